Background: an optimization exercise with open tools, aiming at small area. Do not read the settings as production practice.
Where RTL was checked, it was by simulation tests only, not by an equivalence proof against the original.
The runs stand in the order in which they began. Some may have run side by side, so a run need not build on the results above it, and the first need not be the original design.
Not every run is shown, and edits may drop behaviour that the tests do not exercise.
No functional check of the RTL was part of runs 2 to 4.
The flow treats the clock pin as an ideal source, which a real chip does not have.

<file path="design/flow/design.v">
module udiv_laccp_q #(
    parameter integer DW = 16,
    parameter integer QI = 16,
    parameter integer QF = 8
)(
    input  wire                clk,
    input  wire                rst,         
    input  wire                start,       
    input  wire [DW-1:0]       dividend,    
    input  wire [DW-1:0]       divisor,     
    output reg                 busy,
    output reg                 valid,
    output reg                 div_by_zero,
    output reg  [QI-1:0]       q_int,
    output reg  [QF-1:0]       q_frac,
    output reg  [DW-1:0]       remainder
);
    localparam integer QW   = QI + QF;      
    localparam integer NUMW = DW + QF;      
    localparam integer REMW = DW + 1;       
    localparam integer CW = (QW > 1) ? $clog2(QW+1) : 1;
    reg [CW-1:0]     cnt;
    reg [NUMW-1:0]   num;      
    reg [REMW-1:0]   rem;      
    reg [QW-1:0]     quo;      
    reg [REMW-1:0]   rem_shift;
    reg [NUMW-1:0]   num_shift;
    reg [REMW-1:0]   d_wide;
    wire start_ok        = (!busy) && start;
    wire divisor_is_zero = (divisor == {DW{1'b0}});
    always @(posedge clk) begin
        if (rst) begin
            busy        <= 1'b0;
            valid       <= 1'b0;
            div_by_zero <= 1'b0;
            cnt         <= {CW{1'b0}};
            num         <= {NUMW{1'b0}};
            rem         <= {REMW{1'b0}};
            quo         <= {QW{1'b0}};
            q_int       <= {QI{1'b0}};
            q_frac      <= {QF{1'b0}};
            remainder   <= {DW{1'b0}};
        end else begin
            valid <= 1'b0;
            if (start_ok) begin
                busy        <= 1'b1;
                div_by_zero <= divisor_is_zero;
                num         <= {dividend, {QF{1'b0}}};  
                rem         <= {REMW{1'b0}};
                quo         <= {QW{1'b0}};
                cnt         <= QW[CW-1:0];
            end else if (busy) begin
                if (div_by_zero) begin
                    if (cnt != 0) begin
                        cnt <= cnt - 1'b1;
                    end else begin
                        busy      <= 1'b0;
                        valid     <= 1'b1;
                        q_int     <= {QI{1'b0}};
                        q_frac    <= {QF{1'b0}};
                        remainder <= {DW{1'b0}};
                    end
                end else begin
                    rem_shift = {rem[REMW-2:0], num[NUMW-1]};
                    num_shift = {num[NUMW-2:0], 1'b0};
                    d_wide    = {1'b0, divisor};
                    if (rem_shift >= d_wide) begin
                        rem <= rem_shift - d_wide;
                        quo <= {quo[QW-2:0], 1'b1};
                    end else begin
                        rem <= rem_shift;
                        quo <= {quo[QW-2:0], 1'b0};
                    end
                    num <= num_shift;
                    if (cnt != 0) begin
                        cnt <= cnt - 1'b1;
                    end else begin
                        busy    <= 1'b0;
                        valid   <= 1'b1;
                        q_int   <= quo[QW-1:QF];
                        q_frac  <= quo[QF-1:0];
                        remainder <= rem[DW-1:0];
                    end
                end
            end
        end
    end
endmodule
module udiv_q_laccp_axis #(
    parameter integer DW = 16,   
    parameter integer QI = 16,   
    parameter integer QF = 8     
)(
    input  wire                 clk,
    input  wire                 rst,
    input  wire                 s_axis_tvalid,
    output wire                 s_axis_tready,
    input  wire [DW-1:0]        s_axis_dividend,
    input  wire [DW-1:0]        s_axis_divisor,
    output wire                 m_axis_tvalid,
    input  wire                 m_axis_tready,    
    output wire                 m_axis_div_by_zero,
    output wire [QI-1:0]        m_axis_q_int,
    output wire [QF-1:0]        m_axis_q_frac,
    output wire [DW-1:0]        m_axis_remainder
);
    wire                core_busy, core_valid, core_dz;
    wire [QI-1:0]       core_qi;
    wire [QF-1:0]       core_qf;
    wire [DW-1:0]       core_rem;
    reg out_hold_valid;
    assign s_axis_tready = (!core_busy) && (!out_hold_valid);
    wire in_fire = s_axis_tvalid && s_axis_tready;
    reg  core_start;
    always @(posedge clk) begin
        if (rst) core_start <= 1'b0;
        else     core_start <= in_fire;  
    end
    udiv_laccp_q #(
        .DW(DW), .QI(QI), .QF(QF)
    ) core (
        .clk       (clk),
        .rst       (rst),
        .start     (core_start),
        .dividend  (s_axis_dividend),
        .divisor   (s_axis_divisor),
        .busy      (core_busy),
        .valid     (core_valid),
        .div_by_zero(core_dz),
        .q_int     (core_qi),
        .q_frac    (core_qf),
        .remainder (core_rem)
    );
    reg                 hold_dz;
    reg [QI-1:0]        hold_qi;
    reg [QF-1:0]        hold_qf;
    reg [DW-1:0]        hold_rem;
    assign m_axis_tvalid      = out_hold_valid;
    assign m_axis_div_by_zero = hold_dz;
    assign m_axis_q_int       = hold_qi;
    assign m_axis_q_frac      = hold_qf;
    assign m_axis_remainder   = hold_rem;
    wire out_fire = m_axis_tvalid && m_axis_tready;
    always @(posedge clk) begin
        if (rst) begin
            out_hold_valid <= 1'b0;
            hold_dz        <= 1'b0;
            hold_qi        <= {QI{1'b0}};
            hold_qf        <= {QF{1'b0}};
            hold_rem       <= {DW{1'b0}};
        end else begin
            if (out_fire)
                out_hold_valid <= 1'b0;
            if (core_valid) begin
                out_hold_valid <= 1'b1;
                hold_dz        <= core_dz;
                hold_qi        <= core_qi;
                hold_qf        <= core_qf;
                hold_rem       <= core_rem;
            end
        end
    end
endmodule
`timescale 1ns / 1ps
module CalcFineLantency_US(
        CLK,
        CNTVALUEOUTInit,
        CNTVALUEOUT_slaveInit,
        idelay_tap,
        serdes_latency,
        result,
        is_ultrascale    
    );
    localparam real revision_time = 1.024;      
    parameter kCNTVALUEbit = 9;
    parameter kDELAY_VALUE = 1000.0;      
    parameter kAlignDelay = 54;
    parameter kFreqFastClk = 500;
    parameter kBitPut = 4;       
    parameter kWidthTap = 5;
    parameter kWidthSerdesOffset = 4;
    parameter kFastClkFreq = 500;
    parameter kWidthLaccpFineOffset = 16;
    parameter kdiv_tap_shift = 8;        
    input CLK;
    input [kCNTVALUEbit-1:0] CNTVALUEOUTInit;
    input [kCNTVALUEbit-1:0] CNTVALUEOUT_slaveInit;
    input [kWidthTap-1:0] idelay_tap;
    input signed [kWidthSerdesOffset-1:0] serdes_latency;
    output signed [kWidthLaccpFineOffset-1:0] result;
    output is_ultrascale;      
    localparam DELAY_VALUE_width = 16; 
    wire [DELAY_VALUE_width-1:0] DELAY_VALUE_set;
    assign DELAY_VALUE_set = kDELAY_VALUE * revision_time;  
    localparam quotient_integer_width = 16;
    localparam quotient_fractional_width = 8;
    wire [quotient_integer_width+quotient_fractional_width-1:0] tap_master;
    wire [quotient_integer_width+quotient_fractional_width-1:0] tap_slave;  
    wire [quotient_integer_width+quotient_fractional_width-1:0]s_axis_dividend_tdata_master;
    wire [quotient_integer_width+quotient_fractional_width-1:0] s_axis_divisor_tdata_master;
    assign s_axis_dividend_tdata_master = DELAY_VALUE_set;
    assign s_axis_divisor_tdata_master = CNTVALUEOUTInit - kAlignDelay;
    udiv_q_laccp_axis #(
        .DW(DELAY_VALUE_width), .QI(quotient_integer_width), .QF(quotient_fractional_width)
    ) div_tap_master (
        .clk(CLK),
        .rst(1'b0),
        .s_axis_tvalid(1'b1),
        .s_axis_tready(),
        .s_axis_dividend(s_axis_dividend_tdata_master),
        .s_axis_divisor(s_axis_divisor_tdata_master),
        .m_axis_tvalid(),
        .m_axis_tready(1'b1),
        .m_axis_div_by_zero(),
        .m_axis_q_int(tap_master[quotient_integer_width+quotient_fractional_width-1:quotient_fractional_width]),
        .m_axis_q_frac(tap_master[quotient_fractional_width-1:0]),
        .m_axis_remainder()
    );   
    wire [quotient_integer_width+quotient_fractional_width-1:0] s_axis_dividend_tdata_slave;
    wire [quotient_integer_width+quotient_fractional_width-1:0] s_axis_divisor_tdata_slave;
    assign s_axis_dividend_tdata_slave = DELAY_VALUE_set;
    assign s_axis_divisor_tdata_slave = CNTVALUEOUT_slaveInit;
    udiv_q_laccp_axis #(
        .DW(DELAY_VALUE_width), .QI(quotient_integer_width), .QF(quotient_fractional_width)
    ) div_tap_slave (
        .clk(CLK),
        .rst(1'b0),
        .s_axis_tvalid(1'b1),
        .s_axis_tready(),
        .s_axis_dividend(s_axis_dividend_tdata_slave),
        .s_axis_divisor(s_axis_divisor_tdata_slave),
        .m_axis_tvalid(),
        .m_axis_tready(1'b1),
        .m_axis_div_by_zero(),
        .m_axis_q_int(tap_slave[quotient_integer_width+quotient_fractional_width-1:quotient_fractional_width]),
        .m_axis_q_frac(tap_slave[quotient_fractional_width-1:0]),
        .m_axis_remainder()
    );        
    wire [quotient_integer_width+quotient_fractional_width-1:0] tap_delay;
    assign tap_delay = tap_master + tap_slave;
    reg [quotient_integer_width+quotient_fractional_width-1:0] tap_delay_old;
    always@(posedge CLK)begin
        tap_delay_old <= (tap_delay << kBitPut);
    end     
    wire [kWidthLaccpFineOffset + kdiv_tap_shift-1:0] idelay_val_level1;
    wire [kWidthLaccpFineOffset + kdiv_tap_shift-1:0] idelay_val_level2;
    reg [kWidthLaccpFineOffset-1:0] idelay_val;
    assign idelay_val_level1 = (idelay_tap*tap_delay_old[quotient_integer_width-1:0]);
    assign idelay_val_level2 = idelay_val_level1 >> kdiv_tap_shift;   
    always@(posedge CLK)begin
        idelay_val <= idelay_val_level2;
    end
    wire [11:0] period;
    assign period = 1000 * 500 / kFastClkFreq * revision_time;         
    wire signed [kWidthLaccpFineOffset-1:0] serdes_val_level1;
    reg signed [kWidthLaccpFineOffset-1:0] serdes_val;
    assign serdes_val_level1 = serdes_latency * $signed({1'b0, period});
    always@(posedge CLK)begin
        serdes_val <= serdes_val_level1;
    end   
    assign result = idelay_val + serdes_val;
    assign is_ultrascale = (CNTVALUEOUTInit == 0) ? 1'b0 : 1'b1;
endmodule
`timescale 1ns / 1ps
module CalcCalibDelay(
        CLK,
        is_ultrascale_sec,
        is_ultrascale_pri,
        CalibDelay,
        calibdelay_rx,
        result
    );
    localparam TRUE  = 1'b1;
    localparam FALSE = 1'b0;    
    parameter enCalibDelay = TRUE;
    parameter kCalibDelayWidth = 12;
    parameter kWidthLaccpFineOffset = 16;
    parameter kFastClkFreq = 500;
    input CLK;
    input is_ultrascale_sec;
    input is_ultrascale_pri;    
    input signed [kCalibDelayWidth-1:0] CalibDelay;
    input signed [kCalibDelayWidth-1:0] calibdelay_rx;
    output signed [kWidthLaccpFineOffset-1:0] result;
    wire signed [kCalibDelayWidth:0] diff;   
    assign diff = CalibDelay - calibdelay_rx;
    wire signed [kWidthLaccpFineOffset-1:0] analog_result;
    assign analog_result = {{(kWidthLaccpFineOffset-(kCalibDelayWidth+1)){diff[kCalibDelayWidth]}}, diff};
    reg signed [kWidthLaccpFineOffset-1:0] analog_result_old;
    always@(posedge CLK)begin
        analog_result_old <= analog_result;
    end
    localparam integer period = (1000 * 500) / kFastClkFreq * 1.024;    
    parameter digital_bit = 4;
    parameter digital_delay_7S = 1;
    parameter digital_delay_US = 8;
    wire signed [kWidthLaccpFineOffset-1:0] sec_digital_delay;
    wire signed [kWidthLaccpFineOffset-1:0] prim_digital_delay;
    wire signed [kWidthLaccpFineOffset-1:0] digital_reslt;
    wire signed [15:0] sel_sec  = $signed(is_ultrascale_sec ? digital_delay_US : digital_delay_7S);
    wire signed [15:0] sel_prim = $signed(is_ultrascale_pri ? digital_delay_US : digital_delay_7S);
    wire signed [31:0] sec_tmp  = $signed(period) * sel_sec;
    wire signed [31:0] prim_tmp = $signed(period) * sel_prim;
    assign sec_digital_delay  = sec_tmp [kWidthLaccpFineOffset-1:0];
    assign prim_digital_delay = prim_tmp[kWidthLaccpFineOffset-1:0];
    assign digital_reslt = $signed(sec_digital_delay) - $signed(prim_digital_delay);                                
    reg signed [kWidthLaccpFineOffset-1:0] digital_reslt_old;         
    always@(posedge CLK)begin
        digital_reslt_old <= digital_reslt;
    end         
    wire signed [kWidthLaccpFineOffset-1:0] all_reslt_level1; 
    assign all_reslt_level1 = digital_reslt_old + analog_result_old;
    reg signed [kWidthLaccpFineOffset-1:0] all_result_level1old; 
    always@(posedge CLK)begin
        all_result_level1old <= all_reslt_level1;
    end    
    generate
    if (enCalibDelay == TRUE) begin : g_TRUE  
        assign result = all_result_level1old;
    end else begin : g_False
        assign result = 0;
    end
    endgenerate      
endmodule
`timescale 1ns / 1ps
module LaccpFineOffset (
    input  wire               clk,
    input  wire [8:0]         cntValueInitSec,
    input  wire [8:0]         cntValueSlaveInitSec,
    input  wire [4:0]         idelayTapSec,
    input  wire signed [3:0]  serdesLatencySec,
    input  wire [8:0]         cntValueInitPri,
    input  wire [8:0]         cntValueSlaveInitPri,
    input  wire [4:0]         idelayTapPri,
    input  wire signed [3:0]  serdesLatencyPri,
    input  wire signed [11:0] calibDelay,
    input  wire signed [11:0] calibDelayRx,
    output reg  signed [15:0] fineOffset
);
    localparam integer kFastClkFreq          = 500;
    localparam integer kWidthLaccpFineOffset = 16;
    localparam integer kCalibDelayWidth      = 12;
    wire signed [15:0] dT_sec_US;
    wire signed [15:0] dT_pri_US;
    wire               is_ultrascale_sec;
    wire               is_ultrascale_pri;
    wire signed [15:0] calibdelay_result;
    CalcFineLantency_US #(
        .kFastClkFreq(kFastClkFreq)
    ) u_CalcFineLantency_US_sec (
        .CLK                  (clk),
        .CNTVALUEOUTInit      (cntValueInitSec),
        .CNTVALUEOUT_slaveInit(cntValueSlaveInitSec),
        .idelay_tap           (idelayTapSec),
        .serdes_latency       (serdesLatencySec),
        .result               (dT_sec_US),
        .is_ultrascale        (is_ultrascale_sec)
    );
    CalcFineLantency_US #(
        .kFastClkFreq(kFastClkFreq)
    ) u_CalcFineLantency_US_pri (
        .CLK                  (clk),
        .CNTVALUEOUTInit      (cntValueInitPri),
        .CNTVALUEOUT_slaveInit(cntValueSlaveInitPri),
        .idelay_tap           (idelayTapPri),
        .serdes_latency       (serdesLatencyPri),
        .result               (dT_pri_US),
        .is_ultrascale        (is_ultrascale_pri)
    );
    CalcCalibDelay #(
        .enCalibDelay         (1'b1),
        .kCalibDelayWidth     (kCalibDelayWidth),
        .kWidthLaccpFineOffset(kWidthLaccpFineOffset),
        .kFastClkFreq         (kFastClkFreq)
    ) u_CalcCalibDelay (
        .CLK              (clk),
        .is_ultrascale_sec(is_ultrascale_sec),
        .is_ultrascale_pri(is_ultrascale_pri),
        .CalibDelay       (calibDelay),
        .calibdelay_rx    (calibDelayRx),
        .result           (calibdelay_result)
    );
    localparam signed [9:0]  kTapDelay = 10'sd80;
    localparam signed [11:0] kPeriod   = 12'sd1024;
    wire signed [15:0] dT_sec_7S = $signed({1'b0, idelayTapSec}) * kTapDelay
                                 + serdesLatencySec * kPeriod;
    wire signed [15:0] dT_pri_7S = $signed({1'b0, idelayTapPri}) * kTapDelay
                                 + serdesLatencyPri * kPeriod;
    wire signed [15:0] dT_sec = is_ultrascale_sec ? dT_sec_US : dT_sec_7S;
    wire signed [15:0] dT_pri = is_ultrascale_pri ? dT_pri_US : dT_pri_7S;
    wire signed [15:0] result = dT_sec - dT_pri + calibdelay_result;
    always @(posedge clk) begin
        fineOffset <= {result[15], result[15:1]};
    end
endmodule
</file>
<file path="design/flow/config.mk">
export PLATFORM = sky130hd
export DESIGN_NAME = LaccpFineOffset
export DESIGN_NICKNAME = LaccpFineOffset
export VERILOG_FILES = /design/flow/design.v
export SDC_FILE = /design/flow/constraint.sdc
export NUM_CORES = 4
export LEC_CHECK = 0
export CAP_MARGIN = 20
export CORE_MARGIN = 2
export CORE_UTILIZATION = 40
export SLEW_MARGIN = 20
</file>
<file path="design/flow/constraint.sdc">
create_clock -name core_clock -period 8.0 [get_ports {clk}]
set_input_delay 1.6000 -clock core_clock [delete_from_list [all_inputs] [get_ports {clk}]]
set_output_delay 1.6000 -clock core_clock [all_outputs]
set_load 0.01 [all_outputs]
</file>
<file path="design/flow/run.sh">
#!/bin/bash
# synth_recipe.tcl (not shown) runs the flow's synth.tcl, then flattens the netlist and writes it again
# the make line also repeats each setting of config.mk as NAME=value (left out here)
make -C /OpenROAD-flow-scripts/flow DESIGN_CONFIG=/design/flow/config.mk WORK_HOME=/design/flow/orfs CLKGATE_MAP_FILE= SYNTH_SCRIPT=/design/flow/synth_recipe.tcl finish
</file>
==> qor.csv, run 1 <==
stage,metric,value,unit
synthesis,synth_top_area_cell,dfxtp_1,
worst_setup_path,worst-path-buf-inv,3,
synthesis,avgSynthCellArea,9.26,um2
worst_setup_path,critPathMaxFanout,15,
final_layout,seq_area,8550,um2
worst_setup_path,worstReg2RegEnd,u_CalcFineLantency_US_sec.idelay_val[12],
synthesis,synth_seq_cells,377,
die,start_util,40.5,%
worst_setup_path,start_kind,input pin,
clock_network,cts_resized,0,
routing,viasPerCell,5.10,
worst_setup_path,crit_top_cell,fa_1,
synthesis,synth-xor-area-share,5.19,%
synthesis,synthCells,2353,
timing,timing.final.crit_period,6.07,ns
timing,skew,0.0206,ns
grt,grt_max_degree,47,
worst_setup_path,cp.required,8.50,ns
clock_network,clkTransAtPathRegs,0.06,ns
synthesis,synth_area,21800,um2
synthesis,synth-simple-area-share,17.6,%
timing,relSlewSlack,29.9,%
worst_setup_path,crit_path_max_incr_delay,0.73,ns
worst_setup_path,crit_family,adder cells,
routing,wl_per_cell,14.0,um
grt,antenna_found_initial,0,
final_layout,antenna_cells,0,
grt,grt_pass1_vias,15900,
run_status,outcome,no timing/DRC/antenna violations,
timing,hold_viol,0,
routing,drt_iter0_drc,835,
worst_setup_path,rrSetupSlack,3.47,ns
job,maxCapViolations,0,
worst_setup_path,critPathKind,input pin to flop,
worst_setup_path,cp.depth,15,
timing,max_freq,165,MHz
routing,route.detailed.drc,0,
synthesis,post-synth-top-area-fraction,25.4,%
placement,portBuffers,94,
synthesis,synth_nets,2698,
synthesis,synth_top_family_by_area,adder cells,
placement,place_congestion,0.881,
placement,dp.final_hpwl,32900,um
worst_setup_path,startpoint,idelayTapSec[4],
synthesis,ys_types,75,
worst_setup_path,crit_chain,clkdlybuf4s50_1 -> and2_1 -> fa_1 -> fa_1 -> inv_1 -> fa_1 -> inv_1 -> ha_1 -> or3_1 -> a21oi_1 -> a31oi_1 -> a2111oi_2 -> o21ai_0 -> or4b_1 -> nand3_1,
worst_setup_path,critical_path_arrival,6.57,ns
die,boundaryPins,95,
worst_setup_path,endpoint_kind,flop,
synthesis,ys_warn_count,12,
timing,worstMarginPinSlew,1.05,ns
clock_network,clock_sinks,377,
die,dieArea,56400,um2
grt,grt_use_total,15.9,%
die,die_y,237,um
synthesis,synthAdderAreaFrac,18.3,%
clock_network,htree_num_levels,2,
clock_network,cts_max_path_buffers,3,
timing,tns,0,ns
synthesis,yosysSeqAreaShare,39.2,%
worst_hold_path,whs_path_depth,0,
synthesis,async_reset_ff_share,0,%
routing,first_pass_iters,5,
worst_setup_path,crit_end,u_CalcFineLantency_US_sec.idelay_val[12],
die,die_x,237,um
grt,grt_pass1_wl,75000,um
clock_network,cts-buffers-inserted,42,
timing,final_max_slew_viol_count,0,
worst_setup_path,slowest_stage,clkdlybuf4s50_1,
clock_network,cts_tree,yes,
worst_setup_path,rr_startpoint,u_CalcFineLantency_US_sec.tap_delay_old[7],
final_layout,n_fill_cell,5110,
synthesis,ys_dominant_reg_cell,dfxtp_1,
clock_network,postCtsSetupBuffers,0,
clock_network,clk_latency,0.55,ns
grt,grt_overflow,0,
die,rows,85,
worst_hold_path,hp-class,flop to flop,
synthesis,synth_edf_count,100,
clock_network,cts_hold_buf,0,
timing,rsz0062_at_grt,false,
timing,period_share,75.9,%
routing,postRouteAntennaNets,0,
synthesis,synth_compound_area_share,13.6,%
worst_setup_path,rr_worst_depth,14,
timing,finalSetupViolations,0,
die,core,53800,um2
clock_network,root_buffer,clkbuf_16,
synthesis,muxShareOfSynthArea,1.29,%
final_layout,drive_gt1_share,4.15,%
routing,wl,44200,um
synthesis,ys_top_cells_by_area,"dfxtp_1 (25%), edfxtp_1 (14%), ha_1 (10%), fa_1 (8.0%), nand2_1 (5.5%)",
final_layout,multiInputGateArea,12200,um2
routing,vias,16100,
final_layout,nets,2770,
final_layout,area_growth,13.5,%
[worst min path at each step]
stage	to	from	slack [ns]
after floorplan	u_CalcCalibDelay.all_result_level1old[0]	u_CalcCalibDelay.analog_result_old[0]	0.31
after global placement	u_CalcCalibDelay.all_result_level1old[6]	u_CalcCalibDelay.analog_result_old[6]	0.31
after detailed placement	u_CalcCalibDelay.all_result_level1old[8]	u_CalcCalibDelay.analog_result_old[8]	0.31
after CTS	u_CalcCalibDelay.all_result_level1old[9]	u_CalcCalibDelay.analog_result_old[9]	0.33
after global routing	u_CalcCalibDelay.all_result_level1old[6]	u_CalcCalibDelay.analog_result_old[6]	0.33
final	u_CalcCalibDelay.all_result_level1old[5]	u_CalcCalibDelay.analog_result_old[5]	0.33
[registers in the layout, indices dropped and copies added (netlist names), 12 cells and up]
register                                           count
u_CalcFineLantency_US_sec.idelay_val                  13
u_CalcCalibDelay.all_result_level1old                 16
u_CalcFineLantency_US_sec.div_tap_slave.core.quo      12
u_CalcFineLantency_US_sec.div_tap_master.core.rem     16
u_CalcFineLantency_US_sec.tap_delay_old               12
u_CalcFineLantency_US_sec.div_tap_master.core.quo     12
u_CalcCalibDelay.analog_result_old                    13
u_CalcFineLantency_US_pri.div_tap_master.core.rem     16
u_CalcFineLantency_US_sec.div_tap_slave.core.rem      16
u_CalcFineLantency_US_pri.div_tap_master.core.quo     12
u_CalcFineLantency_US_pri.div_tap_slave.core.quo      12
fineOffset                                            15
u_CalcFineLantency_US_pri.idelay_val                  13
u_CalcFineLantency_US_pri.tap_delay_old               12
u_CalcFineLantency_US_pri.div_tap_slave.core.rem      16
[cell families (layout without fill, tap and decap cells)]
logic type / Yosys count / count (layout)
AND/OR/NAND/NOR: 802 / 802
AO/OA/AOI/OAI: 478 / 478
flip-flops: 377 / 377
buffers and inverters: 273 / 376
adder cells (fa/ha/maj): 266 / 266
XOR/XNOR: 129 / 129
multiplexers: 28 / 28
[cell usage after synthesis (9+ instances only)]
library cell / number
nor3_1: 34
nor2b_1: 78
a21o_1: 31
o21ai_0: 101
a21boi_0: 9
inv_1: 200
and3_1: 9
ha_1: 179
clkbuf_1: 60
xnor2_1: 82
nand4_1: 14
dfxtp_1: 277
fa_1: 87
mux2i_1: 28
a31oi_1: 16
nand2_1: 317
o21a_1: 24
o31ai_1: 11
a211oi_1: 30
edfxtp_1: 100
nor4_1: 13
a21oi_1: 177
or3_1: 15
nand3b_1: 9
nand2b_1: 19
xor2_1: 47
nor2_1: 155
and2_1: 61
a2111oi_0: 13
nand3_1: 38
o211ai_1: 9
[cells in the final DEF (no fill, tap or decap), types with 87 or more instances in the layout]
cell type / n
nor2_1: 155
ha_1: 179
edfxtp_1: 100
o21ai_0: 101
clkdlybuf4s50_1: 94
nand2_1: 317
fa_1: 87
inv_1: 200
a21oi_1: 177
dfxtp_1: 277
[stage by stage]
step,cells,setup slack (ns),cell area (um2),util [%],hold slack (ns)
3_3_place_gp,3077,1.46,23400,43.4,0.315
2_1_floorplan,2353,2.34,21800,-,0.310
5_1_grt,3152,1.64,24700,46.0,0.332
3_5_place_dp,3077,1.36,23400,43.4,0.313
6_report,3152,1.93,24700,46.0,0.326
4_1_cts,3152,1.94,24700,46.0,0.329
[final cells by class]
cell class,instances,area share (%)
clock buffers,52,4.57
clock inverters,23,0.956
inverters,200,3.03
multi-input cells,1703,49.4
flip-flops and latches,377,34.6
well taps,696,3.52
repair buffers,101,4.02
[metal layers]
layer | global-route usage (%) | vias to the layer above | wire, um
met5 | 0 | - | 0
met4 | 4.14 | 0 | 836
met3 | 2.78 | 61 | 1670
met2 | 28.0 | 255 | 21300
met1 | 20.0 | 7570 | 20300
li1 | - | 8193 | -
Power of run 1 is not shown: the default activity estimate is doubtful for this run.
==> inputs of run 2 (changes only) <==
==> design/flow/design.v (replaced) <==
`timescale 1ns / 1ps
module LaccpFineOffset (
    input  wire               clk,
    input  wire [8:0]         cntValueInitSec,
    input  wire [8:0]         cntValueSlaveInitSec,
    input  wire [4:0]         idelayTapSec,
    input  wire signed [3:0]  serdesLatencySec,
    input  wire [8:0]         cntValueInitPri,
    input  wire [8:0]         cntValueSlaveInitPri,
    input  wire [4:0]         idelayTapPri,
    input  wire signed [3:0]  serdesLatencyPri,
    input  wire signed [11:0] calibDelay,
    input  wire signed [11:0] calibDelayRx,
    output reg  signed [15:0] fineOffset
);
    reg [5:0]  cnt;
    reg [8:0]  r1, r2;
    reg [15:0] T;
    reg [19:0] acc;
    wire       endP = cnt[5];
    wire [4:0] j    = cnt[4:0];
    wire [8:0] c  = endP ? cntValueInitPri      : cntValueInitSec;
    wire [8:0] s  = endP ? cntValueSlaveInitPri : cntValueSlaveInitSec;
    wire [4:0] t  = endP ? idelayTapPri         : idelayTapSec;
    wire [3:0] l  = endP ? serdesLatencyPri     : serdesLatencySec;
    wire c_zero = (c == 9'd0);
    wire c_ge54 = (c >= 9'd54);
    wire c_ge56 = (c >= 9'd56);
    wire div_act = (j >= 5'd5)  && (j <= 5'd23);
    wire step0   = (j == 5'd5);
    wire horner  = (j >= 5'd12) && (j <= 5'd23);
    wire mult    = (j >= 5'd24) && (j <= 5'd28);
    wire [2:0] mi = j[2:0];              
    wire frc     = (cnt == 6'd28);
    wire cdr_cyc = (cnt == 6'd61);
    wire ld_cyc  = (cnt == 6'd62);
    wire [8:0]  x1 = c - 9'd54;
    wire        ok1 = div_act && c_ge56;
    wire        ok2 = div_act && (s[8:1] != 8'd0) && !c_zero;
    wire [9:0]  w1 = {r1, step0};
    wire [9:0]  w2 = {r2, step0};
    wire [9:0]  xb1 = ~{1'b0, x1};
    wire [9:0]  xb2 = ~{1'b0, s};
    wire [10:0] k1, k2;
    wire [9:0]  d1, d2;
    assign k1[0] = 1'b1;
    assign k2[0] = 1'b1;
    genvar i;
    generate for (i = 0; i < 10; i = i + 1) begin : g_div
        assign d1[i]   = w1[i] ^ xb1[i] ^ k1[i];
        assign k1[i+1] = (w1[i] & xb1[i]) | (k1[i] & (w1[i] ^ xb1[i]));
        assign d2[i]   = w2[i] ^ xb2[i] ^ k2[i];
        assign k2[i+1] = (w2[i] & xb2[i]) | (k2[i] & (w2[i] ^ xb2[i]));
    end endgenerate
    wire q1 = ok1 && k1[10];
    wire q2 = ok2 && k2[10];
    always @(posedge clk) begin
        r1 <= q1 ? d1[8:0] : w1[8:0];
        r2 <= q2 ? d2[8:0] : w2[8:0];
    end
    wire [3:0] h = j[3:0] - 4'd12;    
    wire inj = horner && ((c_zero && (h == 4'd1 || h == 4'd3)) ||
                          (!c_zero && !c_ge54 && h == 4'd9));
    wire q1e = (q1 && horner) || inj;
    wire q2e = q2 && horner;
    wire [11:0] tc;
    assign tc[0] = 1'b0;
    assign tc[1] = q1e & q2e;
    generate for (i = 1; i < 11; i = i + 1) begin : g_t
        assign tc[i+1] = T[i-1] & tc[i];
    end endgenerate
    always @(posedge clk) begin
        T[0] <= q1e ^ q2e;
        T[11:1] <= T[10:0] ^ tc[11:1];
        T[15:12] <= mult ? T[14:11] : 4'd0;
    end
    wire        tb  = mult && t[mi];
    wire        s0  = mult && (mi == 3'd0);
    wire        s1  = mult && (mi == 3'd1);
    wire        us  = !c_zero;
    wire [5:0]  hi  = s0 ? {l[3], l[3], l} : (s1 ? {2'b00, us, 2'b00, !us} : 6'd0);
    wire [19:0] op_t = tb ? {4'd0, T} : 20'd0;
    wire [19:0] op_k = ld_cyc  ? {{4{calibDelay[11]}},   calibDelay,   4'd0} :
                       cdr_cyc ? {{4{calibDelayRx[11]}}, calibDelayRx, 4'd0} : 20'd0;
    wire [19:0] op   = op_t | op_k | {hi, 14'd0};
    wire        sub  = endP && (mult || cdr_cyc);
    wire [19:0] ob   = op ^ {20{sub}};
    wire [19:0] a_in = ld_cyc ? 20'd0 : acc;
    wire [20:0] ac;
    wire [19:0] sum;
    assign ac[0] = sub;
    generate for (i = 0; i < 20; i = i + 1) begin : g_acc
        assign sum[i]  = a_in[i] ^ ob[i] ^ ac[i];
        assign ac[i+1] = (a_in[i] & ob[i]) | (ac[i] & (a_in[i] ^ ob[i]));
    end endgenerate
    always @(posedge clk) begin
        acc <= {sum[19:4], sum[3:0] | {4{frc}}};
        if (ld_cyc)
            fineOffset <= {acc[19], acc[19:5]};
        cnt <= cnt + 6'd1;
    end
endmodule
==> design/flow/flow/run.sh (new file) <==
#!/bin/bash
# Standard ORFS flow (standard.sh) with two changes:
#  - ports are buffered with sky130_fd_sc_hd__buf_1 (the smallest buffer)
#    instead of the cell buffer_ports picks by default;
#  - CTS uses small clock buffers and inserts no dummy loads.
set -euo pipefail
export BUFFER_PORTS_ARGS="-buffer_cell sky130_fd_sc_hd__buf_1"
export CTS_ARGS="-sink_clustering_enable -repair_clock_nets -dont_use_dummy_load -buf_list {sky130_fd_sc_hd__clkbuf_4 sky130_fd_sc_hd__clkbuf_8}"
bash standard.sh > standard_flow.log 2>&1
==> design/flow/standard.sh (new file) <==
#!/bin/bash
# synth_recipe.tcl (not shown) runs the flow's synth.tcl, then flattens the netlist and writes it again
# the make line also repeats each setting of config.mk as NAME=value (left out here)
make -C /OpenROAD-flow-scripts/flow DESIGN_CONFIG=/design/flow/config.mk WORK_HOME=/design/flow/orfs CLKGATE_MAP_FILE= SYNTH_SCRIPT=/design/flow/synth_recipe.tcl "${@:-finish}"
removed: design/flow/run.sh
==> qor.csv, run 2 <==
stage,metric,value,unit
timing,final_max_slew_viol_count,0,
run_status,so.violations,setup timing,
timing,hold_viol,0,
synthesis,synth_seq_cells,75,
placement,dp.final_hpwl,6850,um
die,boundaryPins,95,
grt,grt_pass1_wl,13900,um
placement,placed_area,5060,um2
final_layout,nets,633,
timing,finalSetupViolations,4,
clock_network,cts_tree,yes,
worst_setup_path,cp.required,8.23,ns
routing,vias,3108,
timing,hold_slack,0.434,ns
timing,relSlewSlack,53.3,%
final_layout,area_growth,18.1,%
synthesis,ys_warn_count,1,
final_layout,final_cells,640,
grt,grt_pass1_vias,3066,
worst_hold_path,hold_path_end,fineOffset[9],
worst_setup_path,critPathKind,input pin to flop,
synthesis,ys_types,55,
clock_network,cts-buffers-inserted,9,
run_status,outcome,failed layout checks,
die,start_util,40.9,%
synthesis,post-synth-top-count-cell,dfxtp_1,
routing,wl_per_cell,13.3,um
die,rows,38,
final_layout,final_common_cell,buf_1,
synthesis,synth_edf_count,15,
synthesis,synth_nets,523,
worst_setup_path,critPathMaxFanout,5,
die,core,10800,um2
clock_network,htree_num_levels,3,
final_layout,top_regs,"acc x20, T x16, fineOffset x15",
synthesis,post-synth-top-area-fraction,27.2,%
routing,viasPerCell,4.86,
worst_hold_path,hp-start,acc[14],
placement,place_congestion,0.842,
routing,postRouteAntennaNets,0,
routing,wl,8540,um
final_layout,antenna_cells,0,
worst_setup_path,rr_startpoint,cnt[5],
grt,antenna_found_initial,0,
synthesis,yosysSeqAreaShare,37.4,%
clock_network,cts_max_path_buffers,2,
final_layout,design_area,5210,um2
die,die_y,109,um
synthesis,ys_dominant_reg_cell,dfxtp_1,
synthesis,avgSynthCellArea,11.3,um2
worst_setup_path,rrSetupSlack,0.01,ns
timing,worstMarginPinSlew,0.694,ns
die,dieArea,11900,um2
final_layout,drive_gt1_share,18.8,%
synthesis,async_reset_ff_share,0,%
synthesis,synth_area,4410,um2
final_layout,top_register,acc,
grt,grt_overflow,0,
clock_network,clkTransAtPathRegs,0.08,ns
timing,max_freq,113,MHz
worst_setup_path,rr_worst_depth,26,
die,die_x,109,um
worst_setup_path,worstReg2RegEnd,acc[19],
final_layout,largest_reg_flops,20,
worst_setup_path,endpoint_kind,flop,
grt,grt_max_degree,38,
clock_network,clock_sinks,75,
job,maxCapViolations,0,
placement,place_inst,628,
grt,grt_use_total,15.2,%
worst_setup_path,start_kind,input pin,
clock_network,root_buffer,clkbuf_8,
synthesis,ys_top_cells_by_area,"dfxtp_1 (27%), fa_1 (15%), edfxtp_1 (10%), mux2_2 (5.9%), ha_1 (5.1%)",
synthesis,synthCells,392,
placement,portBuffers,94,
synthesis,yosys-top-cells-count,"dfxtp_1 (60), fa_1 (34), inv_1 (32)",
timing,timing.final.crit_period,8.87,ns
worst_hold_path,whs_path_depth,0,
routing,drt_iter0_drc,61,
synthesis,synth_top_area_cell,dfxtp_1,
timing,skew,0.0274,ns
worst_setup_path,critical_path_arrival,9.10,ns
timing,tns,-2.17,ns
clock_network,clk_latency,0.35,ns
clock_network,cts_hold_buf,0,
final_layout,final_cell_mix,"buf_1 (94), dfxtp_1 (59), inv_1 (32)",
routing,first_pass_iters,4,
timing,rsz0062_at_grt,true,
routing,route.detailed.drc,0,
worst_hold_path,hp-class,flop to flop,
timing,period_share,111,%
timing,setup_ws,-0.868,ns
## run 2: cell types whose count changed in the layout (fill, tap and decap cells not counted), sizes merged, moves of 97 or more
cell | previous run | this run
nand2 | 317 | 30
dfxtp | 277 | 60
inv | 201 | 32
a21oi | 178 | 17
ha | 179 | 18
nor2 | 155 | 9
buf | 7 | 119
o21ai | 105 | 8
## run 2: worst max-delay path, stage by stage
cell and delay (ns):
buf_1 0.07, mux4_2 0.49, o22ai_4 0.16, o31ai_4 0.10, a21oi_1 0.13, or2_1 0.13, fa_2 0.18, inv_1 0.05
fa_2 0.33, fa_2 0.34, fa_2 0.35, fa_2 0.37, fa_2 0.35, fa_2 0.34, fa_2 0.35, fa_2 0.35
fa_2 0.36, fa_2 0.35, fa_2 0.35, fa_2 0.34, fa_2 0.34, fa_2 0.34, fa_2 0.34, fa_2 0.34
fa_2 0.34, xor2_1 0.17, xnor2_1 0.12
## run 2: layout make-up
class,count,area (um2)
clock buffers,9,124
inverters,32,120
repair buffers,119,541
flip-flops and latches,75,1650
multi-input cells,265,2600
well taps,140,175
fillers,995,5580
## run 2: through the flow
| stage | setup WS [ns] | util, % |
|---|---|---|
| 6_report | -0.868 | 48.3 |
| 3_3_place_gp | -1.23 | 46.8 |
| 5_1_grt | -1.13 | 48.3 |
| 3_5_place_dp | -1.30 | 46.8 |
| 2_1_floorplan | -1.10 | - |
| 4_1_cts | -0.920 | 48.2 |
## run 2: cell families after synthesis
logic type / after synthesis / synth area share, %
flip-flops: 75 / 37.4
buffers and inverters: 52 / 5.36
AND/OR/NAND/NOR: 82 / 9.31
adder cells (fa/ha/maj): 52 / 20.5
XOR/XNOR: 32 / 6.35
multiplexers: 44 / 10.9
AO/OA/AOI/OAI: 55 / 10.1
## run 2: worst max path at each step
stage | startpoint | endpoint | slack, ns | depth (start not counted)
after floorplan | idelayTapPri[1] | acc[19] | -1.10 | 27
after global placement | idelayTapPri[1] | acc[19] | -1.23 | 27
after detailed placement | idelayTapPri[1] | acc[19] | -1.30 | 27
after CTS | idelayTapPri[1] | acc[19] | -0.92 | 27
after global routing | idelayTapPri[1] | acc[19] | -1.13 | 27
final | idelayTapPri[1] | acc[19] | -0.87 | 27
## run 2: repair_timing
action	CTS	global route
setup buffers	2	1
resized for setup	1	0
endpoints found under the setup margin	4	4
pin swaps	3	1
## run 2: layer usage
layer	track usage, %	up-vias	wire, um
met5	0	-	0
met1	20.2	1459	4090
met4	5.22	0	102
met3	2.33	8	387
li1	-	1567	-
met2	25.1	74	3960
Power of run 2 is not shown: the default activity estimate is doubtful for this run.
==> inputs of run 3 (changes only) <==
--- a/design/flow/design.v
+++ b/design/flow/design.v
@@ -14,9 +14,10 @@
     output reg  signed [15:0] fineOffset
 );
     reg [5:0]  cnt;
-    reg [8:0]  r1, r2;
+    reg [8:0]  n1, n2;       
     reg [15:0] T;
     reg [19:0] acc;
+    reg        cy;
     wire       endP = cnt[5];
     wire [4:0] j    = cnt[4:0];
     wire [8:0] c  = endP ? cntValueInitPri      : cntValueInitSec;
@@ -33,30 +34,30 @@
     wire [2:0] mi = j[2:0];              
     wire frc     = (cnt == 6'd28);
     wire cdr_cyc = (cnt == 6'd61);
-    wire ld_cyc  = (cnt == 6'd62);
+    wire ld_cyc  = (cnt == 6'd63);
     wire [8:0]  x1 = c - 9'd54;
     wire        ok1 = div_act && c_ge56;
     wire        ok2 = div_act && (s[8:1] != 8'd0) && !c_zero;
-    wire [9:0]  w1 = {r1, step0};
-    wire [9:0]  w2 = {r2, step0};
-    wire [9:0]  xb1 = ~{1'b0, x1};
-    wire [9:0]  xb2 = ~{1'b0, s};
+    wire [9:0]  nw1 = {n1, !step0};
+    wire [9:0]  nw2 = {n2, !step0};
+    wire [9:0]  xa1 = {1'b0, x1};
+    wire [9:0]  xa2 = {1'b0, s};
     wire [10:0] k1, k2;
-    wire [9:0]  d1, d2;
-    assign k1[0] = 1'b1;
-    assign k2[0] = 1'b1;
+    wire [9:0]  e1, e2;
+    assign k1[0] = 1'b0;
+    assign k2[0] = 1'b0;
     genvar i;
     generate for (i = 0; i < 10; i = i + 1) begin : g_div
-        assign d1[i]   = w1[i] ^ xb1[i] ^ k1[i];
-        assign k1[i+1] = (w1[i] & xb1[i]) | (k1[i] & (w1[i] ^ xb1[i]));
-        assign d2[i]   = w2[i] ^ xb2[i] ^ k2[i];
-        assign k2[i+1] = (w2[i] & xb2[i]) | (k2[i] & (w2[i] ^ xb2[i]));
+        assign e1[i]   = nw1[i] ^ xa1[i] ^ k1[i];
+        assign k1[i+1] = (nw1[i] & xa1[i]) | (k1[i] & (nw1[i] ^ xa1[i]));
+        assign e2[i]   = nw2[i] ^ xa2[i] ^ k2[i];
+        assign k2[i+1] = (nw2[i] & xa2[i]) | (k2[i] & (nw2[i] ^ xa2[i]));
     end endgenerate
-    wire q1 = ok1 && k1[10];
-    wire q2 = ok2 && k2[10];
+    wire q1 = ok1 && !k1[10];
+    wire q2 = ok2 && !k2[10];
     always @(posedge clk) begin
-        r1 <= q1 ? d1[8:0] : w1[8:0];
-        r2 <= q2 ? d2[8:0] : w2[8:0];
+        n1 <= q1 ? e1[8:0] : nw1[8:0];
+        n2 <= q2 ? e2[8:0] : nw2[8:0];
     end
     wire [3:0] h = j[3:0] - 4'd12;    
     wire inj = horner && ((c_zero && (h == 4'd1 || h == 4'd3)) ||
@@ -88,13 +89,20 @@
     wire [19:0] a_in = ld_cyc ? 20'd0 : acc;
     wire [20:0] ac;
     wire [19:0] sum;
+    wire [19:0] cin;
     assign ac[0] = sub;
     generate for (i = 0; i < 20; i = i + 1) begin : g_acc
-        assign sum[i]  = a_in[i] ^ ob[i] ^ ac[i];
-        assign ac[i+1] = (a_in[i] & ob[i]) | (ac[i] & (a_in[i] ^ ob[i]));
+        if (i == 10) begin : g_cut
+            assign cin[i] = cy && !ld_cyc;
+        end else begin : g_rip
+            assign cin[i] = ac[i];
+        end
+        assign sum[i]  = a_in[i] ^ ob[i] ^ cin[i];
+        assign ac[i+1] = (a_in[i] & ob[i]) | (cin[i] & (a_in[i] ^ ob[i]));
     end endgenerate
     always @(posedge clk) begin
         acc <= {sum[19:4], sum[3:0] | {4{frc}}};
+        cy  <= ac[10];
         if (ld_cyc)
             fineOffset <= {acc[19], acc[19:5]};
         cnt <= cnt + 6'd1;
==> design/flow/flow/run.sh (replaced) <==
#!/bin/bash
# Standard ORFS flow (standard.sh) with two changes:
#  - ports are buffered with sky130_fd_sc_hd__buf_1 (the smallest buffer)
#    instead of the cell buffer_ports picks by default;
#  - CTS uses small clock buffers, larger sink clusters and no dummy loads.
set -euo pipefail
export BUFFER_PORTS_ARGS="-buffer_cell sky130_fd_sc_hd__buf_1"
export CTS_ARGS="-sink_clustering_enable -repair_clock_nets -dont_use_dummy_load -sink_clustering_size 30 -sink_clustering_max_diameter 100 -buf_list {sky130_fd_sc_hd__clkbuf_4 sky130_fd_sc_hd__clkbuf_8}"
bash standard.sh > standard_flow.log 2>&1
==> qor.csv, run 3 <==
stage,metric,value,unit
run_status,outcome,no timing/DRC/antenna violations,
grt,grt_use_total,14.9,%
grt,grt_pass1_wl,14900,um
final_layout,antenna_cells,0,
synthesis,post-synth-top-area-fraction,26.8,%
die,die_y,111,um
grt,use_met1,19.6,%
clock_network,postCtsSetupBuffers,0,
routing,wl,8830,um
clock_network,clkTransAtPathRegs,0.08,ns
clock_network,root_buffer,clkbuf_8,
clock_network,cts-buffers-inserted,9,
worst_hold_path,hp-class,flop to flop,
final_layout,final_cell_mix,"buf_1 (94), dfxtp_1 (60), nand2_1 (39)",
routing,vias,3279,
grt,grt_overflow,0,
worst_setup_path,slowest_stage,fa_1,
synthesis,ys_top_cells_by_area,"dfxtp_1 (27%), fa_1 (15%), edfxtp_1 (9.9%), mux2_2 (7.2%), ha_1 (4.7%)",
clock_network,cts_max_path_buffers,2,
routing,postRouteAntennaNets,0,
die,boundaryPins,95,
timing,tns,0,ns
worst_setup_path,critPathMaxFanout,3,
grt,antenna_found_initial,0,
timing,relSlewSlack,57.6,%
final_layout,finish.utilization,46.4,%
timing,timing.final.crit_period,7.13,ns
synthesis,yosysSeqAreaShare,36.7,%
synthesis,ys_warn_count,1,
job,maxCapViolations,0,
grt,grt_pass1_vias,3261,
die,die_x,111,um
clock_network,cts_resized,0,
timing,worstMarginPinSlew,0.635,ns
final_layout,final_common_cell,buf_1,
final_layout,nets,632,
final_layout,drive_gt1_share,11.2,%
synthesis,async_reset_ff_share,0,%
timing,max_freq,140,MHz
grt,use_met3,2.69,%
grt,busiest_layer,met2,
worst_setup_path,crit_top_cell,ha_1,
synthesis,synth_edf_count,15,
worst_setup_path,endpoint_kind,flop,
clock_network,clock_sinks,76,
timing,setup_ws,0.873,ns
clock_network,clk_latency,0.34,ns
final_layout,largest_reg_flops,20,
clock_network,htree_num_levels,3,
clock_network,cts_tree,yes,
final_layout,area_growth,12.1,%
timing,period_share,89.1,%
die,start_util,41.4,%
synthesis,yosys-top-cells-count,"dfxtp_1 (61), nand2_1 (39), inv_1 (36)",
synthesis,ys_dominant_reg_cell,dfxtp_1,
timing,finalSetupViolations,0,
clock_network,cts_hold_buf,0,
die,dieArea,12200,um2
die,rows,38,
worst_setup_path,start_kind,input pin,
routing,first_pass_iters,6,
worst_setup_path,cp.required,8.24,ns
timing,skew,0.0226,ns
routing,wl_per_cell,13.8,um
synthesis,synth_top_area_cell,dfxtp_1,
synthesis,avgSynthCellArea,11.0,um2
placement,dp.final_hpwl,6870,um
synthesis,synth_area,4550,um2
worst_setup_path,critical_path_arrival,7.37,ns
synthesis,synthCells,414,
timing,final_max_slew_viol_count,0,
placement,portBuffers,94,
synthesis,synth_nets,544,
worst_setup_path,crit_path_max_incr_delay,0.42,ns
grt,grt_max_degree,27,
worst_setup_path,crit_family,adder cells,
grt,grt_use_met2,24.1,%
routing,route.detailed.drc,0,
synthesis,post-synth-top-count-cell,dfxtp_1,
synthesis,synth_seq_cells,76,
placement,place_congestion,0.766,
timing,rsz0062_at_grt,false,
timing,hold_viol,0,
synthesis,ys_types,55,
die,core,11000,um2
worst_setup_path,critPathKind,input pin to flop,
routing,viasPerCell,5.12,
final_layout,top_register,acc,
routing,drt_iter0_drc,104,
worst_setup_path,worst-path-buf-inv,2,
final_layout,top_regs,"acc x20, T x16, fineOffset x15",
placement,pre_cts_slack,0.500,ns
-- run 3: changes by cell type after synthesis, sizes merged, moves of 3 or more --
cell    before  now
a21boi       0   12
a21oi       17    7
a222oi       0   10
nand2       30   40
a22o        10    1
mux2i       20   11
mux2        23   29
o21ai        8   13
inv         32   36
and2         2    5
and3b        0    3
nor4         5    8
-- run 3: final cells by class --
class	count	area (um2)
Sequential cell	76	1670
Timing Repair Buffer	99	390
Fill cell	1069	5880
Inverter	36	135
Tap cell	140	175
Clock buffer	9	124
Multi-Input combinational cell	280	2600
-- run 3: cell families after synthesis --
kind of cell / share of synthesized area, %
xor gates and xnor gates: 6.35
muxes: 9.87
adders and majority gates: 19.6
buffers and inverters: 6.02
AOI/OAI and AO/OA: 9.82
DFF: 36.7
and+or+nand+nor: 11.6
-- run 3: stage by stage --
stage                     hold slack (ns)  instance area, um2  std cells
after detailed placement            0.420                4980        631
final                               0.434                5100        640
after floorplan                     0.400                4550        414
after global placement              0.410                4980        631
after global routing                0.447                5100        640
after CTS                           0.426                5100        640
-- run 3: worst register-to-register path, stage by stage, from the launching register on --
cell and delay [ns]:
dfxtp_1 0.60, ha_1 0.46, nand4_1 0.27, ha_1 0.31, fa_1 0.38, fa_1 0.39
fa_1 0.40, fa_1 0.40, fa_1 0.41, fa_1 0.40, fa_1 0.38, inv_1 0.08
fa_1 0.16, o221ai_1 0.19, nor4_1 0.29, ha_1 0.21, ha_1 0.14, ha_1 0.14
ha_1 0.14, ha_1 0.14, ha_1 0.14, ha_1 0.14, ha_1 0.14, ha_1 0.14
ha_1 0.13, ha_1 0.15, xor2_1 0.13
-- run 3: worst paths after layout --
path | to | depth (start not counted) | slack [ns] | startpoint
max | T[11] | 26 | 0.87 | cntValueInitPri[1]
min | fineOffset[4] | 0 | 0.43 | acc[9]
max reg2reg | T[11] | 26 | 1.11 | cnt[0]
min reg2reg | fineOffset[4] | 0 | 0.43 | acc[9]
-- run 3: layer usage --
metal / part of all wire, % / wire length [um]
met5: 0 / 0
met2: 47 / 4110
met4: 2.1 / 184
met3: 5.1 / 446
met1: 46 / 4080
Power of run 3 is not shown: the default activity estimate is doubtful for this run.
==> inputs of run 4 (changes only) <==
--- a/design/flow/config.mk
+++ b/design/flow/config.mk
@@ -7,5 +7,6 @@
 export LEC_CHECK = 0
 export CAP_MARGIN = 20
 export CORE_MARGIN = 2
-export CORE_UTILIZATION = 40
+export CORE_UTILIZATION = 65
+export PLACE_DENSITY = 0.75
 export SLEW_MARGIN = 20
==> qor.csv, run 4 <==
stage,metric,value,unit
run_status,outcome,no timing/DRC/antenna violations,
final_layout,antenna_cells,0,
placement,place_congestion,0.786,
job,maxCapViolations,0,
timing,finalSetupViolations,0,
synthesis,post-synth-top-count-cell,dfxtp_1,
die,die_y,87.7,um
routing,viasPerCell,5.39,
worst_setup_path,start_kind,input pin,
die,core,6790,um2
clock_network,cts-buffers-inserted,9,
final_layout,area_growth,10.9,%
worst_hold_path,hp-class,flop to flop,
clock_network,clock_sinks,76,
grt,antenna_found_initial,0,
grt,grt_pass1_wl,14000,um
grt,grt_overflow,0,
synthesis,synthCells,414,
synthesis,ys_dominant_reg_cell,dfxtp_1,
routing,wl_per_cell,13.8,um
timing,hold_viol,0,
synthesis,synth_seq_cells,76,
worst_setup_path,cp.required,8.24,ns
synthesis,ys_types,55,
synthesis,avgSynthCellArea,11.0,um2
clock_network,cts_resized,0,
die,dieArea,7680,um2
final_layout,largest_reg_flops,20,
routing,top_layer_used,met4,
worst_setup_path,slowest_stage,fa_1,
routing,vias,3213,
clock_network,cts_max_path_buffers,2,
worst_setup_path,critPathKind,input pin to flop,
synthesis,yosysSeqAreaShare,36.7,%
routing,wl,8240,um
grt,grt_pass1_vias,3165,
timing,final_max_slew_viol_count,0,
routing,drt_iter0_drc,152,
synthesis,ys_top_cells_by_area,"dfxtp_1 (27%), fa_1 (15%), edfxtp_1 (9.9%), mux2_2 (7.2%), ha_1 (4.7%)",
synthesis,yosys-top-cells-count,"dfxtp_1 (61), nand2_1 (39), inv_1 (36)",
routing,wl_met2,4080,um
die,die_x,87.7,um
die,boundaryPins,95,
synthesis,ys_warn_count,1,
timing,max_freq,138,MHz
clock_network,root_buffer,clkbuf_8,
routing,first_pass_iters,5,
worst_setup_path,crit_top_cell,ha_1,
grt,grt_use_total,23.6,%
placement,pre_cts_slack,0.411,ns
clock_network,cts_hold_buf,0,
worst_setup_path,startpoint,cntValueInitPri[0],
worst_setup_path,rr_startpoint,cnt[1],
final_layout,finish.utilization,74.3,%
timing,period_share,90.7,%
clock_network,clk_latency,0.35,ns
die,start_util,67.0,%
synthesis,async_reset_ff_share,0,%
routing,drt-met1-wl,3590,um
placement,portBuffers,94,
routing,route.detailed.drc,0,
timing,worstMarginPinSlew,0.624,ns
clock_network,htree_num_levels,3,
routing,wl_met3,393,um
final_layout,top_register,acc,
synthesis,synth_top_area_cell,dfxtp_1,
timing,relSlewSlack,58.4,%
timing,tns,0,ns
final_layout,top_regs,"acc x20, T x16, fineOffset x15",
die,rows,30,
worst_hold_path,hp-start,acc[12],
final_layout,final_cell_mix,"buf_1 (94), dfxtp_1 (60), nand2_1 (39)",
timing,skew,0.0332,ns
worst_setup_path,endpoint_kind,flop,
worst_setup_path,rrSetupSlack,1.04,ns
placement,dp.final_hpwl,6350,um
worst_setup_path,critPathMaxFanout,2,
grt,grt_max_degree,31,
synthesis,synth_area,4550,um2
synthesis,synth_nets,544,
final_layout,final_common_cell,buf_1,
timing,rsz0062_at_grt,false,
clock_network,cts_tree,yes,
clock_network,postCtsSetupBuffers,0,
final_layout,nets,632,
synthesis,post-synth-top-area-fraction,26.8,%
worst_setup_path,crit_path_max_incr_delay,0.42,ns
routing,postRouteAntennaNets,0,
clock_network,clkTransAtPathRegs,0.08,ns
timing,setup_ws,0.747,ns
synthesis,synth_edf_count,15,
worst_setup_path,critical_path_arrival,7.50,ns
timing,timing.final.crit_period,7.25,ns
final_layout,drive_gt1_share,11.2,%
## run 4: cells by family (layout without fill, tap and decap cells)
logic type      count (synthesis)  after routing  share of synthesized area, %
mux                            40             40                          9.87
simple gates                   98             98                          11.6
buf+inv                        58            144                          6.02
xor+xnor                       33             33                          6.35
fa+ha+maj                      51             51                          19.6
compound gates                 58             58                          9.82
flops                          76             76                          36.7
## run 4: routing by layer
metal  up-vias  global-route usage, %
met2        87                   39.9
met4         0                   10.3
met1      1502                   29.8
li1       1605                      -
met5         -                      0
met3        19                   3.96
## run 4: worst max-delay path, delay by kind of cell
| family | cells | cell delay (ns) |
|---|---|---|
| buffers and inverters | 3 | 0.22 |
| XOR/XNOR | 1 | 0.14 |
| AO/OA/AOI/OAI | 2 | 0.18 |
| AND/OR/NAND/NOR | 1 | 0.06 |
| adder cells (fa/ha/maj) | 20 | 5.10 |
| multiplexers | 1 | 0.17 |
## run 4: cell type report
class                           count  area, um2
Sequential cell                    76       1670
Tap cell                           96        120
Inverter                           36        135
Multi-Input combinational cell    280       2600
Fill cell                         512       1750
Timing Repair Buffer               99        390
Clock buffer                        9        124
## run 4: final timing paths
path                                       to  depth (start not counted)
worst min-delay path            fineOffset[7]                          0
worst min register to register  fineOffset[7]                          0
worst max-delay path                    T[11]                         28
worst max register to register          T[11]                         29
## run 4: metrics by stage
step	cells	hold slack (ns)	cell area (um2)
2_1_floorplan	414	0.400	4550
3_3_place_gp	587	0.408	4920
3_5_place_dp	587	0.415	4920
4_1_cts	596	0.430	5050
5_1_grt	596	0.437	5050
6_report	596	0.431	5050
Power of run 4 is not shown: the default activity estimate is doubtful for this run.
==> inputs of run 5 (changes only) <==
--- a/design/flow/design.v
+++ b/design/flow/design.v
@@ -14,7 +14,7 @@
     output reg  signed [15:0] fineOffset
 );
     reg [5:0]  cnt;
-    reg [8:0]  n1, n2;       
+    reg [8:0]  r1, r2;
     reg [15:0] T;
     reg [19:0] acc;
     reg        cy;
@@ -27,39 +27,40 @@
     wire c_zero = (c == 9'd0);
     wire c_ge54 = (c >= 9'd54);
     wire c_ge56 = (c >= 9'd56);
-    wire div_act = (j >= 5'd5)  && (j <= 5'd23);
-    wire step0   = (j == 5'd5);
-    wire horner  = (j >= 5'd12) && (j <= 5'd23);
-    wire mult    = (j >= 5'd24) && (j <= 5'd28);
-    wire [2:0] mi = j[2:0];              
-    wire frc     = (cnt == 6'd28);
-    wire cdr_cyc = (cnt == 6'd61);
+    wire [4:0] p = {j[4:2] + {2'b00, endP}, j[1:0]};
+    wire div_act = (p >= 5'd8)  && (p <= 5'd26);
+    wire step0   = (p == 5'd8);
+    wire horner  = (p >= 5'd15) && (p <= 5'd26);
+    wire mult    = (p >= 5'd27);
+    wire [2:0] mi = p[2:0] - 3'd3;       
+    wire frc     = (cnt == 6'd31);
+    wire cdr_cyc = (cnt == 6'd60);
     wire ld_cyc  = (cnt == 6'd63);
     wire [8:0]  x1 = c - 9'd54;
     wire        ok1 = div_act && c_ge56;
     wire        ok2 = div_act && (s[8:1] != 8'd0) && !c_zero;
-    wire [9:0]  nw1 = {n1, !step0};
-    wire [9:0]  nw2 = {n2, !step0};
-    wire [9:0]  xa1 = {1'b0, x1};
-    wire [9:0]  xa2 = {1'b0, s};
+    wire [9:0]  w1 = {r1, step0};
+    wire [9:0]  w2 = {r2, step0};
+    wire [9:0]  xb1 = ~{1'b0, x1};
+    wire [9:0]  xb2 = ~{1'b0, s};
     wire [10:0] k1, k2;
-    wire [9:0]  e1, e2;
-    assign k1[0] = 1'b0;
-    assign k2[0] = 1'b0;
+    wire [9:0]  d1, d2;
+    assign k1[0] = 1'b1;
+    assign k2[0] = 1'b1;
     genvar i;
     generate for (i = 0; i < 10; i = i + 1) begin : g_div
-        assign e1[i]   = nw1[i] ^ xa1[i] ^ k1[i];
-        assign k1[i+1] = (nw1[i] & xa1[i]) | (k1[i] & (nw1[i] ^ xa1[i]));
-        assign e2[i]   = nw2[i] ^ xa2[i] ^ k2[i];
-        assign k2[i+1] = (nw2[i] & xa2[i]) | (k2[i] & (nw2[i] ^ xa2[i]));
+        assign d1[i]   = w1[i] ^ xb1[i] ^ k1[i];
+        assign k1[i+1] = (w1[i] & xb1[i]) | (k1[i] & (w1[i] ^ xb1[i]));
+        assign d2[i]   = w2[i] ^ xb2[i] ^ k2[i];
+        assign k2[i+1] = (w2[i] & xb2[i]) | (k2[i] & (w2[i] ^ xb2[i]));
     end endgenerate
-    wire q1 = ok1 && !k1[10];
-    wire q2 = ok2 && !k2[10];
+    wire q1 = ok1 && k1[10];
+    wire q2 = ok2 && k2[10];
     always @(posedge clk) begin
-        n1 <= q1 ? e1[8:0] : nw1[8:0];
-        n2 <= q2 ? e2[8:0] : nw2[8:0];
+        r1 <= q1 ? d1[8:0] : w1[8:0];
+        r2 <= q2 ? d2[8:0] : w2[8:0];
     end
-    wire [3:0] h = j[3:0] - 4'd12;    
+    wire [3:0] h = p[3:0] - 4'd15;    
     wire inj = horner && ((c_zero && (h == 4'd1 || h == 4'd3)) ||
                           (!c_zero && !c_ge54 && h == 4'd9));
     wire q1e = (q1 && horner) || inj;
==> design/flow/flow/run.sh (replaced) <==
#!/bin/bash
# Standard ORFS flow (standard.sh), with these changes:
#  - after the standard synthesis, its combinational logic is re-mapped with
#    an area-oriented ABC script (reabc.tcl); flip-flops, adder cells and tie
#    cells are kept as the standard synthesis made them;
#  - ports are buffered with sky130_fd_sc_hd__buf_1 (the smallest buffer);
#  - CTS uses small clock buffers and inserts no dummy loads.
set -euo pipefail
HERE=$(pwd)
R=$HERE/orfs/results/sky130hd/LaccpFineOffset/base
export BUFFER_PORTS_ARGS="-buffer_cell sky130_fd_sc_hd__buf_1"
export CTS_ARGS="-sink_clustering_enable -repair_clock_nets -dont_use_dummy_load -buf_list {sky130_fd_sc_hd__clkbuf_4 sky130_fd_sc_hd__clkbuf_8}"

bash standard.sh "$R/1_2_yosys.v" > synth_standard.log 2>&1
cp "$R/1_2_yosys.v" standard_1_2_yosys.v

export LIB=$FLOW_HOME/platforms/sky130hd/lib/sky130_fd_sc_hd__tt_025C_1v80.lib
export DONT_USE="$(make -s -C "$FLOW_HOME" DESIGN_CONFIG="$HERE/config.mk" WORK_HOME="$HERE/orfs" print-DONT_USE_CELLS | sed -n 's/^DONT_USE_CELLS: //p')"
export IN_V=$HERE/standard_1_2_yosys.v OUT_V=$HERE/reabc_1_2_yosys.v STAT_OUT=$HERE/reabc_stat.txt
export TOP=$FLOW_TOP ABC_SCRIPT=$HERE/flow/reabc.abc
yosys -c flow/reabc.tcl > reabc.log 2>&1
cp "$OUT_V" "$R/1_2_yosys.v"

bash standard.sh > standard_flow.log 2>&1
==> design/flow/flow/reabc.abc (new file) <==
&get -n
&st
&dch
&nf -R 1000
&put
topo
dnsize
==> design/flow/flow/reabc.tcl (new file) <==
# Re-map the combinational logic of the standard synthesis netlist with an
# area-oriented ABC script. Flip-flops, adder cells and tie cells are kept
# as they are (same instances, names and cell types).
yosys -import
set lib $::env(LIB)
read_liberty -ignore_miss_func $lib
read_verilog -sv $::env(IN_V)
hierarchy -top $::env(TOP)
setattr -mod -set keep_hierarchy 1 sky130_fd_sc_hd__df* sky130_fd_sc_hd__edf* sky130_fd_sc_hd__fa_* sky130_fd_sc_hd__ha_* sky130_fd_sc_hd__conb_1
flatten
opt_clean
set du {}
foreach c $::env(DONT_USE) { lappend du -dont_use $c }
abc -liberty $lib {*}$du -script $::env(ABC_SCRIPT)
setundef -zero
hilomap -singleton -hicell sky130_fd_sc_hd__conb_1 HI -locell sky130_fd_sc_hd__conb_1 LO
splitnets
opt_clean -purge
tee -o $::env(STAT_OUT) stat -liberty $lib
blackbox sky130_fd_sc_hd__*
write_verilog -noattr -nohex -nodec $::env(OUT_V)
--- a/design/flow/config.mk
+++ b/design/flow/config.mk
@@ -7,6 +7,5 @@
 export LEC_CHECK = 0
 export CAP_MARGIN = 20
 export CORE_MARGIN = 2
-export CORE_UTILIZATION = 65
-export PLACE_DENSITY = 0.75
+export CORE_UTILIZATION = 40
 export SLEW_MARGIN = 20
==> qor.csv, run 5 <==
stage,metric,value,unit
final_layout,top_register,acc,
timing,relSlewSlack,58.5,%
final_layout,final_cells,631,
routing,drt_iter0_drc,147,
placement,placed_area,4820,um2
die,start_util,41.1,%
grt,grt_pass1_vias,3082,
timing,setup_ws,0.593,ns
placement,portBuffers,94,
timing,max_freq,135,MHz
clock_network,htree_num_levels,3,
routing,wl_per_cell,12.7,um
synthesis,synth_nets,516,
routing,top_layer_used,met4,
worst_setup_path,worstReg2RegEnd,T[11],
die,dieArea,11400,um2
synthesis,ys_warn_count,1,
placement,place_inst,622,
worst_setup_path,cp.required,8.23,ns
routing,first_pass_iters,5,
timing,timing.final.crit_period,7.41,ns
worst_setup_path,rr_startpoint,cnt[0],
worst_setup_path,critPathMaxFanout,3,
final_layout,final_cell_mix,"buf_1 (94), dfxtp_1 (60), nand2_1 (36)",
clock_network,cts_max_path_buffers,2,
worst_setup_path,endpoint_kind,flop,
timing,worstMarginPinSlew,0.622,ns
worst_setup_path,startpoint,cntValueInitPri[1],
worst_setup_path,crit_end,T[11],
die,die_y,107,um
grt,grt_max_degree,45,
worst_setup_path,start_kind,input pin,
clock_network,cts-buffers-inserted,9,
final_layout,final_common_cell,buf_1,
timing,period_share,92.6,%
routing,wl,7990,um
final_layout,top_regs,"acc x20, T x16, fineOffset x15",
routing,postRouteAntennaNets,0,
routing,wl_met3,341,um
placement,dp.final_hpwl,6320,um
final_layout,drive_gt1_share,4.44,%
worst_setup_path,rr_worst_depth,30,
die,die_x,107,um
run_status,outcome,no timing/DRC/antenna violations,
clock_network,cts_hold_buf,0,
final_layout,largest_reg_flops,20,
worst_setup_path,critical_path_arrival,7.64,ns
worst_setup_path,critPathKind,input pin to flop,
clock_network,root_buffer,clkbuf_8,
clock_network,clk_latency,0.33,ns
final_layout,n_fill_cell,991,
grt,grt_overflow,0,
die,boundaryPins,95,
die,rows,37,
grt,antenna_found_initial,0,
clock_network,cts_tree,yes,
grt,grt_use_total,15.1,%
final_layout,nets,630,
clock_network,clkTransAtPathRegs,0.08,ns
final_layout,antenna_cells,0,
job,maxCapViolations,0,
synthesis,avgSynthCellArea,11.0,um2
worst_hold_path,hp-class,flop to flop,
timing,rsz0062_at_grt,false,
die,core,10300,um2
clock_network,cts_resized,0,
timing,tns,0,ns
routing,wl_met2,3790,um
clock_network,postCtsSetupBuffers,0,
placement,place_congestion,0.755,
clock_network,clock_sinks,76,
routing,route.detailed.drc,0,
synthesis,synthCells,383,
timing,finalSetupViolations,0,
timing,final_max_slew_viol_count,0,
placement,pre_cts_slack,0.278,ns
grt,grt_pass1_wl,13700,um
final_layout,area_growth,17.1,%
synthesis,synth_area,4220,um2
routing,drt-met1-wl,3780,um
routing,viasPerCell,4.92,
final_layout,design_area,4940,um2
timing,hold_viol,0,
timing,skew,0.0212,ns
routing,vias,3103,
worst_setup_path,rrSetupSlack,0.81,ns
run 5: worst min path at each step:
stage | start | end | slack (ns) | depth (start not counted)
after floorplan | acc[9] | fineOffset[4] | 0.40 | 0
after global placement | acc[9] | fineOffset[4] | 0.41 | 0
after detailed placement | acc[9] | fineOffset[4] | 0.42 | 0
after CTS | acc[12] | fineOffset[7] | 0.43 | 0
after global routing | acc[12] | fineOffset[7] | 0.45 | 0
final | acc[12] | fineOffset[7] | 0.43 | 0
run 5: area by class of cell:
| class | instances | area (um2) | share of cell area [%] |
|---|---|---|---|
| inverters | 35 | 131 | 2.66 |
| flip-flops and latches | 76 | 1670 | 33.9 |
| well taps | 136 | 170 | 3.44 |
| clock buffers | 9 | 124 | 2.51 |
| repair buffers | 103 | 420 | 8.51 |
| multi-input cells | 272 | 2420 | 49.0 |
run 5: metrics by stage:
step	hold slack (ns)	util, %
finish	0.428	48.1
CTS	0.431	48.1
detailed placement	0.416	46.9
floorplan	0.401	-
global route	0.450	48.1
global placement	0.412	46.9
run 5: layer usage:
layer | up-vias | global-route usage [%]
met2 | 70 | 25.5
met3 | 5 | 2.55
met1 | 1481 | 19.6
li1 | 1547 | -
met5 | - | 0
met4 | 0 | 5.38
run 5: critical path, stage by stage:
cell	delay [ns]
buf_1	0.08
mux2_1	0.36
fa_1	0.43
fa_1	0.40
fa_1	0.40
fa_1	0.38
fa_1	0.39
fa_1	0.39
fa_1	0.37
clkinv_1	0.07
fa_1	0.16
nor2b_1	0.13
nor3_1	0.08
a31oi_1	0.17
a21oi_1	0.10
ha_1	0.21
ha_1	0.18
ha_1	0.17
ha_1	0.18
ha_1	0.18
ha_1	0.17
ha_1	0.18
ha_1	0.18
ha_1	0.18
ha_1	0.18
ha_1	0.19
xor2_1	0.14
Power of run 5 is not shown: the default activity estimate is doubtful for this run.
==> inputs of run 6 (changes only) <==
--- a/design/flow/config.mk
+++ b/design/flow/config.mk
@@ -5,7 +5,7 @@
 export SDC_FILE = /design/flow/constraint.sdc
 export NUM_CORES = 4
 export LEC_CHECK = 0
-export CAP_MARGIN = 20
+export CAP_MARGIN = 0
 export CORE_MARGIN = 2
 export CORE_UTILIZATION = 40
-export SLEW_MARGIN = 20
+export SLEW_MARGIN = 0
==> qor.csv, run 6 <==
stage,metric,value,unit
run_status,outcome,no timing/DRC/antenna violations,
synthesis,avgSynthCellArea,11.0,um2
die,rows,37,
routing,route.detailed.drc,0,
placement,dp.final_hpwl,6320,um
timing,max_freq,135,MHz
worst_setup_path,crit_top_cell,ha_1,
grt,grt_pass1_vias,3082,
timing,hold_slack,0.428,ns
timing,period_share,92.6,%
grt,grt_use_total,15.1,%
die,start_util,41.1,%
worst_setup_path,critPathMaxFanout,3,
worst_setup_path,crit_path_max_incr_delay,0.43,ns
worst_setup_path,crit_family,adder cells,
final_layout,top_register,acc,
clock_network,cts_resized,0,
timing,relSlewSlack,58.5,%
routing,drt_iter0_drc,147,
final_layout,largest_reg_flops,20,
timing,finalSetupViolations,0,
worst_setup_path,cp.required,8.23,ns
synthesis,synthCells,383,
timing,timing.final.crit_period,7.41,ns
final_layout,nets,630,
clock_network,clkTransAtPathRegs,0.08,ns
final_layout,antenna_cells,0,
die,die_x,107,um
synthesis,synth_nets,516,
worst_setup_path,slowest_stage,fa_1,
routing,vias,3103,
timing,worstMarginPinSlew,0.622,ns
worst_setup_path,worst-path-buf-inv,2,
routing,wl,7990,um
grt,grt_max_degree,45,
worst_hold_path,hp-class,flop to flop,
synthesis,ys_warn_count,1,
synthesis,synth_area,4220,um2
clock_network,cts-buffers-inserted,9,
grt,antenna_found_initial,0,
clock_network,clk_latency,0.33,ns
clock_network,clock_sinks,76,
clock_network,root_buffer,clkbuf_8,
die,die_y,107,um
final_layout,top_regs,"acc x20, T x16, fineOffset x15",
timing,rsz0062_at_grt,false,
job,maxCapViolations,0,
worst_setup_path,endpoint_kind,flop,
routing,first_pass_iters,5,
clock_network,postCtsSetupBuffers,0,
clock_network,htree_num_levels,3,
worst_setup_path,critPathKind,input pin to flop,
grt,grt_pass1_wl,13700,um
grt,grt_overflow,0,
clock_network,cts_tree,yes,
timing,skew,0.0212,ns
clock_network,cts_max_path_buffers,2,
routing,postRouteAntennaNets,0,
placement,portBuffers,94,
worst_setup_path,rrSetupSlack,0.81,ns
die,core,10300,um2
final_layout,final_cell_mix,"buf_1 (94), dfxtp_1 (60), nand2_1 (36)",
timing,tns,0,ns
timing,hold_viol,0,
die,boundaryPins,95,
timing,final_max_slew_viol_count,0,
clock_network,cts_hold_buf,0,
routing,viasPerCell,4.92,
worst_setup_path,critical_path_arrival,7.64,ns
placement,place_congestion,0.755,
final_layout,area_growth,17.1,%
routing,wl_per_cell,12.7,um
die,dieArea,11400,um2
final_layout,drive_gt1_share,4.44,%
final_layout,final_common_cell,buf_1,
worst_setup_path,start_kind,input pin,
-- run 6: path summary, 6_finish.rpt --
| kind | to | from | cells past startpoint |
|---|---|---|---|
| setup / recovery | T[11] | cntValueInitPri[1] | 27 |
| hold / removal | fineOffset[7] | acc[12] | 0 |
| setup reg to reg | T[11] | cnt[0] | 30 |
| hold reg to reg | fineOffset[7] | acc[12] | 0 |
-- run 6: through the flow --
stage,utilization (%),cells,instance area (um2),worst slack (ns)
2_1_floorplan,-,383,4220,0.123
3_3_place_gp,46.9,622,4820,0.348
3_5_place_dp,46.9,622,4820,0.278
4_1_cts,48.1,631,4940,0.613
5_1_grt,48.1,631,4940,0.325
6_report,48.1,631,4940,0.593
-- run 6: metal layers --
layer	track usage (%)	part of all wire [%]	wire length, um	vias to the layer above
met4	5.38	0.93	74	0
met1	19.6	47	3780	1481
li1	-	-	-	1547
met2	25.5	47	3790	70
met5	0	0	0	-
met3	2.55	4.3	341	5
-- run 6: final cells by class --
class,count,area [um2]
fillers,991,5340
multi-input cells,272,2420
flip-flops and latches,76,1670
repair buffers,103,420
well taps,136,170
inverters,35,131
clock buffers,9,124
Power of run 6 is not shown: the default activity estimate is doubtful for this run.
==> inputs of run 7 (changes only) <==
--- a/design/flow/flow/run.sh
+++ b/design/flow/flow/run.sh
@@ -4,11 +4,14 @@
 #    an area-oriented ABC script (reabc.tcl); flip-flops, adder cells and tie
 #    cells are kept as the standard synthesis made them;
 #  - ports are buffered with sky130_fd_sc_hd__buf_1 (the smallest buffer);
-#  - CTS uses small clock buffers and inserts no dummy loads.
+#  - the clock is buffered by flow/pre_cts.tcl (a clkbuf_4 driving six
+#    clkbuf_8, each next to a sixth of the registers) instead of
+#    TritonCTS's H-tree.
 set -euo pipefail
 HERE=$(pwd)
 R=$HERE/orfs/results/sky130hd/LaccpFineOffset/base
 export BUFFER_PORTS_ARGS="-buffer_cell sky130_fd_sc_hd__buf_1"
+export PRE_CTS_TCL=$HERE/flow/pre_cts.tcl
 export CTS_ARGS="-sink_clustering_enable -repair_clock_nets -dont_use_dummy_load -buf_list {sky130_fd_sc_hd__clkbuf_4 sky130_fd_sc_hd__clkbuf_8}"
 
 bash standard.sh "$R/1_2_yosys.v" > synth_standard.log 2>&1
==> design/flow/flow/pre_cts.tcl (new file) <==
# Clock buffering in place of TritonCTS's H-tree: the registers are split by
# position into NCOL x NROW groups of about equal size (by x, then by y); a
# clkbuf_8 at the middle of each group drives its clock pins, and one
# clkbuf_4 fed by the clock port drives the group buffers. Every register is
# two equal buffer stages from the clock port.
set ncol 3
set nrow 2
set block [ord::get_db_block]
set db [ord::get_db]
set clk_net [$block findNet clk]
set sinks {}
foreach it [$clk_net getITerms] {
  set bb [[$it getInst] getBBox]
  lappend sinks [list [expr {([$bb xMin] + [$bb xMax]) / 2}] [expr {([$bb yMin] + [$bb yMax]) / 2}] $it]
}
set n [llength $sinks]
# NCOL columns by x, each split in NROW rows by y
set byx [lsort -integer -index 0 $sinks]
set groups {}
for {set c 0} {$c < $ncol} {incr c} {
  set col [lrange $byx [expr {$c * $n / $ncol}] [expr {($c + 1) * $n / $ncol - 1}]]
  set byy [lsort -integer -index 1 $col]
  set m [llength $byy]
  for {set r 0} {$r < $nrow} {incr r} {
    lappend groups [lrange $byy [expr {$r * $m / $nrow}] [expr {($r + 1) * $m / $nrow - 1}]]
  }
}
set root_m [$db findMaster sky130_fd_sc_hd__clkbuf_4]
set leaf_m [$db findMaster sky130_fd_sc_hd__clkbuf_8]
set root [odb::dbInst_create $block $root_m clkbuf_root]
set trunk [odb::dbNet_create $block clk_trunk]
$trunk setSigType CLOCK
set gi 0; set rx 0; set ry 0
foreach g $groups {
  set buf [odb::dbInst_create $block $leaf_m clkbuf_leaf_$gi]
  set net [odb::dbNet_create $block clk_leaf_$gi]
  $net setSigType CLOCK
  set sx 0; set sy 0
  foreach s $g {
    set it [lindex $s 2]
    $it disconnect
    $it connect $net
    set sx [expr {$sx + [lindex $s 0]}]
    set sy [expr {$sy + [lindex $s 1]}]
  }
  set cx [expr {$sx / [llength $g]}]; set cy [expr {$sy / [llength $g]}]
  [$buf findITerm A] connect $trunk
  [$buf findITerm X] connect $net
  $buf setLocation $cx $cy
  $buf setPlacementStatus PLACED
  set rx [expr {$rx + $cx}]; set ry [expr {$ry + $cy}]
  puts "pre_cts: clkbuf_leaf_$gi drives [llength $g] clock pins"
  incr gi
}
[$root findITerm A] connect $clk_net
[$root findITerm X] connect $trunk
$root setLocation [expr {$rx / $gi}] [expr {$ry / $gi}]
$root setPlacementStatus PLACED
set_cts_config -skip_nets [list clk clk_trunk]
--- a/design/flow/config.mk
+++ b/design/flow/config.mk
@@ -5,7 +5,8 @@
 export SDC_FILE = /design/flow/constraint.sdc
 export NUM_CORES = 4
 export LEC_CHECK = 0
-export CAP_MARGIN = 0
+export CAP_MARGIN = 20
 export CORE_MARGIN = 2
 export CORE_UTILIZATION = 40
-export SLEW_MARGIN = 0
+export GPL_TIMING_DRIVEN = 0
+export SLEW_MARGIN = 20
==> qor.csv, run 7 <==
stage,metric,value,unit
grt,grt_pass1_vias,3071,
placement,dp.final_hpwl,6140,um
worst_setup_path,rr_startpoint,cnt[5],
final_layout,largest_reg_flops,20,
grt,grt_max_degree,28,
final_layout,area_growth,16.2,%
timing,skew,0.00325,ns
clock_network,clkTransAtPathRegs,0.08,ns
placement,portBuffers,94,
final_layout,design_area,4900,um2
placement,placed_area,4780,um2
final_layout,final_cells,624,
worst_setup_path,start_kind,input pin,
die,die_y,107,um
routing,postRouteAntennaNets,0,
die,die_x,107,um
final_layout,final_cell_mix,"buf_1 (94), dfxtp_1 (60), nand2_1 (36)",
worst_setup_path,critical_path_arrival,7.81,ns
worst_setup_path,crit_family,adder cells,
timing,worstMarginPinSlew,0.979,ns
worst_hold_path,whs_path_depth,0,
die,start_util,41.1,%
die,core,10300,um2
job,maxCapViolations,0,
routing,wl_per_cell,12.8,um
worst_hold_path,hp-start,acc[9],
clock_network,cts_hold_buf,0,
grt,grt_use_total,14.3,%
timing,setup_ws,0.487,ns
routing,route.detailed.drc,0,
placement,place_congestion,0.806,
timing,finalSetupViolations,0,
worst_hold_path,hp-class,flop to flop,
synthesis,ys_warn_count,1,
timing,timing.final.crit_period,7.51,ns
synthesis,synthCells,383,
worst_setup_path,rrSetupSlack,0.53,ns
worst_setup_path,slowest_stage,fa_1,
clock_network,clk_latency,0.40,ns
synthesis,avgSynthCellArea,11.0,um2
synthesis,synth_area,4220,um2
final_layout,drive_gt1_share,3.08,%
die,dieArea,11400,um2
synthesis,synth_nets,516,
timing,max_freq,133,MHz
grt,grt_pass1_wl,13800,um
final_layout,top_regs,"acc x20, T x16, fineOffset x15",
routing,drt_iter0_drc,146,
grt,grt_overflow,0,
worst_setup_path,crit_top_cell,ha_1,
timing,relSlewSlack,34.6,%
worst_setup_path,endpoint_kind,flop,
routing,wl,8020,um
routing,vias,3079,
worst_setup_path,crit_path_max_incr_delay,0.42,ns
routing,first_pass_iters,4,
timing,rsz0062_at_grt,false,
final_layout,final_common_cell,buf_1,
die,boundaryPins,95,
final_layout,top_register,acc,
timing,hold_viol,0,
worst_setup_path,cp.required,8.29,ns
worst_setup_path,worst-path-buf-inv,2,
final_layout,nets,622,
timing,period_share,93.9,%
worst_setup_path,critPathMaxFanout,11,
placement,place_inst,614,
grt,antenna_found_initial,1,
routing,viasPerCell,4.93,
die,rows,37,
run_status,outcome,no timing/DRC/antenna violations,
worst_setup_path,rr_worst_depth,32,
timing,final_max_slew_viol_count,0,
worst_hold_path,hold_path_end,fineOffset[4],
placement,pre_cts_slack,-0.499,ns
worst_setup_path,critPathKind,input pin to flop,
worst_setup_path,worstReg2RegEnd,T[11],
-- run 7: cell count changes in the layout (fill, tap and decap cells not counted), sizes merged --
cell / before / now
buf: 103 / 97
clkbuf: 9 / 7
diode: 0 / 1
-- run 7: through the flow --
stage / TNS [ns] / util (%) / hold WS [ns]
after floorplan: 0 / - / 0.401
after global placement: -4.29 / 46.2 / 0.413
after detailed placement: -1.51 / 46.5 / 0.412
after CTS: 0 / 47.5 / 0.415
after global routing: 0 / 47.7 / 0.447
final: 0 / 47.7 / 0.431
-- run 7: cell type report --
| class | instances | area (um2) |
|---|---|---|
| Antenna cell | 1 | 2.50 |
| Buffer | 7 | 90.1 |
| Fill cell | 992 | 5380 |
| Inverter | 35 | 131 |
| Multi-Input combinational cell | 272 | 2430 |
| Sequential cell | 76 | 1680 |
| Tap cell | 136 | 170 |
| Timing Repair Buffer | 97 | 399 |
-- run 7: worst register-to-register path: cells and delay by family, from the launching register on --
family,cells,cell delay (ns)
xor gates and xnor gates,2,0.33
and+or+nand+nor,3,0.54
adders and majority gates,22,5.48
buffers and inverters,3,0.32
DFF,1,0.42
AOI/OAI and AO/OA,2,0.28
-- run 7: how the worst max path moves through the flow --
| stage | start | to | slack (ns) | cells after the start |
|---|---|---|---|---|
| after CTS | cntValueInitPri[1] | T[11] | 0.002 | 27 |
| after detailed placement | cntValueSlaveInitPri[0] | T[11] | -0.50 | 29 |
| after global routing | cnt[5] | T[11] | 0.06 | 32 |
| final | cntValueInitPri[1] | T[11] | 0.49 | 27 |
| after floorplan | cnt[5] | T[11] | 0.12 | 31 |
| after global placement | cnt[5] | T[11] | -0.94 | 31 |
-- run 7: timing repair --
action	CTS	global route
buffers inserted	1	1
setup endpoints to repair	5	2
resized for setup	1	1
pin swaps	0	0
-- run 7: per-layer routing --
layer | track usage [%] | up-vias | wire [um]
li1 | - | 1537 | -
met1 | 18.9 | 1463 | 3550
met3 | 1.64 | 8 | 475
met5 | 0 | - | 0
met2 | 26.1 | 71 | 3910
met4 | 1.48 | 0 | 85
Power of run 7 is not shown: the default activity estimate is doubtful for this run.
==> inputs of run 8 (changes only) <==
--- a/design/flow/config.mk
+++ b/design/flow/config.mk
@@ -8,5 +8,4 @@
 export CAP_MARGIN = 20
 export CORE_MARGIN = 2
 export CORE_UTILIZATION = 40
-export GPL_TIMING_DRIVEN = 0
 export SLEW_MARGIN = 20
==> qor.csv, run 8 <==
stage,metric,value,unit
run_status,outcome,no timing/DRC/antenna violations,
worst_setup_path,critPathKind,input pin to flop,
clock_network,cts_resized,0,
worst_setup_path,rr_startpoint,cnt[0],
routing,first_pass_iters,7,
die,core,10300,um2
synthesis,ys_warn_count,1,
worst_setup_path,critPathMaxFanout,3,
final_layout,top_regs,"acc x20, T x16, fineOffset x15",
routing,route.detailed.drc,0,
worst_hold_path,whs_path_depth,0,
final_layout,drive_gt1_share,4.06,%
worst_hold_path,hp-start,acc[12],
timing,hold_viol,0,
timing,finalSetupViolations,0,
worst_hold_path,hold_path_end,fineOffset[7],
die,rows,37,
worst_setup_path,cp.required,8.30,ns
worst_setup_path,worstReg2RegEnd,T[11],
die,die_y,107,um
timing,timing.final.crit_period,7.34,ns
die,boundaryPins,95,
clock_network,cts_hold_buf,0,
die,die_x,107,um
final_layout,n_fill_cell,993,
synthesis,synthCells,383,
final_layout,nets,628,
worst_setup_path,rr_worst_depth,30,
placement,dp.final_hpwl,6320,um
final_layout,finish.utilization,47.8,%
die,start_util,41.1,%
placement,portBuffers,94,
synthesis,avgSynthCellArea,11.0,um2
grt,grt_pass1_vias,3055,
routing,postRouteAntennaNets,0,
timing,final_max_slew_viol_count,0,
timing,rsz0062_at_grt,false,
synthesis,synth_area,4220,um2
grt,grt_pass1_wl,13700,um
clock_network,clkTransAtPathRegs,0.08,ns
worst_setup_path,rrSetupSlack,0.78,ns
worst_setup_path,start_kind,input pin,
timing,tns,0,ns
worst_hold_path,hp-class,flop to flop,
final_layout,final_cells,630,
routing,wl,7970,um
grt,grt_use_total,14.3,%
timing,relSlewSlack,58.8,%
final_layout,area_growth,16.3,%
final_layout,largest_reg_flops,20,
final_layout,top_register,acc,
worst_setup_path,critical_path_arrival,7.64,ns
clock_network,clk_latency,0.40,ns
routing,viasPerCell,4.91,
routing,drt_iter0_drc,131,
placement,place_congestion,0.755,
grt,grt_max_degree,45,
timing,skew,0.00892,ns
synthesis,synth_nets,516,
timing,worstMarginPinSlew,0.618,ns
timing,hold_slack,0.432,ns
placement,place_inst,622,
final_layout,final_cell_mix,"buf_1 (94), dfxtp_1 (60), nand2_1 (36)",
final_layout,final_common_cell,buf_1,
routing,vias,3092,
routing,wl_per_cell,12.7,um
timing,period_share,91.7,%
grt,grt_overflow,0,
clock_network,postCtsSetupBuffers,0,
grt,antenna_found_initial,1,
die,dieArea,11400,um2
timing,max_freq,136,MHz
job,maxCapViolations,0,
worst_setup_path,endpoint_kind,flop,
==> run 8: stage by stage <==
| step | worst slack [ns] | cell area [um2] |
|---|---|---|
| 2_1_floorplan | 0.123 | 4220 |
| 3_3_place_gp | 0.348 | 4820 |
| 3_5_place_dp | 0.278 | 4820 |
| 4_1_cts | 0.242 | 4910 |
| 5_1_grt | 0.333 | 4910 |
| 6_report | 0.661 | 4910 |
==> run 8: layer usage <==
metal,wire [um],track usage (%),up-vias
met5,0,0,-
met4,73,1.67,0
met3,443,1.70,8
met2,3820,25.5,73
met1,3630,19.3,1466
li1,-,-,1545
==> run 8: layout make-up <==
class | instances | area, um2 | share of cell area (%)
timing repair buffer | 103 | 420 | 8.56
antenna | 1 | 2.50 | 0.0510
inverter | 35 | 131 | 2.68
buffer | 7 | 90.1 | 1.84
sequential | 76 | 1670 | 34.1
tap | 136 | 170 | 3.47
multi-input combinational | 272 | 2420 | 49.3
==> run 8: worst max-delay path, cell delays in order <==
cell      delay (ns)
buf_1           0.08
mux2_1          0.36
fa_1            0.44
fa_1            0.40
fa_1            0.39
fa_1            0.38
fa_1            0.39
fa_1            0.39
fa_1            0.37
clkinv_1        0.07
fa_1            0.16
nor2b_1         0.13
nor3_1          0.08
a31oi_1         0.17
a21oi_1         0.10
ha_1            0.21
ha_1            0.18
ha_1            0.17
ha_1            0.18
ha_1            0.18
ha_1            0.17
ha_1            0.18
ha_1            0.18
ha_1            0.18
ha_1            0.18
ha_1            0.18
xor2_1          0.13
==> run 8: how the worst max path moves through the flow <==
stage | start | endpoint | slack (ns) | cells past startpoint
finish | cntValueInitPri[1] | T[11] | 0.66 | 27
global route | cnt[2] | T[11] | 0.33 | 31
CTS | cntValueInitPri[1] | T[11] | 0.24 | 27
detailed placement | cntValueInitPri[1] | T[11] | 0.28 | 27
global placement | cntValueInitPri[1] | T[11] | 0.35 | 27
floorplan | cnt[5] | T[11] | 0.12 | 31
Power of run 8 is not shown: the default activity estimate is doubtful for this run.
==> inputs of run 9 (changes only) <==
==> design/flow/flow/reabc.abc (replaced) <==
&get -n
&st
&if -K 6 -a
&mfs
&st
&dch
&nf -R 1000
&put
topo
dnsize
==> qor.csv, run 9 <==
stage,metric,value,unit
final_layout,n_fill_cell,989,
clock_network,clk_latency,0.41,ns
worst_setup_path,crit_path_max_incr_delay,0.42,ns
timing,worstMarginPinSlew,0.727,ns
worst_hold_path,hp-class,flop to flop,
final_layout,antenna_cells,0,
die,dieArea,11300,um2
worst_setup_path,startpoint,cntValueInitPri[1],
final_layout,final_common_cell,buf_1,
worst_setup_path,critical_path_arrival,7.55,ns
final_layout,final_cell_mix,"buf_1 (94), dfxtp_1 (61), nand2_1 (44)",
worst_hold_path,hold_path_end,fineOffset[9],
clock_network,postCtsSetupBuffers,0,
clock_network,cts_resized,0,
clock_network,clkTransAtPathRegs,0.08,ns
routing,wl,8440,um
timing,skew,0.0109,ns
worst_setup_path,worstReg2RegEnd,T[11],
clock_network,cts_hold_buf,0,
worst_setup_path,cp.required,8.30,ns
synthesis,ys_warn_count,1,
worst_setup_path,rrSetupSlack,0.78,ns
worst_setup_path,critPathMaxFanout,3,
timing,relSlewSlack,51.4,%
grt,grt_pass1_wl,14300,um
routing,first_pass_iters,6,
grt,grt_max_degree,41,
synthesis,synthCells,379,
placement,dp.final_hpwl,6580,um
timing,max_freq,138,MHz
die,die_y,106,um
grt,grt_use_total,15.1,%
worst_hold_path,whs_path_depth,0,
worst_setup_path,crit_top_cell,ha_1,
final_layout,top_register,acc,
timing,period_share,90.6,%
die,rows,37,
worst_setup_path,rr_worst_depth,31,
final_layout,area_growth,16.0,%
worst_setup_path,rr_startpoint,cnt[2],
routing,viasPerCell,4.92,
die,boundaryPins,95,
worst_setup_path,critPathKind,input pin to flop,
synthesis,avgSynthCellArea,11.1,um2
timing,tns,0,ns
die,die_x,106,um
final_layout,nets,622,
grt,antenna_found_initial,1,
timing,finalSetupViolations,0,
placement,portBuffers,94,
routing,drt_iter0_drc,118,
routing,vias,3066,
timing,timing.final.crit_period,7.25,ns
routing,route.detailed.drc,0,
final_layout,drive_gt1_share,3.49,%
final_layout,top_regs,"acc x20, T x16, fineOffset x15",
worst_setup_path,start_kind,input pin,
grt,grt_overflow,0,
synthesis,synth_nets,512,
routing,postRouteAntennaNets,0,
die,core,10300,um2
timing,hold_viol,0,
worst_setup_path,slowest_stage,fa_1,
placement,place_congestion,0.802,
final_layout,largest_reg_flops,20,
grt,grt_pass1_vias,3065,
worst_hold_path,hp-start,acc[14],
run_status,outcome,no timing/DRC/antenna violations,
synthesis,synth_area,4200,um2
die,start_util,40.9,%
routing,wl_per_cell,13.5,um
job,maxCapViolations,0,
worst_setup_path,endpoint_kind,flop,
timing,final_max_slew_viol_count,0,
timing,rsz0062_at_grt,false,
## run 9: worst max path at each step
stage	to	slack, ns
2_1_floorplan	T[11]	0.28
3_3_place_gp	T[11]	0.40
3_5_place_dp	T[11]	0.33
4_1_cts	T[11]	0.32
5_1_grt	T[11]	0.37
6_report	T[11]	0.75
## run 9: worst max-delay path, delay by kind of cell
family	cells	cell delay, ns
xor gates and xnor gates	1	0.14
muxes	1	0.36
and+or+nand+nor	2	0.18
adders and majority gates	19	4.92
buffers and inverters	2	0.16
AOI/OAI and AO/OA	1	0.20
## run 9: final cells by class
class / count / area (um2) / area share, %
inverters: 32 / 120 / 2.47
repair buffers: 101 / 405 / 8.32
plain buffers: 7 / 90.1 / 1.85
well taps: 136 / 170 / 3.49
flip-flops and latches: 76 / 1670 / 34.3
multi-input cells: 271 / 2410 / 49.6
## run 9: metrics by stage
| step | worst slack [ns] | std cells | util (%) | hold WS (ns) | area (um2) |
|---|---|---|---|---|---|
| final | 0.752 | 623 | 47.4 | 0.436 | 4870 |
| after global routing | 0.372 | 623 | 47.4 | 0.444 | 4870 |
| after CTS | 0.316 | 623 | 47.4 | 0.419 | 4870 |
| after detailed placement | 0.327 | 616 | 46.5 | 0.419 | 4780 |
| after global placement | 0.398 | 616 | 46.5 | 0.408 | 4780 |
| after floorplan | 0.279 | 379 | - | 0.401 | 4210 |
## run 9: per-layer routing
metal  track usage, %  share of wire (%)  vias to the layer above
li1                 -                  -                     1541
met1             20.5                 45                     1438
met2             27.0                 48                       80
met3             2.15                5.7                        7
met4             1.02               0.84                        0
met5                0                  0                        -
Power of run 9 is not shown: the default activity estimate is doubtful for this run.

-- port drivers added, routing unchanged --
How much do the figures lean on ideal ports? The routed layouts below were timed once more, with nothing changed but the port constraints. Step 1 assumes that a clkbuf_16 drives the clock port and a buf_2 every other input. Step 2, shift: input delay + t, output delay - t, t = (earliest + latest rising clock arrival at the registers) / 2. This alone moves slack from input paths to output paths. a / b / c = ideal / step 1 / step 2; a / b = the first two.
run	shift t [ns]	setup WS [ns]	latest minus earliest clock arrival (ns)	slew at the worst register clock pin (ns)	worst data-port slew with drivers (ns)
run 1	0.597	1.927 / 1.936 / 1.340	0.028 / 0.027	0.07 / 0.07	0.06
run 2	0.364	-0.868 / -0.865 / -1.229	0.028 / 0.027	0.09 / 0.09	0.04
run 3	0.366	0.873 / 0.887 / 0.521	0.023 / 0.023	0.08 / 0.08	0.04
run 4	0.362	0.747 / 0.754 / 0.392	0.036 / 0.036	0.08 / 0.08	0.03
run 5	0.354	0.593 / 0.599 / 0.246	0.022 / 0.021	0.08 / 0.08	0.04
run 6	0.354	0.593 / 0.599 / 0.246	0.022 / 0.021	0.08 / 0.08	0.04
run 7	0.430	0.487 / 0.499 / 0.069	0.004 / 0.004	0.08 / 0.08	0.04
run 8	0.433	0.661 / 0.671 / 0.237	0.009 / 0.009	0.09 / 0.09	0.04
run 9	0.433	0.752 / 0.764 / 0.331	0.011 / 0.011	0.09 / 0.09	0.04
The setup slack of run 1, which loses most, moves by +0.009 ns with the drivers and by -0.587 ns with both steps.
